Background: an optimization exercise with open tools, aiming at small area, a short achievable clock period and few clock cycles. Do not read the settings as production practice. In this exercise RTL edits were held to simulation tests only and were not proved equivalent to the original. The runs stand in the order in which they began. Some may have run side by side, so a run need not build on the results above it, and the first need not be the original design. Some runs may be left out. An edit can pass the tests and still lose a function that they never use. Power is estimated from default activity; no workload was simulated.

<file path="flow/design.v">
`timescale 1ns / 1ps
`timescale 1ns / 1ps
 `timescale 1ns / 1ps
module ALU(
    input wire [31:0] Operand1,
    input wire [31:0] Operand2,
    input wire [3:0] AluContrl,
    output reg [31:0] AluOut
    );
    always@(*)
    begin
        case(AluContrl)
            4'd0: AluOut <= Operand1 << Operand2[4:0];
            4'd1: AluOut <= Operand1 >> Operand2[4:0];
            4'd2: AluOut <= $signed(Operand1) >>> Operand2[4:0];
            4'd3: AluOut <= $signed(Operand1) + $signed(Operand2);
            4'd4: AluOut <= $signed(Operand1) - $signed(Operand2);
            4'd5: AluOut <= Operand1 ^ Operand2;
            4'd6:  AluOut <= Operand1 | Operand2;
            4'd7: AluOut <= Operand1 & Operand2;
            4'd8: AluOut <= ($signed(Operand1) < $signed(Operand2)) ? 32'b1:32'b0;
            4'd9: AluOut<= (Operand1 < Operand2) ? 32'b1:32'b0;
            4'd10: AluOut <= Operand2; 
            default: AluOut <= 32'b0;
        endcase
    end
endmodule
`timescale 1ns / 1ps
 `timescale 1ns / 1ps
module BranchDecisionMaking(
    input wire [2:0] BranchTypeE,
    input wire [31:0] Operand1,Operand2,
    output reg BranchE);
    always@(*)
    begin
        case(BranchTypeE)
            3'd0: BranchE <= 0;
            3'd1: BranchE <= (Operand1 == Operand2);
            3'd2: BranchE <= (Operand1 != Operand2);
            3'd3: BranchE <= ($signed(Operand1) < $signed(Operand2));
            3'd4: BranchE <= (Operand1 < Operand2);
            3'd5: BranchE <= ($signed(Operand1) >= $signed(Operand2));
            3'd6:BranchE <= (Operand1 >= Operand2);
            default: BranchE <= 0;
        endcase
    end
endmodule
`timescale 1ns / 1ps
 `timescale 1ns / 1ps
module ControlUnit(
    input wire [6:0] Op,
    input wire [2:0] Fn3,
    input wire [6:0] Fn7,
    output wire JalD,
    output wire JalrD,
    output reg [2:0] RegWriteD,
    output wire MemToRegD,
    output reg [3:0] MemWriteD,
    output wire LoadNpcD,
    output wire [1:0] RegReadD, 
    output reg [2:0] BranchTypeD,
    output reg [3:0] AluContrlD,
    output wire [1:0] AluSrc2D,
    output wire AluSrc1D,
    output reg [2:0] ImmType        
    );
    localparam lui_op=  7'b0110111;
    localparam auipc_op=7'b0010111;
    localparam jal_op=  7'b1101111;
    localparam jalr_op= 7'b1100111;
    localparam br_op=   7'b1100011;
    localparam load_op= 7'b0000011;
    localparam store_op=7'b0100011;
    localparam IType_op=7'b0010011;  
    localparam RType_op=7'b0110011; 
    wire LUI,AUIPC,JAL,JALR;
    wire BEQ,BNE,BLT,BGE,BLTU,BGEU;
    wire LB,LH,LW,LBU,LHU;
    wire SB,SH,SW;
    wire ADDI,SLTI,SLTIU,XORI,ORI,ANDI,SLLI,SRLI,SRAI;
    wire ADD,SUB,SLL,SLT,SLTU,XOR,SRL,SRA,OR,AND;
    assign LUI= (Op == lui_op);
    assign AUIPC= (Op == auipc_op);
    assign JAL = (Op == jal_op);
    assign JALR = (Op == jalr_op);
    assign BEQ = (Op == br_op)&&(Fn3 == 3'b000);
    assign BNE = (Op == br_op)&&(Fn3 == 3'b001);
    assign BLT = (Op == br_op)&&(Fn3 == 3'b100);
    assign BGE = (Op == br_op)&&(Fn3 == 3'b101);
    assign BLTU = (Op == br_op)&&(Fn3 == 3'b110);
    assign BGEU = (Op == br_op)&&(Fn3 == 3'b111);
    assign LB = (Op == load_op)&&(Fn3 == 3'b000);
    assign LH = (Op == load_op)&&(Fn3 == 3'b001);
    assign LW = (Op == load_op)&&(Fn3 == 3'b010);
    assign LBU = (Op == load_op)&&(Fn3 == 3'b100);
    assign LHU = (Op == load_op)&&(Fn3 == 3'b101);
    assign SB = (Op == store_op)&&(Fn3 == 3'b000);
    assign SH = (Op == store_op)&&(Fn3 == 3'b001);
    assign SW = (Op == store_op)&&(Fn3 == 3'b010);
    assign ADDI = (Op == IType_op )&&(Fn3 == 3'b000);
    assign SLTI = (Op == IType_op )&&(Fn3 == 3'b010);
    assign SLTIU = (Op == IType_op )&&(Fn3 == 3'b011);
    assign XORI = (Op == IType_op )&&(Fn3 == 3'b100);
    assign ORI = (Op == IType_op )&&(Fn3 == 3'b110);
    assign ANDI = (Op == IType_op )&&(Fn3 == 3'b111);
    localparam Fn7_0=7'b0000000;
    localparam Fn7_1=7'b0100000;
    assign SLLI= (Op == IType_op)&&(Fn3 == 3'b001)&&(Fn7 == Fn7_0);
    assign SRLI= (Op == IType_op)&&(Fn3 == 3'b101)&&(Fn7 == Fn7_0);
    assign SRAI= (Op == IType_op)&&(Fn3 == 3'b101)&&(Fn7 == Fn7_1);
    assign ADD = (Op == RType_op)&&(Fn3 == 3'b000)&&(Fn7 == Fn7_0);
    assign SUB = (Op == RType_op)&&(Fn3 == 3'b000)&&(Fn7 == Fn7_1);
    assign SLL = (Op == RType_op)&&(Fn3 == 3'b001)&&(Fn7 == Fn7_0);
    assign SLT = (Op == RType_op)&&(Fn3 == 3'b010)&&(Fn7 == Fn7_0);
    assign SLTU = (Op == RType_op)&&(Fn3 == 3'b011)&&(Fn7 == Fn7_0);
    assign XOR = (Op == RType_op)&&(Fn3 == 3'b100)&&(Fn7 == Fn7_0);
    assign SRL = (Op == RType_op)&&(Fn3 == 3'b101)&&(Fn7 == Fn7_0);
    assign SRA = (Op == RType_op)&&(Fn3 == 3'b101)&&(Fn7 == Fn7_1);
    assign OR = (Op == RType_op)&&(Fn3 == 3'b110)&&(Fn7 == Fn7_0);
    assign AND = (Op == RType_op)&&(Fn3 == 3'b111)&&(Fn7 == Fn7_0);
    assign JalD=JAL;
    assign JalrD=JALR;
    wire OtherWriteReg; 
    assign OtherWriteReg=(LUI||AUIPC||JAL||JALR)||(Op==IType_op)||(Op==RType_op);
    always@(*)
    begin
        case ({LB,LH,LW,LBU,LHU,OtherWriteReg})
            6'b100000: RegWriteD <= 3'd1;
            6'b010000: RegWriteD <= 3'd2;
            6'b001000: RegWriteD <= 3'd3;
            6'b000100: RegWriteD <= 3'd4;
            6'b000010: RegWriteD <= 3'd5;
            6'b000001: RegWriteD <= 3'd3;
            default: RegWriteD <= 3'b0;
        endcase
    end
    assign MemToRegD=(LB || LH || LW || LBU || LHU);
    always@(*)
    begin
        case ({SB,SH,SW})
            3'b100: MemWriteD <= 4'b0001;
            3'b010: MemWriteD <= 4'b0011;
            3'b001: MemWriteD <= 4'b1111;
            default: MemWriteD <= 4'b0000;
        endcase
    end
    assign LoadNpcD=(JAL||JALR);
    assign RegReadD[1]=JALR||(Op==br_op)||(Op==load_op)||(Op==store_op)||(Op==IType_op)||(Op==RType_op);
    assign RegReadD[0]=(Op==br_op)||(Op==store_op)||(Op==RType_op);
    always@(*)
    begin
        case ({BEQ,BNE,BLT,BLTU,BGE,BGEU})
            6'b100000: BranchTypeD <= 3'd1;
            6'b010000: BranchTypeD <= 3'd2;
            6'b001000: BranchTypeD <= 3'd3;
            6'b000100: BranchTypeD <= 3'd4;
            6'b000010: BranchTypeD <= 3'd5;
            6'b000001: BranchTypeD <= 3'd6;
            default: BranchTypeD <= 3'd0;
        endcase
    end
    always@(*)
    begin
        if((Op==load_op)||(Op==store_op)||ADD||ADDI||AUIPC||JALR)begin AluContrlD <= 4'd3; end
        else if(SUB)begin AluContrlD <= 4'd4; end
        else if(LUI)begin AluContrlD <= 4'd10; end 
        else if(XOR||XORI)begin AluContrlD <= 4'd5; end
        else if(OR||ORI)begin AluContrlD <= 4'd6;  end
        else if(AND||ANDI)begin AluContrlD <= 4'd7; end
        else if(SLL||SLLI)begin AluContrlD <= 4'd0; end
        else if(SRL||SRLI)begin AluContrlD <= 4'd1; end
        else if(SRA||SRAI)begin AluContrlD <= 4'd2; end
        else if(SLT||SLTI)begin AluContrlD <= 4'd8; end
        else if(SLTU||SLTIU)begin AluContrlD <= 4'd9; end
        else begin AluContrlD <= 4'd0; end
    end
    assign AluSrc1D = (AUIPC);
    assign AluSrc2D = (SLLI||SRLI||SRAI)? 2'b01 : ((Op==br_op||Op==RType_op)? 2'b00 : 2'b10);
    always@(*)
    begin
        if(Op==RType_op)begin ImmType<=3'd0; end
        else if(Op==IType_op || Op==load_op || JALR) begin ImmType<=3'd1; end
        else if(Op==store_op)begin ImmType<=3'd2; end
        else if(Op==br_op)begin ImmType<=3'd3; end
        else if(LUI||AUIPC)begin ImmType<=3'd4; end
        else if(JAL)begin ImmType<=3'd5; end
        else begin ImmType<=3'd0; end
    end
endmodule
`timescale 1ns / 1ps
 `timescale 1ns / 1ps
module DataExt(
    input wire [31:0] IN,
    input wire [1:0] LoadedBytesSelect,
    input wire [2:0] RegWriteW,
    output reg [31:0] OUT
    );    
    always@(*)
    begin
        case (RegWriteW)
            3'b0: OUT <= 32'b0;
            3'd1: begin
                case (LoadedBytesSelect)
                    2'b00: OUT <= {{25{IN[7]}},IN[6:0]};
                    2'b01: OUT <= {{25{IN[15]}},IN[14:8]};
                    2'b10: OUT <= {{25{IN[23]}},IN[22:16]};
                    2'b11: OUT <= {{25{IN[31]}},IN[30:24]};
                    default: OUT <= 32'b0;
                endcase
            end
            3'd2: begin
                casex (LoadedBytesSelect)
                    2'b0x: OUT <= {{17{IN[15]}},IN[14:0]};
                    2'b1x: OUT <= {{17{IN[31]}},IN[30:16]}; 
                    default: OUT <= 32'b0;
                endcase
            end
            3'd3: OUT <= IN;
            3'd4: begin
                case (LoadedBytesSelect)
                    2'b00: OUT <= {24'b0,IN[7:0]};
                    2'b01: OUT <= {24'b0,IN[15:8]};
                    2'b10: OUT <= {24'b0,IN[23:16]};
                    2'b11: OUT <= {24'b0,IN[31:24]};
                    default: OUT <= 32'b0;
                endcase
            end
            3'd5: begin
                casex (LoadedBytesSelect)
                    2'b0x: OUT <= {16'b0,IN[15:0]};
                    2'b1x: OUT <= {16'b0,IN[31:16]};
                    default: OUT <= 32'b0;
                endcase
            end
            default: OUT <= 32'b0;
        endcase
    end
endmodule
`timescale 1ns / 1ps
module EXSegReg(
    input wire clk,
    input wire en,
    input wire clear,
    input wire [31:0] PCD,
    output reg [31:0] PCE, 
    input wire [31:0] JalNPC,
    output reg [31:0] BrNPC, 
    input wire [31:0] ImmD,
    output reg [31:0] ImmE,
    input wire [4:0] RdD,
    output reg [4:0] RdE,
    input wire [4:0] Rs1D,
    output reg [4:0] Rs1E,
    input wire [4:0] Rs2D,
    output reg [4:0] Rs2E,
    input wire [31:0] RegOut1D,
    output reg [31:0] RegOut1E,
    input wire [31:0] RegOut2D,
    output reg [31:0] RegOut2E,
    input wire JalrD,
    output reg JalrE,
    input wire [2:0] RegWriteD,
    output reg [2:0] RegWriteE,
    input wire MemToRegD,
    output reg MemToRegE,
    input wire [3:0] MemWriteD,
    output reg [3:0] MemWriteE,
    input wire LoadNpcD,
    output reg LoadNpcE,
    input wire [1:0] RegReadD,
    output reg [1:0] RegReadE, 
    input wire [2:0] BranchTypeD,
    output reg [2:0] BranchTypeE,
    input wire [4:0] AluContrlD,
    output reg [4:0] AluContrlE,
    input wire AluSrc1D,
    output reg AluSrc1E,
    input wire [1:0] AluSrc2D,
    output reg [1:0] AluSrc2E
    );
    always@(posedge clk) begin
        if(en)
            if(clear)
                begin
                PCE<=32'b0; 
                BrNPC<=32'b0; 
                ImmE<=32'b0;
                RdE<=32'b0;
                Rs1E<=5'b0;
                Rs2E<=5'b0;
                RegOut1E<=32'b0;
                RegOut2E<=32'b0;
                JalrE<=1'b0;
                RegWriteE<=1'b0;
                MemToRegE<=1'b0;
                MemWriteE<=1'b0;
                LoadNpcE<=1'b0;
                RegReadE<=2'b00;
                BranchTypeE <= 3'b0;
                AluContrlE<=5'b0;
                AluSrc1E<=1'b0; 
                AluSrc2E<=2'b0;     
            end else begin
                PCE<=PCD; 
                BrNPC<=JalNPC; 
                ImmE<=ImmD;
                RdE<=RdD;
                Rs1E<=Rs1D;
                Rs2E<=Rs2D;
                RegOut1E<=RegOut1D;
                RegOut2E<=RegOut2D;
                JalrE<=JalrD;
                RegWriteE<=RegWriteD;
                MemToRegE<=MemToRegD;
                MemWriteE<=MemWriteD;
                LoadNpcE<=LoadNpcD;
                RegReadE<=RegReadD;
                BranchTypeE <= BranchTypeD;
                AluContrlE<=AluContrlD;
                AluSrc1E<=AluSrc1D;
                AluSrc2E<=AluSrc2D;         
            end
        end
endmodule
`timescale 1ns / 1ps
module HarzardUnit(
    input wire CpuRst, ICacheMiss, DCacheMiss, 
    input wire BranchE, JalrE, JalD, 
    input wire [4:0] Rs1D, Rs2D, Rs1E, Rs2E, RdE, RdM, RdW,
    input wire [1:0] RegReadE,
    input wire [2:0] MemToRegE, RegWriteM, RegWriteW,
    output reg StallF, FlushF, StallD, FlushD, StallE, FlushE, StallM, FlushM, StallW, FlushW,
    output wire [1:0] Forward1E, Forward2E  
    );
    always@(*)
    begin
        if(CpuRst)begin
            StallF=1'b0;
            StallD=1'b0;
            StallE=1'b0;
            StallM=1'b0;
            StallW=1'b0;
            FlushF=1'b1;
            FlushD=1'b1;
            FlushE=1'b1;
            FlushM=1'b1;
            FlushW=1'b1;
        end
        else begin
            if(MemToRegE && ((RdE==Rs1D )||(RdE==Rs2D))&& RdE!=0)begin
                StallF=1'b1;  
                StallD=1'b1;
                StallE=1'b0;
                StallM=1'b0;
                StallW=1'b0;
                FlushF=1'b0;
                FlushD=1'b0;
                FlushE=1'b1;  
                FlushM=1'b0;
                FlushW=1'b0;
            end
            else if(BranchE || JalrE)begin
                StallF=1'b0;
                StallD=1'b0;
                StallE=1'b0;
                StallM=1'b0;
                StallW=1'b0;
                FlushF=1'b0;   
                FlushD=1'b1;
                FlushE=1'b1;
                FlushM=1'b0;
                FlushW=1'b0;
            end
            else if(JalD)begin
                StallF=1'b0;
                StallD=1'b0;
                StallE=1'b0;
                StallM=1'b0;
                StallW=1'b0;
                FlushF=1'b0;     
                FlushD=1'b1;
                FlushE=1'b0;
                FlushM=1'b0;
                FlushW=1'b0;
            end
            else begin
                StallF=1'b0;
                StallD=1'b0;
                StallE=1'b0;
                StallM=1'b0;
                StallW=1'b0;
                FlushF=1'b0;
                FlushD=1'b0;
                FlushE=1'b0;
                FlushM=1'b0;
                FlushW=1'b0;
            end
        end
    end
    assign Forward1E[0]=(|RegWriteW)&&(RdW!=0)&&(!((RdM==Rs1E)&&(|RegWriteM)))&&(RdW==Rs1E)&&RegReadE[1];
    assign Forward1E[1]=(|RegWriteM)&&(RdM!=0)&&(RdM==Rs1E)&&RegReadE[1];
    assign Forward2E[0]=(|RegWriteW)&&(RdW!=0)&&(!((RdM==Rs2E)&&(|RegWriteM)))&&(RdW==Rs2E)&&RegReadE[0];
    assign Forward2E[1]=(|RegWriteM)&&(RdM!=0)&&(RdM==Rs2E)&&RegReadE[1];
endmodule
`timescale 1ns / 1ps
module IDSegReg(
    input wire clk,
    input wire clear,
    input wire en,
    input wire [31:0] A,
    output wire [31:0] RD,
    input wire [31:0] RD_raw,
    input wire [31:0] PCF,
    output reg [31:0] PCD 
    );
    always@(posedge clk)
        if(en)
            PCD <= clear ? 0: PCF;
    reg stall_ff;
    reg clear_ff;
    reg [31:0] RD_old;
    always @ (posedge clk)
    begin
        stall_ff<=~en;
        clear_ff<=clear;
        RD_old<=RD_raw;
    end    
    assign RD = stall_ff ? RD_old : (clear_ff ? 32'b0 : RD_raw );
endmodule
`timescale 1ns / 1ps
module IFSegReg(
    input wire clk,
    input wire en, clear,
    input wire [31:0] PC_In,
    output reg [31:0] PCF
    );
    always@(posedge clk)
        if(en) begin
            if(clear)
                PCF <= 0;
            else 
                PCF <= PC_In;
        end
endmodule
`timescale 1ns / 1ps
 `timescale 1ns / 1ps
module ImmOperandUnit(
    input wire [31:7] In,
    input wire [2:0] Type,
    output reg [31:0] Out
    );
    always@(*)
    begin
        case(Type)
            3'd0: Out<=32'b0;
            3'd1: Out<={ {21{In[31]}}, In[30:20] };
            3'd2: Out<={ {21{In[31]}}, In[30:25],In[11:7]};
            3'd3: Out<={ {20{In[31]}},In[7],In[30:25],In[11:8],1'b0};   
            3'd4: Out<={ In[31:12],12'b0};
            3'd5: Out<={ {12{In[31]}},In[19:12],In[20],In[30:21],1'b0};                                     
            default:Out<=32'h00000000;
        endcase
    end
endmodule
`timescale 1ns / 1ps
module MEMSegReg(
    input wire clk,
    input wire en,
    input wire clear,
    input wire [31:0] AluOutE,
    output reg [31:0] AluOutM, 
    input wire [31:0] ForwardData2,
    output reg [31:0] StoreDataM, 
    input wire [4:0] RdE,
    output reg [4:0] RdM,
    input wire [31:0] PCE,
    output reg [31:0] PCM,
    input wire [2:0] RegWriteE,
    output reg [2:0] RegWriteM,
    input wire MemToRegE,
    output reg MemToRegM,
    input wire [3:0] MemWriteE,
    output reg [3:0] MemWriteM,
    input wire LoadNpcE,
    output reg LoadNpcM
    );
    always@(posedge clk)
        if(en) begin
            AluOutM    <= clear ?     0 : AluOutE;
            StoreDataM <= clear ?     0 : ForwardData2;
            RdM        <= clear ?  5'h0 : RdE;
            PCM        <= clear ?     0 : PCE;
            RegWriteM  <= clear ?  3'h0 : RegWriteE;
            MemToRegM  <= clear ?  1'b0 : MemToRegE;
            MemWriteM  <= clear ?  4'b0 : MemWriteE;
            LoadNpcM   <= clear ?     0 : LoadNpcE;
        end
endmodule
`timescale 1ns / 1ps
module NPC_Generator(
    input wire [31:0] PCF,JalrTarget, BranchTarget, JalTarget,
    input wire BranchE,JalD,JalrE,
    output reg [31:0] PC_In
    );
    always@(*)
    begin
        if(JalrE)begin PC_In<=JalrTarget; end
        else if(BranchE)begin PC_In<=BranchTarget; end
        else if(JalD)begin PC_In<=JalTarget; end
        else begin PC_In<=PCF+4; end
    end 
endmodule
`timescale 1ns / 1ps
module RegisterFile(
    input wire clk,
    input wire rst,
    input wire WE3,
    input wire [4:0] A1,
    input wire [4:0] A2,
    input wire [4:0] A3,
    input wire [31:0] WD3,
    output wire [31:0] RD1,
    output wire [31:0] RD2
    );
    reg [31:0] RegFile[31:1];
    integer i;
    always@(negedge clk or posedge rst) 
    begin 
        if(rst)                                 for(i=1;i<32;i=i+1) RegFile[i][31:0]<=32'b0;
        else if( (WE3==1'b1) && (A3!=5'b0) )    RegFile[A3]<=WD3;   
    end
    assign RD1= (A1==5'b0)?32'b0:RegFile[A1];
    assign RD2= (A2==5'b0)?32'b0:RegFile[A2];
endmodule
`timescale 1ns / 1ps
module WBSegReg(
    input wire clk,
    input wire en,
    input wire clear,
    input wire [31:0] A,
    input wire [31:0] WD,
    input wire [3:0] WE,
    output wire [31:0] RD,
    output reg [1:0] LoadedBytesSelect,
    input wire [31:0] RD_raw,
    output wire [3:0] WE_test,
    output wire [31:0] WD_test,
    input wire [31:0] ResultM,
    output reg [31:0] ResultW, 
    input wire [4:0] RdM,
    output reg [4:0] RdW,
    input wire [2:0] RegWriteM,
    output reg [2:0] RegWriteW,
    input wire MemToRegM,
    output reg MemToRegW
    );
    always@(posedge clk)
        if(en) begin
            LoadedBytesSelect <= clear ? 2'b00 : A[1:0];
            RegWriteW         <= clear ?  1'b0 : RegWriteM;
            MemToRegW         <= clear ?  1'b0 : MemToRegM;
            ResultW           <= clear ?     0 : ResultM;
            RdW               <= clear ?  5'b0 : RdM;
        end
	assign WE_test= (|WE)? ((WE==4'b0001)? (WE<<A[1:0]):((WE==4'b0011)? ((A[1]==1'b0)? 4'b0011:4'b1100):4'b1111)):WE;
	assign WD_test= (|WE)? ((WE==4'b0001)? ({WD[7:0],WD[7:0],WD[7:0],WD[7:0]}) : ((WE==4'b0011)? ({WD[15:0],WD[15:0]}) : WD)  ):WD;
    reg stall_ff;
    reg clear_ff;
    reg [31:0] RD_old;
    always @ (posedge clk)
    begin
        stall_ff<=~en;
        clear_ff<=clear;
        RD_old<=RD_raw;
    end    
    assign RD = stall_ff ? RD_old : (clear_ff ? 32'b0 : RD_raw );
endmodule
`timescale 1ns / 1ps
module RV32Core(
    input wire CPU_CLK,
    input wire CPU_RST,
    output wire [31:0] IMEM_Addr,
    input wire [31:0] IMEM_RData,
    output wire [31:0] DMEM_Addr,
    output wire [31:0] DMEM_WData,
    output wire [3:0] DMEM_WE,
    input wire [31:0] DMEM_RData
    );
    wire StallF, FlushF, StallD, FlushD, StallE, FlushE, StallM, FlushM, StallW, FlushW;
    wire [31:0] PC_In;
    wire [31:0] PCF;
    wire [31:0] Instr, PCD;
    wire JalD, JalrD, LoadNpcD, MemToRegD, AluSrc1D;
    wire [2:0] RegWriteD;
    wire [3:0] MemWriteD;
    wire [1:0] RegReadD;
    wire [2:0] BranchTypeD;
    wire [4:0] AluContrlD;
    wire [1:0] AluSrc2D;
    wire [2:0] RegWriteW;
    wire [4:0] RdW;
    wire [31:0] RegWriteData;
    wire [31:0] DM_RD_Ext;
    wire [2:0] ImmType;
    wire [31:0] ImmD;
    wire [31:0] JalNPC;
    wire [31:0] BrNPC; 
    wire [31:0] ImmE;
    wire [6:0] OpCodeD, Funct7D;
    wire [2:0] Funct3D;
    wire [4:0] Rs1D, Rs2D, RdD;
    wire [4:0] Rs1E, Rs2E, RdE;
    wire [31:0] RegOut1D;
    wire [31:0] RegOut1E;
    wire [31:0] RegOut2D;
    wire [31:0] RegOut2E;
    wire JalrE;
    wire [2:0] RegWriteE;
    wire MemToRegE;
    wire [3:0] MemWriteE;
    wire LoadNpcE;
    wire [1:0] RegReadE;
    wire [2:0] BranchTypeE;
    wire [3:0] AluContrlE;
    wire AluSrc1E;
    wire [1:0] AluSrc2E;
    wire [31:0] Operand1;
    wire [31:0] Operand2;
    wire BranchE;
    wire [31:0] AluOutE;
    wire [31:0] AluOutM; 
    wire [31:0] ForwardData1;
    wire [31:0] ForwardData2;
    wire [31:0] PCE;
    wire [31:0] StoreDataM; 
    wire [4:0] RdM;
    wire [31:0] PCM;
    wire [2:0] RegWriteM;
    wire MemToRegM;
    wire [3:0] MemWriteM;
    wire LoadNpcM;
    wire [31:0] DM_RD;
    wire [31:0] ResultM;
    wire [31:0] ResultW;
    wire MemToRegW;
    wire [1:0] Forward1E;
    wire [1:0] Forward2E;
    wire [1:0] LoadedBytesSelect;
    assign {Funct7D, Rs2D, Rs1D, Funct3D, RdD, OpCodeD} = Instr;
    assign JalNPC=ImmD+PCD;
    assign ForwardData1 = Forward1E[1]?(AluOutM):( Forward1E[0]?RegWriteData:RegOut1E );
    assign Operand1 = AluSrc1E?PCE:ForwardData1;
    assign ForwardData2 = Forward2E[1]?(AluOutM):( Forward2E[0]?RegWriteData:RegOut2E );
    assign Operand2 = AluSrc2E[1]?(ImmE):( AluSrc2E[0]?Rs2E:ForwardData2 );
    assign ResultM = LoadNpcM ? (PCM+4) : AluOutM;
    assign RegWriteData = ~MemToRegW?ResultW:DM_RD_Ext;
    assign IMEM_Addr = PCF;
    assign DMEM_Addr = AluOutM;
    NPC_Generator NPC_Generator1(
        .PCF(PCF),
        .JalrTarget(AluOutE), 
        .BranchTarget(BrNPC), 
        .JalTarget(JalNPC),
        .BranchE(BranchE),
        .JalD(JalD),
        .JalrE(JalrE),
        .PC_In(PC_In)
    );
    IFSegReg IFSegReg1(
        .clk(CPU_CLK),
        .en(~StallF),
        .clear(FlushF), 
        .PC_In(PC_In),
        .PCF(PCF)
    );
    IDSegReg IDSegReg1(
        .clk(CPU_CLK),
        .clear(FlushD),
        .en(~StallD),
        .A(PCF),
        .RD(Instr),
        .RD_raw(IMEM_RData),
        .PCF(PCF),
        .PCD(PCD) 
    );
    ControlUnit ControlUnit1(
        .Op(OpCodeD),
        .Fn3(Funct3D),
        .Fn7(Funct7D),
        .JalD(JalD),
        .JalrD(JalrD),
        .RegWriteD(RegWriteD),
        .MemToRegD(MemToRegD),
        .MemWriteD(MemWriteD),
        .LoadNpcD(LoadNpcD),
        .RegReadD(RegReadD),
        .BranchTypeD(BranchTypeD),
        .AluContrlD(AluContrlD),
        .AluSrc1D(AluSrc1D),
        .AluSrc2D(AluSrc2D),
        .ImmType(ImmType)
    );
    ImmOperandUnit ImmOperandUnit1(
        .In(Instr[31:7]),
        .Type(ImmType),
        .Out(ImmD)
    );
    RegisterFile RegisterFile1(
        .clk(CPU_CLK),
        .rst(CPU_RST),
        .WE3(|RegWriteW),
        .A1(Rs1D),
        .A2(Rs2D),
        .A3(RdW),
        .WD3(RegWriteData),
        .RD1(RegOut1D),
        .RD2(RegOut2D)
    );
    EXSegReg EXSegReg1(
        .clk(CPU_CLK),
        .en(~StallE),
        .clear(FlushE),
        .PCD(PCD),
        .PCE(PCE), 
        .JalNPC(JalNPC),
        .BrNPC(BrNPC), 
        .ImmD(ImmD),
        .ImmE(ImmE),
        .RdD(RdD),
        .RdE(RdE),
        .Rs1D(Rs1D),
        .Rs1E(Rs1E),
        .Rs2D(Rs2D),
        .Rs2E(Rs2E),
        .RegOut1D(RegOut1D),
        .RegOut1E(RegOut1E),
        .RegOut2D(RegOut2D),
        .RegOut2E(RegOut2E),
        .JalrD(JalrD),
        .JalrE(JalrE),
        .RegWriteD(RegWriteD),
        .RegWriteE(RegWriteE),
        .MemToRegD(MemToRegD),
        .MemToRegE(MemToRegE),
        .MemWriteD(MemWriteD),
        .MemWriteE(MemWriteE),
        .LoadNpcD(LoadNpcD),
        .LoadNpcE(LoadNpcE),
        .RegReadD(RegReadD),
        .RegReadE(RegReadE),
        .BranchTypeD(BranchTypeD),
        .BranchTypeE(BranchTypeE),
        .AluContrlD(AluContrlD),
        .AluContrlE(AluContrlE),
        .AluSrc1D(AluSrc1D),
        .AluSrc1E(AluSrc1E),
        .AluSrc2D(AluSrc2D),
        .AluSrc2E(AluSrc2E)
    	); 
    ALU ALU1(
        .Operand1(Operand1),
        .Operand2(Operand2),
        .AluContrl(AluContrlE),
        .AluOut(AluOutE)
    	);
    BranchDecisionMaking BranchDecisionMaking1(
        .BranchTypeE(BranchTypeE),
        .Operand1(Operand1),
        .Operand2(Operand2),
        .BranchE(BranchE)
        );
    MEMSegReg MEMSegReg1(
        .clk(CPU_CLK),
        .en(~StallM),
        .clear(FlushM),
        .AluOutE(AluOutE),
        .AluOutM(AluOutM), 
        .ForwardData2(ForwardData2),
        .StoreDataM(StoreDataM), 
        .RdE(RdE),
        .RdM(RdM),
        .PCE(PCE),
        .PCM(PCM),
        .RegWriteE(RegWriteE),
        .RegWriteM(RegWriteM),
        .MemToRegE(MemToRegE),
        .MemToRegM(MemToRegM),
        .MemWriteE(MemWriteE),
        .MemWriteM(MemWriteM),
        .LoadNpcE(LoadNpcE),
        .LoadNpcM(LoadNpcM)
    );
    WBSegReg WBSegReg1(
        .clk(CPU_CLK),
        .en(~StallW),
        .clear(FlushW),
        .A(AluOutM),
        .WD(StoreDataM),
        .WE(MemWriteM),
        .RD(DM_RD),
        .LoadedBytesSelect(LoadedBytesSelect),
        .RD_raw(DMEM_RData),
        .WE_test(DMEM_WE),
        .WD_test(DMEM_WData),
        .ResultM(ResultM),
        .ResultW(ResultW), 
        .RdM(RdM),
        .RdW(RdW),
        .RegWriteM(RegWriteM),
        .RegWriteW(RegWriteW),
        .MemToRegM(MemToRegM),
        .MemToRegW(MemToRegW)
    );
    DataExt DataExt1(
        .IN(DM_RD),
        .LoadedBytesSelect(LoadedBytesSelect),
        .RegWriteW(RegWriteW),
        .OUT(DM_RD_Ext)
    );
    HarzardUnit HarzardUnit1(
        .CpuRst(CPU_RST),
        .BranchE(BranchE),
        .JalrE(JalrE),
        .JalD(JalD),
        .Rs1D(Rs1D),
        .Rs2D(Rs2D),
        .Rs1E(Rs1E),
        .Rs2E(Rs2E),
        .RegReadE(RegReadE),
        .MemToRegE(MemToRegE),
        .RdE(RdE),
        .RdM(RdM),
        .RegWriteM(RegWriteM),
        .RdW(RdW),
        .RegWriteW(RegWriteW),
        .ICacheMiss(1'b0),
        .DCacheMiss(1'b0),
        .StallF(StallF),
        .FlushF(FlushF),
        .StallD(StallD),
        .FlushD(FlushD),
        .StallE(StallE),
        .FlushE(FlushE),
        .StallM(StallM),
        .FlushM(FlushM),
        .StallW(StallW),
        .FlushW(FlushW),
        .Forward1E(Forward1E),
        .Forward2E(Forward2E)
    	);    
endmodule
</file>
<file path="flow/config.mk">
export PLATFORM = sky130hd
export DESIGN_NAME = RV32Core
export DESIGN_NICKNAME = RV32Core
export VERILOG_FILES = /design/flow/design.v
export SDC_FILE = /design/flow/constraint.sdc
export NUM_CORES = 4
export LEC_CHECK = 0
export CAP_MARGIN = 20
export CORE_MARGIN = 2
export CORE_UTILIZATION = 40
export SLEW_MARGIN = 20
</file>
<file path="flow/run.sh">
#!/bin/bash
# synth_recipe.tcl (not shown) runs the flow's synth.tcl, then flattens the netlist and writes it again
# the make line also repeats each setting of config.mk as NAME=value (left out here)
make -C /OpenROAD-flow-scripts/flow DESIGN_CONFIG=/design/flow/config.mk WORK_HOME=/design/flow/orfs CLKGATE_MAP_FILE= SYNTH_SCRIPT=/design/flow/synth_recipe.tcl finish
</file>
<file path="flow/constraint.sdc">
create_clock -name core_clock -period 10.0 [get_ports {CPU_CLK}]
set_input_delay 2.0000 -clock core_clock [delete_from_list [all_inputs] [get_ports {CPU_CLK}]]
set_output_delay 2.0000 -clock core_clock [all_outputs]
set_load 0.01 [all_outputs]
</file>
==> flow_summary.json, run 1 <==
{
  "endpoint_kind": "register",
  "maxClockFrequency_ghz": 0.1060,
  "cts.sinks": 1439,
  "htreeDepth": 4,
  "crit_fanout": 33,
  "crit_start": "DMEM_RData[23]",
  "cts_tree": "done",
  "wl_per_cell_um": 36.95,
  "maxCapViolCount": 0,
  "ctsResizeCount": 0,
  "yosysSeqAreaShare_pct": 45.54,
  "synth_top_area_share_pct": 32.85,
  "gp_congestion": 1.058,
  "grt_max_degree": 133,
  "period_share_pct": 94.34,
  "final_cells": 11280,
  "core-area_um2": 187800,
  "ir_drop_uv": 164.3,
  "synthArstFlopShare_pct": 68.94,
  "max-slew-margin-rel_pct": 13.06,
  "antenna_found_initial": 27,
  "ioPinCount": 166,
  "status": "no timing/DRC/antenna violations",
  "ys_top_cells_by_area": "dfrtn_1 33%, dfxtp_1 10%, o21ai_0 8.0%",
  "drt_wl_total_um": 416600,
  "postSynthCellCount": 8633,
  "synth_area_per_cell_um2": 8.754,
  "initial_core_util_pct": 40.24,
  "hold_path.startpoint": "EXSegReg1.RegWriteE[1]",
  "row_count": 159,
  "synth-edff-count": 64,
  "final_hold_viol_count": 0,
  "ys_ff_latch": 1439,
  "vias_per_cell": 6.980,
  "layout.nets": 8822,
  "post_cts_buffers": 0,
  "vias": 78700,
  "power.leakage_nw": 36.73,
  "area_growth_pct": 15.28,
  "arrival_ns": 9.96,
  "dieHeight_um": 438.7,
  "utilization_pct": 46.39,
  "cts_hold_buf": 0,
  "place_ws_ns": 0.2575,
  "hold_class": "reg -> reg",
  "ys.flop_type": "dfrtn_1",
  "final_common_cell": "nand2_1",
  "tightest_slew_ns": 1.304,
  "skew_ns": 0.1088,
  "synth.largest_area_cell": "dfrtn_1",
  "crit_top_cell": "buf_4",
  "dp_hpwl_um": 269900,
  "ys_types": 107,
  "rr_worst_depth": 24,
  "largest_register_ffs": 992,
  "drt-initial-drc-count": 14570,
  "cts.clk_slew.worst_paths_ns": 0.07,
  "crit_type": "in -> reg",
  "root_buffer": "clkbuf_16",
  "final_cell_mix": "1245 x nand2_1, 1207 x o21ai_0, 992 x dfrtn_1",
  "slowest_delay_ns": 0.74,
  "grt_pass1_wl_um": 570400,
  "track_usage_pct": 41.93,
  "drc_errors": 0,
  "postRouteAntennaNets": 0,
  "io_buffers": 165,
  "top_register": "RegisterFile1.RegFile",
  "slew_viol_final": 0,
  "grt_overflow": 0,
  "critPathRequiredTime_ns": 10.53,
  "die-width_um": 438.7,
  "min_period_ns": 9.434,
  "finalPower_mw": 14.47,
  "r2r-start": "WBSegReg1.MemToRegW",
  "cts_buffers": 151,
  "rsz0062_at_grt": "false",
  "yosysWarnings": 17,
  "cts_buffer_depth": 3,
  "start_kind": "input pin",
  "holdPathStages": 1,
  "slowest_stage": "o311ai_1",
  "dp.cells": 10970,
  "clk-insertion-delay-late_ns": 0.85,
  "dr.pass1.iters": 13,
  "syn_area_um2": 75570,
  "timing.final.ws_setup_ns": 0.5657,
  "setup_viol": 0,
  "dieArea_um2": 192400,
  "drive_gt1_share_pct": 10.48,
  "first_global_vias": 72310,
  "powerDensity_nw_per_um2": 166.0
}
[cell usage after synthesis (60+ instances only)]
master,instances
a211oi_1,92
a21oi_1,431
a221oi_1,148
a222oi_1,60
a22o_1,142
a22oi_1,673
and2_1,112
clkbuf_1,645
dfrtn_1,992
dfxtp_1,383
edfxtp_1,64
ha_1,130
inv_1,136
mux2i_1,135
nand2_1,1269
nand3_1,174
nand4_1,189
nor2_1,402
nor2b_1,107
nor3_1,160
nor4_1,60
o211ai_1,69
o21ai_0,1207
xnor2_1,72
[cell type report]
type,count,area [um^2]
sequential,1439,34420
tap,2495,3122
timing repair buffer,589,5305
clock buffer,225,4473
inverter,141,556.8
multi-input combinational,6301,38560
fill,18180,100700
antenna,40,100.1
clock inverter,46,583.1
[path summary, 6_finish.rpt]
path / end / slack [ns]
setup / recovery: IFSegReg1.PCF[7] / 0.57
hold / removal: MEMSegReg1.RegWriteM[1] / 0.45
setup reg to reg: IFSegReg1.PCF[7] / 1.15
hold reg to reg: MEMSegReg1.RegWriteM[1] / 0.45
max in group asynchronous: RegisterFile1.RegFile[22][30] / 2.57
min in group asynchronous: RegisterFile1.RegFile[29][6] / 6.23
[per-stage QoR]
| stage | hold WS, ns | instance area, um^2 | setup TNS [ns] |
|---|---|---|---|
| after detailed placement | 0.4340 | 81920 | 0 |
| after floorplan | 0.4138 | 75620 | -329.42 |
| final | 0.4463 | 87110 | 0 |
| after global placement | 0.4304 | 81920 | 0 |
| after CTS | 0.4472 | 86980 | 0 |
| after global routing | 0.4643 | 87020 | 0 |
[cell families (layout without fill, tap and decap cells)]
group / Yosys count / count (layout) / synth area share (%)
other: 0 / 40 / 0
AND/OR/NAND/NOR: 2636 / 2636 / 15.90
multiplexers: 181 / 181 / 2.492
adder cells (fa/ha/maj): 133 / 133 / 2.232
AO/OA/AOI/OAI: 3223 / 3223 / 27.71
buffers and inverters: 893 / 1001 / 4.646
XOR/XNOR: 128 / 128 / 1.483
flip-flops: 1439 / 1439 / 45.54
[report_power, final]
group,total [mW],internal (mW),switching [mW]
registers,6.09,5.96,0.134
clock network,5.91,3.32,2.59
logic,2.46,0.766,1.70
[per-layer routing]
metal | vias up | global-route usage [%] | wire (um)
met5 | - | 1.563 | 391
met4 | 19 | 25.15 | 32160
met3 | 1995 | 18.07 | 65090
met2 | 7081 | 56.51 | 162500
met1 | 37860 | 54.92 | 156500
li1 | 31750 | - | -
[worst max-delay path: cells and delay by family]
| family | cells | cell delay (ns) |
|---|---|---|
| AOI/OAI and AO/OA | 12 | 4.48 |
| muxes | 1 | 0.35 |
| buffers and inverters | 7 | 1.57 |
| adders and majority gates | 1 | 0.38 |
| and+or+nand+nor | 6 | 1.16 |
Testbench counts, summed over its fixed seeds: cycles 14,393.
==> inputs of run 2 (changes only) <==
==> flow/design.v (replaced) <==
`timescale 1ns / 1ps
module RV32Core(
    input  wire        CPU_CLK,
    input  wire        CPU_RST,
    output wire [31:0] IMEM_Addr,
    input  wire [31:0] IMEM_RData,
    output wire [31:0] DMEM_Addr,
    output wire [31:0] DMEM_WData,
    output wire [3:0]  DMEM_WE,
    input  wire [31:0] DMEM_RData
    );
    wire clk = CPU_CLK;
    wire rst = CPU_RST;
    reg  [31:2] pc;                  
    reg  [31:2] f_pc;                
    reg         f_v;                 
    reg  [31:0] s_ir;                
    reg  [31:2] s_pc;
    reg         s_v;
    reg  [31:0] d_ir;                
    reg  [31:2] d_pc;
    reg         d_v;
    reg  [31:0] e_a, e_b, e_c;       
    reg  [3:0]  e_fa, e_fb, e_fc;    
    reg  [4:0]  e_rd;
    reg         e_wen, e_ld, e_st, e_jalr;
    reg         e_beq, e_bne, e_blt, e_bge, e_bltu, e_bgeu;
    reg         e_sub, e_sra;
    reg         e_sadd, e_sslt, e_ssltu, e_sxor, e_sor, e_sand, e_ssll, e_ssr, e_sc;
    reg  [2:0]  e_f3;
    reg  [31:0] m_res;
    reg  [31:0] m_wdata;
    reg  [3:0]  m_we;
    reg  [4:0]  m_rd;
    reg         m_wen, m_ld;
    reg  [2:0]  m_f3;
    reg  [31:0] w_res;
    reg  [4:0]  w_rd;
    reg         w_wen, w_ld;
    reg  [2:0]  w_f3;
    reg  [31:0] x_res;
    reg  [4:0]  x_rd;
    reg         x_wen;
    reg  [31:0] rf [1:31];
    wire [4:0] d_opc   = d_ir[6:2];
    wire       d_lui   = d_opc == 5'b01101;
    wire       d_auipc = d_opc == 5'b00101;
    wire       d_jal   = d_opc == 5'b11011;
    wire       d_jalr  = d_opc == 5'b11001;
    wire       d_br    = d_opc == 5'b11000;
    wire       d_ld    = d_opc == 5'b00000;
    wire       d_st    = d_opc == 5'b01000;
    wire       d_opi   = d_opc == 5'b00100;
    wire       d_opr   = d_opc == 5'b01100;
    wire [2:0] d_f3    = d_ir[14:12];
    wire [4:0] d_rd    = d_ir[11:7];
    wire [4:0] d_rs1   = d_ir[19:15];
    wire [4:0] d_rs2   = d_ir[24:20];
    wire       d_alu   = d_opi | d_opr;
    wire d_use1 = d_jalr | d_br | d_ld | d_st | d_alu;
    wire d_use2 = d_br | d_st | d_opr;
    wire d_wen  = (d_lui | d_auipc | d_jal | d_jalr | d_ld | d_alu) & (d_rd != 5'd0);
    wire [31:0] imm_i = {{20{d_ir[31]}}, d_ir[31:20]};
    wire [31:0] imm_s = {{20{d_ir[31]}}, d_ir[31:25], d_ir[11:7]};
    wire [31:0] imm_u = {d_ir[31:12], 12'b0};
    wire [31:2] imm_b = {{19{d_ir[31]}}, d_ir[31], d_ir[7], d_ir[30:25], d_ir[11:9]};
    wire [31:2] imm_j = {{11{d_ir[31]}}, d_ir[31], d_ir[19:12], d_ir[20], d_ir[30:22]};
    wire [31:2] d_tgt  = d_pc + (d_br ? imm_b : imm_j);
    wire [31:2] d_link = d_pc + 30'd1;
    wire [31:0] rf1 = (d_rs1 == 5'd0) ? 32'b0 : (x_wen && x_rd == d_rs1) ? x_res : rf[d_rs1];
    wire [31:0] rf2 = (d_rs2 == 5'd0) ? 32'b0 : (x_wen && x_rd == d_rs2) ? x_res : rf[d_rs2];
    wire e_hit1 = e_wen && e_rd == d_rs1;
    wire m_hit1 = m_wen && m_rd == d_rs1;
    wire w_hit1 = w_wen && w_rd == d_rs1;
    wire e_hit2 = e_wen && e_rd == d_rs2;
    wire m_hit2 = m_wen && m_rd == d_rs2;
    wire w_hit2 = w_wen && w_rd == d_rs2;
    wire lu1 = e_hit1 ? e_ld : (m_hit1 & m_ld);
    wire lu2 = e_hit2 ? e_ld : (m_hit2 & m_ld);
    wire hold = d_v & ((d_use1 & lu1) | (d_use2 & lu2));
    wire [3:0] fs1 = e_hit1 ? 4'b0010 : m_hit1 ? 4'b0100 : w_hit1 ? 4'b1000 : 4'b0001;
    wire [3:0] fs2 = e_hit2 ? 4'b0010 : m_hit2 ? 4'b0100 : w_hit2 ? 4'b1000 : 4'b0001;
    wire [31:0] a_val = d_auipc ? {d_pc, 2'b00} : d_lui ? 32'b0 : rf1;
    wire [31:0] b_val = (d_opr | d_br) ? rf2 : d_st ? imm_s : (d_lui | d_auipc) ? imm_u : imm_i;
    wire [31:0] c_val = d_st ? rf2 : d_br ? {d_tgt, 2'b00} : {d_link, 2'b00};
    wire [31:0] A = ({32{e_fa[0]}} & e_a) | ({32{e_fa[1]}} & m_res) |
                    ({32{e_fa[2]}} & w_res) | ({32{e_fa[3]}} & x_res);
    wire [31:0] B = ({32{e_fb[0]}} & e_b) | ({32{e_fb[1]}} & m_res) |
                    ({32{e_fb[2]}} & w_res) | ({32{e_fb[3]}} & x_res);
    wire [31:0] C = ({32{e_fc[0]}} & e_c) | ({32{e_fc[1]}} & m_res) |
                    ({32{e_fc[2]}} & w_res) | ({32{e_fc[3]}} & x_res);
    wire [32:0] sum = {1'b0, A} + {1'b0, B ^ {32{e_sub}}} + {32'b0, e_sub};
    wire        ltu = ~sum[32];
    wire        lt  = (A[31] ^ B[31]) ? A[31] : sum[31];
    wire        eq  = (A == B);
    wire [31:0] a_rev;
    genvar gi;
    generate
        for (gi = 0; gi < 32; gi = gi + 1) begin : g_rev
            assign a_rev[gi] = A[31 - gi];
        end
    endgenerate
    wire [31:0] sh_in  = e_ssll ? a_rev : A;
    wire [31:0] sh_out = $signed({e_sra & A[31], sh_in}) >>> B[4:0];
    wire [31:0] sh_rev;
    generate
        for (gi = 0; gi < 32; gi = gi + 1) begin : g_rev2
            assign sh_rev[gi] = sh_out[31 - gi];
        end
    endgenerate
    wire [31:0] res = ({32{e_sadd}}  & sum[31:0]) |
                      ({32{e_sslt}}  & {31'b0, lt}) |
                      ({32{e_ssltu}} & {31'b0, ltu}) |
                      ({32{e_sxor}}  & (A ^ B)) |
                      ({32{e_sor}}   & (A | B)) |
                      ({32{e_sand}}  & (A & B)) |
                      ({32{e_ssll}}  & sh_rev) |
                      ({32{e_ssr}}   & sh_out) |
                      ({32{e_sc}}    & e_c);
    wire taken = (e_beq & eq) | (e_bne & ~eq) | (e_blt & lt) | (e_bge & ~lt) |
                 (e_bltu & ltu) | (e_bgeu & ~ltu);
    wire redir_e = taken | e_jalr;
    wire [31:2] tgt_e = e_jalr ? sum[31:2] : e_c[31:2];
    wire [3:0] st_we = (e_f3[1:0] == 2'b00) ? (4'b0001 << sum[1:0]) :
                       (e_f3[1:0] == 2'b01) ? (sum[1] ? 4'b1100 : 4'b0011) : 4'b1111;
    wire [31:0] st_data = (e_f3[1:0] == 2'b00) ? {4{C[7:0]}} :
                          (e_f3[1:0] == 2'b01) ? {2{C[15:0]}} : C;
    wire [1:0]  w_off = w_res[1:0];
    wire [15:0] ld_h  = w_off[1] ? DMEM_RData[31:16] : DMEM_RData[15:0];
    wire [7:0]  ld_b  = w_off[0] ? ld_h[15:8] : ld_h[7:0];
    wire [31:0] ld_val = (w_f3[1:0] == 2'b00) ? {{24{ld_b[7] & ~w_f3[2]}}, ld_b} :
                         (w_f3[1:0] == 2'b01) ? {{16{ld_h[15] & ~w_f3[2]}}, ld_h} :
                         DMEM_RData;
    wire jal_d = d_v & d_jal & ~redir_e;
    wire d_go  = d_v & ~hold & ~redir_e;
    always @(posedge clk or posedge rst) begin
        if (rst) begin
            pc  <= 30'b0;
            f_v <= 1'b0;
            s_v <= 1'b0;
            d_v <= 1'b0;
        end else begin
            f_v <= ~(redir_e | jal_d);
            if (redir_e)     pc <= tgt_e;
            else if (jal_d)  pc <= d_tgt;
            else if (!hold)  pc <= pc + 30'd1;
            if (redir_e | jal_d) begin
                s_v <= 1'b0;
                d_v <= 1'b0;
            end else if (hold) begin
                if (!s_v) s_v <= f_v;
            end else begin
                s_v <= 1'b0;
                d_v <= s_v | f_v;
            end
        end
    end
    always @(posedge clk) begin
        f_pc <= pc;
        if (hold) begin
            if (!s_v) begin
                s_ir <= IMEM_RData;
                s_pc <= f_pc;
            end
        end else begin
            d_ir <= s_v ? s_ir : IMEM_RData;
            d_pc <= s_v ? s_pc : f_pc;
        end
    end
    always @(posedge clk or posedge rst) begin
        if (rst) begin
            e_wen <= 1'b0; e_ld <= 1'b0; e_st <= 1'b0; e_jalr <= 1'b0;
            e_beq <= 1'b0; e_bne <= 1'b0; e_blt <= 1'b0; e_bge <= 1'b0;
            e_bltu <= 1'b0; e_bgeu <= 1'b0;
        end else begin
            e_wen  <= d_go & d_wen;
            e_ld   <= d_go & d_ld;
            e_st   <= d_go & d_st;
            e_jalr <= d_go & d_jalr;
            e_beq  <= d_go & d_br & (d_f3 == 3'b000);
            e_bne  <= d_go & d_br & (d_f3 == 3'b001);
            e_blt  <= d_go & d_br & (d_f3 == 3'b100);
            e_bge  <= d_go & d_br & (d_f3 == 3'b101);
            e_bltu <= d_go & d_br & (d_f3 == 3'b110);
            e_bgeu <= d_go & d_br & (d_f3 == 3'b111);
        end
    end
    always @(posedge clk) begin
        e_a   <= a_val;
        e_b   <= b_val;
        e_c   <= c_val;
        e_fa  <= (d_use1 & ~d_lui & ~d_auipc) ? fs1 : 4'b0001;
        e_fb  <= (d_opr | d_br) ? fs2 : 4'b0001;
        e_fc  <= d_st ? fs2 : 4'b0001;
        e_rd  <= d_rd;
        e_f3  <= d_f3;
        e_sub <= d_br | (d_alu & (d_f3 == 3'b010 || d_f3 == 3'b011)) |
                 (d_opr & d_f3 == 3'b000 & d_ir[30]);
        e_sra <= d_ir[30];
        e_sadd  <= d_lui | d_auipc | d_ld | d_st | (d_alu & d_f3 == 3'b000);
        e_sslt  <= d_alu & d_f3 == 3'b010;
        e_ssltu <= d_alu & d_f3 == 3'b011;
        e_sxor  <= d_alu & d_f3 == 3'b100;
        e_sor   <= d_alu & d_f3 == 3'b110;
        e_sand  <= d_alu & d_f3 == 3'b111;
        e_ssll  <= d_alu & d_f3 == 3'b001;
        e_ssr   <= d_alu & d_f3 == 3'b101;
        e_sc    <= d_jal | d_jalr;
    end
    always @(posedge clk or posedge rst) begin
        if (rst) begin
            m_we  <= 4'b0;
            m_wen <= 1'b0;
            m_ld  <= 1'b0;
        end else begin
            m_we  <= e_st ? st_we : 4'b0;
            m_wen <= e_wen;
            m_ld  <= e_ld;
        end
    end
    always @(posedge clk) begin
        m_res   <= res;
        m_wdata <= st_data;
        m_rd    <= e_rd;
        m_f3    <= e_f3;
    end
    always @(posedge clk or posedge rst) begin
        if (rst) begin
            w_wen <= 1'b0;
            w_ld  <= 1'b0;
            x_wen <= 1'b0;
        end else begin
            w_wen <= m_wen;
            w_ld  <= m_ld;
            x_wen <= w_wen;
        end
    end
    always @(posedge clk) begin
        w_res <= m_res;
        w_rd  <= m_rd;
        w_f3  <= m_f3;
        x_res <= w_ld ? ld_val : w_res;
        x_rd  <= w_rd;
    end
    always @(posedge clk) begin
        if (x_wen) rf[x_rd] <= x_res;
    end
    assign IMEM_Addr  = {pc, 2'b00};
    assign DMEM_Addr  = m_res;
    assign DMEM_WData = m_wdata;
    assign DMEM_WE    = m_we;
endmodule
==> run 2 against run 1 <==
Still clean. Via count shrank 35%. Cell count shrank 29%. Non-clock buffer count shrank 284. Hold slack lost 0.12 ns. Global-route usage shrank 14 points. Worst setup slack gained 3.0 ns. Sequential power grew 34%. Final area shrank 2.5%. Register-to-register slack gained 2.4 ns. Critical path type is now reg -> reg. Critical endpoint is now pc[6]. Highest routed layer unchanged.
==> flow_summary.json, run 2 <==
{
  "status": "no timing/DRC/antenna violations",
  "synth-compound-area-share_pct": 9.837,
  "final_cell_mix": "1112 x edfxtp_1, 595 x mux4_2, 328 x nand2_1",
  "post_cts_buffers": 0,
  "path_buf_inv": 4,
  "drt_wl_total_um": 267800,
  "slew_viol_final": 0,
  "arrival_ns": 7.13,
  "final_hold_viol_count": 0,
  "ir_drop_uv": 154.8,
  "cts_hold_buf": 0,
  "synth-edff-count": 1112,
  "powerDensity_nw_per_um2": 213.9,
  "gr-usage-met1_pct": 35.91,
  "synth_common_cells": "1112 x edfxtp_1, 595 x mux4_2, 352 x nor2_1",
  "final_common_cell": "edfxtp_1",
  "cts_tree": "done",
  "crit_fanout": 33,
  "tns_ns": 0,
  "row_count": 158,
  "synthSimpleGateAreaFrac_pct": 5.940,
  "maxCapViolCount": 0,
  "first_global_vias": 49920,
  "ys.flop_type": "edfxtp_1",
  "grt_max_degree": 128,
  "critPathRequiredTime_ns": 10.69,
  "antenna_found_initial": 16,
  "synth-adder-area-share_pct": 2.163,
  "start_kind": "register",
  "cts.clk_slew.worst_paths_ns": 0.06,
  "core-area_um2": 185600,
  "critPathTopFamily": "compound AO/OA/AOI/OAI gates",
  "postSynthCellCount": 5236,
  "slowest_stage": "dfxtp_1",
  "busiest_layer": "met2",
  "met3_usage_pct": 7.089,
  "htreeDepth": 4,
  "max-slew-margin-rel_pct": 16.22,
  "ctsResizeCount": 0,
  "dr.pass1.iters": 10,
  "syn_area_um2": 74740,
  "skew_ns": 0.07852,
  "wl_per_cell_um": 33.68,
  "synth_area_per_cell_um2": 14.27,
  "slowest_delay_ns": 0.98,
  "drc_errors": 0,
  "initial_core_util_pct": 40.26,
  "crit_top_cell": "buf_4",
  "die-width_um": 436.3,
  "vias": 51210,
  "min_period_ns": 6.437,
  "gp_congestion": 1.050,
  "root_buffer": "clkbuf_16",
  "tightest_slew_ns": 1.257,
  "area_growth_pct": 13.61,
  "dieArea_um2": 190300,
  "synthArstFlopShare_pct": 3.514,
  "yosysMostFrequentCell": "edfxtp_1",
  "cts_buffers": 161,
  "synthXorXnorAreaFrac_pct": 1.934,
  "synth_top_area_share_pct": 44.68,
  "ys_top_cells_by_area": "edfxtp_1 45%, mux4_2 18%, dfxtp_1 8.5%",
  "dp_hpwl_um": 173600,
  "vias_per_cell": 6.441,
  "cts_buffer_depth": 3,
  "drt-initial-drc-count": 6825,
  "largest_register_ffs": 992,
  "path_cells": "a22oi_1, nand2_1, buf_4, clkinv_2, xnor2_1, inv_1, fa_1, nand2b_1, a21oi_1, o21ba_2, a31oi_1, o31a_2, nand4b_1, nor3b_2, buf_4, nand2_2, mux2_1",
  "power.leakage_nw": 29.56,
  "muxShareOfSynthArea_pct": 22.54,
  "endpoint_kind": "register",
  "io_buffers": 161,
  "hold_class": "reg -> reg",
  "crit_type": "reg -> reg",
  "grt_pass1_wl_um": 375900,
  "rr_worst_depth": 17,
  "final_cells": 7950,
  "met2_usage_pct": 42.78,
  "yosysSeqAreaShare_pct": 54.88,
  "critical_path_depth": 17,
  "period_share_pct": 64.37,
  "dp.cells": 7638,
  "rsz0062_at_grt": "false",
  "ys_ff_latch": 1480,
  "maxClockFrequency_ghz": 0.1554,
  "dieHeight_um": 436.3,
  "clk-insertion-delay-late_ns": 0.85,
  "track_usage_pct": 27.58,
  "grt_overflow": 0,
  "drive_gt1_share_pct": 21.76,
  "postRouteAntennaNets": 0,
  "setup_viol": 0,
  "layout.nets": 5515,
  "synth_top_family_by_area": "multiplexers",
  "synth.largest_area_cell": "edfxtp_1",
  "ioPinCount": 166,
  "cts.sinks": 1480,
  "yosysWarnings": 1,
  "ys_types": 97,
  "holdPathStages": 0,
  "top_register": "rf"
}
==> run 2: changes by cell type after synthesis, moves of 397 or more <==
| cell | delta |
|---|---|
| a22oi_1 | -481 |
| clkbuf_1 | -397 |
| dfrtn_1 | -992 |
| edfxtp_1 | +1048 |
| mux4_2 | +595 |
| nand2_1 | -940 |
| o21ai_0 | -1078 |
==> run 2: cell families (layout without fill, tap and decap cells) <==
| kind of cell | count (synthesis) | in the layout |
|---|---|---|
| xor+xnor | 165 | 165 |
| buf+inv | 490 | 712 |
| other cells | 1 | 13 |
| mux | 928 | 928 |
| flops | 1480 | 1480 |
| compound gates | 1062 | 1062 |
| simple gates | 982 | 982 |
| fa+ha+maj | 128 | 128 |
==> run 2: per-layer routing <==
metal	wire (um)	part of all wire, %
met1	102400	38
met2	122200	46
met3	27600	10
met4	15100	5.6
met5	470	0.18
==> run 2: metrics by stage <==
stage	total power, mW	utilization (%)	setup WS [ns]	hold slack, ns	instance area [um^2]
after detailed placement	11.92	42.73	3.648	0.3138	79330
after global routing	18.63	45.73	3.251	0.3297	84890
after floorplan	9.955	-	5.280	0.3096	74740
after global placement	11.89	42.73	3.672	0.3148	79330
after CTS	18.07	45.72	3.619	0.3274	84880
final	18.16	45.74	3.563	0.3253	84910
==> run 2: worst paths after layout <==
path	from	end	slack, ns
setup reg to reg	w_res[1]	pc[6]	3.56
hold / removal	m_f3[1]	w_f3[1]	0.33
setup / recovery	w_res[1]	pc[6]	3.56
max in group asynchronous	CPU_RST	e_jalr	7.70
hold reg to reg	m_f3[1]	w_f3[1]	0.33
min in group asynchronous	CPU_RST	e_st	1.73
==> run 2: cell type report <==
cell class	count	area, um^2
Fill cell	16120	100700
Sequential cell	1480	41060
Multi-Input combinational cell	3267	32000
Clock buffer	207	4378
Tap cell	2480	3103
Timing Repair Buffer	305	2768
Clock inverter	94	1172
Inverter	106	399.1
Antenna cell	11	27.53
==> run 2: power breakdown <==
part,switching (mW),internal (mW)
clock network,2.63,3.56
logic,2.32,1.51
registers,0.927,7.22
total,5.88,12.3
Testbench counts for the RTL of run 2, summed over its fixed seeds: cycles 15,970.
==> inputs of run 3 (changes only) <==
--- a/flow/config.mk
+++ b/flow/config.mk
@@ -6,6 +6,9 @@
 export NUM_CORES = 4
 export LEC_CHECK = 0
+export ABC_CLOCK_PERIOD_IN_PS = 3000
 export CAP_MARGIN = 20
 export CORE_MARGIN = 2
-export CORE_UTILIZATION = 40
+export CORE_UTILIZATION = 50
+export SETUP_SLACK_MARGIN = 5
 export SLEW_MARGIN = 20
+export TNS_END_PERCENT = 100
==> run 3 against run 2 <==
Global-route usage grew 7.9 points. Via count grew 0.74%. Power shrank 0.34%. First-iteration DRC count grew 7.0%. Clock skew shrank 0.045 ns. Maximum frequency grew 33%. Die area shrank 20%. Combinational power grew 3%. Non-clock buffer count grew 19.
==> flow_summary.json, run 3 <==
{
  "status": "no timing/DRC/antenna violations",
  "dieHeight_um": 390.6,
  "start_kind": "register",
  "fillers": 11800,
  "io_buffers": 161,
  "die-width_um": 390.6,
  "drive_gt1_share_pct": 22.21,
  "cts_buffer_depth": 3,
  "synth_area_per_cell_um2": 14.27,
  "swShare_pct": 32.43,
  "muxShareOfSynthArea_pct": 22.54,
  "critPathTopFamily": "compound AO/OA/AOI/OAI gates",
  "dr.pass1.iters": 7,
  "synth_top_family_by_area": "multiplexers",
  "synth_common_cells": "1112 x edfxtp_1, 595 x mux4_2, 352 x nor2_1",
  "core-area_um2": 148000,
  "seqPwrFrac_pct": 45.0,
  "holdPathStages": 0,
  "slowest_delay_ns": 0.52,
  "internal-power_mw": 12.23,
  "synth.largest_area_cell": "edfxtp_1",
  "rsz0062_at_grt": "true",
  "yosysWarnings": 1,
  "fin_hold_ws_ns": 0.3268,
  "maxCapViolCount": 0,
  "dp_hpwl_um": 181300,
  "yosysSeqAreaShare_pct": 54.88,
  "period_share_pct": 48.42,
  "max-slew-margin-rel_pct": 18.98,
  "area_growth_pct": 13.01,
  "drc_errors": 0,
  "hold_class": "reg -> reg",
  "drt-initial-drc-count": 7302,
  "drt_wl_total_um": 273500,
  "setup_viol": 0,
  "rr_endpoint": "e_c[30]",
  "skew_ns": 0.03386,
  "slowest_stage": "edfxtp_1",
  "synthArstFlopShare_pct": 3.514,
  "critPathRequiredTime_ns": 10.73,
  "vias_per_cell": 6.962,
  "track_usage_pct": 35.49,
  "yosysMostFrequentCell": "edfxtp_1",
  "synthXorXnorAreaFrac_pct": 1.934,
  "final_cell_mix": "1112 x edfxtp_1, 595 x mux4_2, 327 x nand2_1",
  "maxClockFrequency_ghz": 0.2065,
  "place_ws_ns": 3.826,
  "postRouteAntennaNets": 0,
  "clk-insertion-delay-late_ns": 0.82,
  "synth_top_area_share_pct": 44.68,
  "slew_viol_final": 0,
  "grt_overflow": 0,
  "htreeDepth": 4,
  "root_buffer": "clkbuf_16",
  "timing.final.ws_setup_ns": 5.158,
  "final_common_cell": "edfxtp_1",
  "tns_ns": 0,
  "synth-adder-area-share_pct": 2.163,
  "seq_area_um2": 41070,
  "largest_register_ffs": 992,
  "finalPower_mw": 18.10,
  "ys_types": 97,
  "antenna_found_initial": 17,
  "power.share.clock_pct": 33.3,
  "row_count": 141,
  "path_buf_inv": 1,
  "grt_pass1_wl_um": 378900,
  "combPwrFrac_pct": 21.7,
  "synth-edff-count": 1112,
  "ys_ff_latch": 1480,
  "initial_core_util_pct": 50.49,
  "multi_input_area_um2": 32120,
  "powerDensity_nw_per_um2": 214.3,
  "grt_max_degree": 104,
  "cts_tree": "done",
  "crit_fanout": 38,
  "synthSimpleGateAreaFrac_pct": 5.940,
  "ys.flop_type": "edfxtp_1",
  "top_register": "rf",
  "postSynthCellCount": 5236,
  "syn_area_um2": 74740,
  "vias": 51590,
  "cts_buffers": 160,
  "path_cells": "nor4b_2, bufbuf_16, nand2_8, mux2_2, ha_1, fa_1, a211oi_1, o21ai_0, a31o_2, a211o_1, a21oi_2, o41ai_1, a21oi_1, mux2i_1, and3_1",
  "r2r-start": "d_ir[3]",
  "p_sw_mw": 5.870,
  "arrival_ns": 5.58,
  "gp_congestion": 1.034,
  "min_period_ns": 4.842,
  "wl_per_cell_um": 36.91,
  "cts.clk_slew.worst_paths_ns": 0.06,
  "min_to": "w_f3[0]",
  "crit_type": "reg -> reg",
  "synth-compound-area-share_pct": 9.837,
  "final_hold_viol_count": 0,
  "r2r_slack_ns": 5.16,
  "ys_top_cells_by_area": "edfxtp_1 45%, mux4_2 18%, dfxtp_1 8.5%",
  "tightest_slew_ns": 1.215,
  "hold_path.startpoint": "m_f3[0]",
  "ioPinCount": 166,
  "rr_worst_depth": 15,
  "dieArea_um2": 152600,
  "layout.nets": 5535,
  "cts.sinks": 1480,
  "first_global_vias": 49640,
  "power.leakage_nw": 29.67,
  "endpoint_kind": "register",
  "ir_drop_uv": 156.5
}
-- run 3: cell counts after synthesis --
Identical to the previous run, type by type.
-- run 3: logic make-up (layout without fill, tap and decap cells) --
family,count (synthesis),count (layout)
AOI/OAI and AO/OA,1062,1062
xor gates and xnor gates,165,165
adders and majority gates,128,128
buffers and inverters,490,727
DFF,1480,1480
muxes,928,928
other,1,7
and+or+nand+nor,982,983
-- run 3: cell type report --
class / count / share of cell area [%]
antenna: 5 / 0.01481
clock buffer: 206 / 5.201
clock inverter: 90 / 1.110
inverter: 106 / 0.4800
multi-input combinational: 3268 / 38.02
sequential: 1480 / 48.62
tap: 1930 / 2.859
timing repair buffer: 324 / 3.681
timing repair inverter: 1 / 0.005926
-- run 3: worst max-delay path by stage --
| stage | from | to | slack (ns) | cells after the start |
|---|---|---|---|---|
| after detailed placement | w_res[1] | pc[6] | 3.83 | 16 |
| after global routing | d_ir[21] | s_pc[25] | 4.92 | 9 |
| after CTS | e_fb[2] | pc[6] | 5.01 | 18 |
| after global placement | w_res[1] | pc[6] | 3.89 | 16 |
| after floorplan | d_ir[16] | s_ir[10] | 5.28 | 8 |
| final | d_ir[3] | e_c[30] | 5.16 | 15 |
-- run 3: power groups by stage --
| stage | Clock (mW) | Sequential [mW] | Combinational [mW] |
|---|---|---|---|
| floorplan | 0 | 7.77 | 2.18 |
| CTS | 6.08 | 8.07 | 3.83 |
| global route | 6.32 | 8.11 | 4.13 |
| detailed placement | 0 | 8.19 | 3.80 |
| finish | 6.02 | 8.14 | 3.94 |
| global placement | 0 | 8.20 | 3.78 |
-- run 3: per-stage QoR --
step | std cells | cell area, um^2 | util [%]
4_1_cts | 7392 | 84200 | 56.89
6_report | 7410 | 84460 | 57.06
3_3_place_gp | 7088 | 78680 | 53.15
3_5_place_dp | 7091 | 78740 | 53.20
5_1_grt | 7405 | 84450 | 57.05
2_1_floorplan | 5237 | 74740 | -
-- run 3: routing by layer --
metal	global-route usage (%)	vias to the layer above	part of all wire [%]
li1	-	21190	-
met1	49.59	26740	40
met2	53.97	3068	45
met3	8.402	573	11
met4	13.87	18	4.4
met5	0	-	0.050
-- run 3: what timing repair did --
item	in CTS	in global routing
gates cloned	1	1
buffers inserted	4	9
resized for setup	15	26
setup endpoints to repair	58	53
hold buffers	0	0
pin swaps	0	2
==> inputs of run 4 (changes only) <==
==> flow/design.v (replaced) <==
`timescale 1ns / 1ps
module RV32Core(
    input  wire        CPU_CLK,
    input  wire        CPU_RST,
    output wire [31:0] IMEM_Addr,
    input  wire [31:0] IMEM_RData,
    output wire [31:0] DMEM_Addr,
    output wire [31:0] DMEM_WData,
    output wire [3:0]  DMEM_WE,
    input  wire [31:0] DMEM_RData
    );
    wire clk = CPU_CLK;
    wire rst = CPU_RST;
    reg  [13:2] pc;                  
    reg         f_v;                 
    reg         d_old;               
    reg         r_ff;                
    reg  [31:0] ir_old;
    reg  [13:2] d_pc;                
    wire [31:0] d_ir = d_old ? ir_old : IMEM_RData;
    wire        d_v  = (d_old | f_v) & ~r_ff;
    reg  [31:0] e_a, e_b, e_c;       
    reg  [2:0]  e_fa, e_fb, e_fc;    
    reg  [4:0]  e_rd;
    reg         e_wen, e_ld, e_st, e_jalr;
    reg         e_br, e_beqne, e_binv;   
    reg         e_csgn;                  
    reg         e_sub, e_sra;
    reg         e_sadd, e_sslt, e_sxor, e_sor, e_sand, e_ssll, e_ssr, e_sc;
    reg  [2:0]  e_f3;
    reg  [31:0] m_res;
    reg  [31:0] m_wdata;
    reg  [3:0]  m_we;
    reg  [4:0]  m_rd;
    reg         m_wen, m_ld;
    reg  [2:0]  m_f3;
    reg  [31:0] w_res;
    reg  [4:0]  w_rd;
    reg         w_wen;
    reg         w_s00, w_s01, w_s02, w_s03, w_s11, w_s13, w_sw, w_alu;
    reg         w_f1, w_f23;         
    reg         w_g7, w_g15, w_g23, w_g31;   
    reg  [31:0] rf [1:31];
    wire [4:0] d_opc   = d_ir[6:2];
    wire       d_lui   = d_opc == 5'b01101;
    wire       d_auipc = d_opc == 5'b00101;
    wire       d_jal   = d_opc == 5'b11011;
    wire       d_jalr  = d_opc == 5'b11001;
    wire       d_br    = d_opc == 5'b11000;
    wire       d_ld    = d_opc == 5'b00000;
    wire       d_st    = d_opc == 5'b01000;
    wire       d_opi   = d_opc == 5'b00100;
    wire       d_opr   = d_opc == 5'b01100;
    wire [2:0] d_f3    = d_ir[14:12];
    wire [4:0] d_rd    = d_ir[11:7];
    wire [4:0] d_rs1   = d_ir[19:15];
    wire [4:0] d_rs2   = d_ir[24:20];
    wire       d_alu   = d_opi | d_opr;
    wire d_use1 = d_jalr | d_br | d_ld | d_st | d_alu;
    wire d_use2 = d_br | d_st | d_opr;
    wire d_wen  = (d_lui | d_auipc | d_jal | d_jalr | d_ld | d_alu) & (d_rd != 5'd0);
    wire [31:0] imm_i = {{20{d_ir[31]}}, d_ir[31:20]};
    wire [31:0] imm_s = {{20{d_ir[31]}}, d_ir[31:25], d_ir[11:7]};
    wire [31:0] imm_u = {d_ir[31:12], 12'b0};
    wire [31:2] imm_b = {{19{d_ir[31]}}, d_ir[31], d_ir[7], d_ir[30:25], d_ir[11:9]};
    wire [31:2] imm_j = {{11{d_ir[31]}}, d_ir[31], d_ir[19:12], d_ir[20], d_ir[30:22]};
    wire [13:2] tgt_b  = d_pc + imm_b[13:2];
    wire [13:2] tgt_j  = d_pc + imm_j[13:2];
    wire [13:2] d_tgt  = d_jal ? tgt_j : tgt_b;
    wire [14:2] d_link = {1'b0, d_pc} + 13'd1;
    wire [31:0] wb_data;
    reg  [31:0] rd1, rd2;
    integer ri;
    always @(*) begin
        rd1 = 32'b0;
        rd2 = 32'b0;
        for (ri = 1; ri < 32; ri = ri + 1) begin
            rd1 = rd1 | ({32{d_rs1 == ri}} & rf[ri]);
            rd2 = rd2 | ({32{d_rs2 == ri}} & rf[ri]);
        end
    end
    wire byp1 = w_wen && w_rd == d_rs1;
    wire byp2 = w_wen && w_rd == d_rs2;
    wire [31:0] rf1 = byp1 ? wb_data : rd1;
    wire [31:0] rf2 = byp2 ? wb_data : rd2;
    wire e_hit1 = e_wen && e_rd == d_rs1;
    wire m_hit1 = m_wen && m_rd == d_rs1;
    wire e_hit2 = e_wen && e_rd == d_rs2;
    wire m_hit2 = m_wen && m_rd == d_rs2;
    wire lu1 = e_hit1 ? e_ld : (m_hit1 & m_ld);
    wire lu2 = e_hit2 ? e_ld : (m_hit2 & m_ld);
    wire hold = d_v & ((d_use1 & lu1) | (d_use2 & lu2));
    wire [2:0] fs1 = e_hit1 ? 3'b010 : m_hit1 ? 3'b100 : 3'b001;
    wire [2:0] fs2 = e_hit2 ? 3'b010 : m_hit2 ? 3'b100 : 3'b001;
    wire [31:0] a_val = d_auipc ? {18'b0, d_pc, 2'b00} : d_lui ? 32'b0 : rf1;
    wire [31:0] b_val = (d_opr | d_br) ? rf2 : d_st ? imm_s : (d_lui | d_auipc) ? imm_u : imm_i;
    wire d_bpred = d_br & d_ir[31];
    wire [31:0] c_val = d_st ? rf2 : (d_br & ~d_bpred) ? {18'b0, tgt_b, 2'b00} : {17'b0, d_link, 2'b00};
    wire [31:0] A = ({32{e_fa[0]}} & e_a) | ({32{e_fa[1]}} & m_res) | ({32{e_fa[2]}} & w_res);
    wire [31:0] B = ({32{e_fb[0]}} & e_b) | ({32{e_fb[1]}} & m_res) | ({32{e_fb[2]}} & w_res);
    wire [31:0] C = ({32{e_fc[0]}} & e_c) | ({32{e_fc[1]}} & m_res) | ({32{e_fc[2]}} & w_res);
    wire [31:0] sum = A + (B ^ {32{e_sub}}) + {31'b0, e_sub};
    wire        lt  = {A[31] ^ e_csgn, A[30:0]} < {B[31] ^ e_csgn, B[30:0]};
    wire        eq  = (A == B);
    wire [31:0] a_rev;
    genvar gi;
    generate
        for (gi = 0; gi < 32; gi = gi + 1) begin : g_rev
            assign a_rev[gi] = A[31 - gi];
        end
    endgenerate
    wire [31:0] sh_in  = e_ssll ? a_rev : A;
    wire [31:0] sh_out = $signed({e_sra & A[31], sh_in}) >>> B[4:0];
    wire [31:0] sh_rev;
    generate
        for (gi = 0; gi < 32; gi = gi + 1) begin : g_rev2
            assign sh_rev[gi] = sh_out[31 - gi];
        end
    endgenerate
    wire [31:0] res = ({32{e_sadd}}  & sum[31:0]) |
                      ({32{e_sslt}}  & {31'b0, lt}) |
                      ({32{e_sxor}}  & (A ^ B)) |
                      ({32{e_sor}}   & (A | B)) |
                      ({32{e_sand}}  & (A & B)) |
                      ({32{e_ssll}}  & sh_rev) |
                      ({32{e_ssr}}   & sh_out) |
                      ({32{e_sc}}    & e_c);
    wire e_brk   = e_br & ~r_ff;
    wire e_jalrk = e_jalr & ~r_ff;
    wire redir_e = (e_brk & ((e_beqne ? eq : lt) ^ e_binv)) | e_jalrk;
    wire [13:2] tgt_e = e_jalr ? sum[13:2] : e_c[13:2];
    wire [3:0] st_we = (e_f3[1:0] == 2'b00) ? (4'b0001 << sum[1:0]) :
                       (e_f3[1:0] == 2'b01) ? (sum[1] ? 4'b1100 : 4'b0011) : 4'b1111;
    wire [31:0] st_data = (e_f3[1:0] == 2'b00) ? {4{C[7:0]}} :
                          (e_f3[1:0] == 2'b01) ? {2{C[15:0]}} : C;
    wire [31:0] R = DMEM_RData;
    wire        ld_sgn = (w_g7 & R[7]) | (w_g15 & R[15]) | (w_g23 & R[23]) | (w_g31 & R[31]);
    assign wb_data[7:0]   = ({8{w_s00}} & R[7:0]) | ({8{w_s01}} & R[15:8]) |
                            ({8{w_s02}} & R[23:16]) | ({8{w_s03}} & R[31:24]) |
                            ({8{w_alu}} & w_res[7:0]);
    assign wb_data[15:8]  = ({8{w_s11}} & R[15:8]) | ({8{w_s13}} & R[31:24]) |
                            {8{w_f1 & ld_sgn}} | ({8{w_alu}} & w_res[15:8]);
    assign wb_data[31:16] = ({16{w_sw}} & R[31:16]) | {16{w_f23 & ld_sgn}} |
                            ({16{w_alu}} & w_res[31:16]);
    wire d_go    = d_v & ~hold;
    wire redir_d = d_go & (d_jal | d_bpred);
    always @(posedge clk or posedge rst) begin
        if (rst) begin
            pc    <= 12'b0;
            f_v   <= 1'b0;
            d_old <= 1'b0;
            r_ff  <= 1'b0;
        end else begin
            f_v   <= ~redir_d;
            d_old <= hold;
            r_ff  <= redir_e;
            if (redir_e)      pc <= tgt_e;
            else if (redir_d) pc <= d_tgt;
            else if (!hold)  pc <= pc + 12'd1;
        end
    end
    always @(posedge clk) begin
        ir_old <= d_ir;
        if (!hold) d_pc <= pc;
    end
    always @(posedge clk or posedge rst) begin
        if (rst) begin
            e_wen <= 1'b0; e_ld <= 1'b0; e_st <= 1'b0; e_jalr <= 1'b0;
            e_br <= 1'b0;
        end else begin
            e_wen  <= d_go & d_wen;
            e_ld   <= d_go & d_ld;
            e_st   <= d_go & d_st;
            e_jalr <= d_go & d_jalr;
            e_br   <= d_go & d_br;
        end
    end
    always @(posedge clk) begin
        e_a   <= a_val;
        e_b   <= b_val;
        e_c   <= c_val;
        e_fa  <= (d_use1 & ~d_lui & ~d_auipc) ? fs1 : 3'b001;
        e_fb  <= (d_opr | d_br) ? fs2 : 3'b001;
        e_fc  <= d_st ? fs2 : 3'b001;
        e_rd  <= d_rd;
        e_f3  <= d_f3;
        e_sub <= d_opr & d_f3 == 3'b000 & d_ir[30];
        e_beqne <= ~d_f3[2];
        e_binv  <= d_f3[0] ^ d_bpred;
        e_csgn  <= d_br ? ~d_f3[1] : ~d_f3[0];
        e_sra <= d_ir[30];
        e_sadd  <= d_lui | d_auipc | d_ld | d_st | (d_alu & d_f3 == 3'b000);
        e_sslt  <= d_alu & d_f3[2:1] == 2'b01;
        e_sxor  <= d_alu & d_f3 == 3'b100;
        e_sor   <= d_alu & d_f3 == 3'b110;
        e_sand  <= d_alu & d_f3 == 3'b111;
        e_ssll  <= d_alu & d_f3 == 3'b001;
        e_ssr   <= d_alu & d_f3 == 3'b101;
        e_sc    <= d_jal | d_jalr;
    end
    always @(posedge clk or posedge rst) begin
        if (rst) begin
            m_we  <= 4'b0;
            m_wen <= 1'b0;
            m_ld  <= 1'b0;
        end else begin
            m_we  <= (e_st & ~r_ff) ? st_we : 4'b0;
            m_wen <= e_wen & ~r_ff;
            m_ld  <= e_ld & ~r_ff;
        end
    end
    always @(posedge clk) begin
        m_res   <= res;
        m_wdata <= st_data;
        m_rd    <= e_rd;
        m_f3    <= e_f3;
    end
    wire [1:0] m_a   = m_res[1:0];
    wire       m_isb = m_f3[1:0] == 2'b00;
    wire       m_ish = m_f3[1:0] == 2'b01;
    wire       m_isw = m_f3[1:0] == 2'b10;
    wire       m_sx  = ~m_f3[2];
    always @(posedge clk or posedge rst) begin
        if (rst) begin
            w_wen <= 1'b0;
        end else begin
            w_wen <= m_wen;
        end
    end
    always @(posedge clk) begin
        w_res <= m_res;
        w_rd  <= m_rd;
        w_alu <= ~m_ld;
        w_s00 <= m_ld & ((m_isb & m_a == 2'd0) | (m_ish & ~m_a[1]) | m_isw);
        w_s01 <= m_ld & m_isb & m_a == 2'd1;
        w_s02 <= m_ld & ((m_isb & m_a == 2'd2) | (m_ish & m_a[1]));
        w_s03 <= m_ld & m_isb & m_a == 2'd3;
        w_s11 <= m_ld & ((m_ish & ~m_a[1]) | m_isw);
        w_s13 <= m_ld & m_ish & m_a[1];
        w_sw  <= m_ld & m_isw;
        w_f1  <= m_ld & m_isb;
        w_f23 <= m_ld & (m_isb | m_ish);
        w_g7  <= m_ld & m_sx & m_isb & m_a == 2'd0;
        w_g15 <= m_ld & m_sx & ((m_isb & m_a == 2'd1) | (m_ish & ~m_a[1]));
        w_g23 <= m_ld & m_sx & m_isb & m_a == 2'd2;
        w_g31 <= m_ld & m_sx & ((m_isb & m_a == 2'd3) | (m_ish & m_a[1]));
    end
    always @(posedge clk) begin
        for (ri = 1; ri < 32; ri = ri + 1)
            if (w_wen && w_rd == ri) rf[ri] <= wb_data;
    end
    assign IMEM_Addr  = {18'b0, pc, 2'b00};
    assign DMEM_Addr  = m_res;
    assign DMEM_WData = m_wdata;
    assign DMEM_WE    = m_we;
endmodule
==> flow/flow/run.sh (new file) <==
#!/bin/bash
# The standard layout (standard.sh: standard synthesis and ORFS flow) with:
#  - ABC area-oriented mapping (timing repair then works on the critical paths),
#  - sky130_fd_sc_hd__buf_4 as the port buffer (the default pick is a slow
#    delay cell that footprint-matched resizing cannot swap out),
#  - CTS without dummy loads.
# The make output goes to flow_make.log; ORFS writes each step's log under orfs/logs.
set -uo pipefail
bash standard.sh \
  SETUP_SLACK_MARGIN=6 \
  ABC_AREA=1 \
  TNS_END_PERCENT=100 \
  CORE_UTILIZATION=50 \
  "BUFFER_PORTS_ARGS=-buffer_cell sky130_fd_sc_hd__buf_4" \
  "CTS_ARGS=-sink_clustering_enable -repair_clock_nets -dont_use_dummy_load" \
  finish > flow_make.log 2>&1
==> flow/standard.sh (new file) <==
#!/bin/bash
# synth_recipe.tcl (not shown) runs the flow's synth.tcl, then flattens the netlist and writes it again
# the make line also repeats each setting of config.mk as NAME=value (left out here)
make -C /OpenROAD-flow-scripts/flow DESIGN_CONFIG=/design/flow/config.mk WORK_HOME=/design/flow/orfs CLKGATE_MAP_FILE= SYNTH_SCRIPT=/design/flow/synth_recipe.tcl "${@:-finish}"
--- a/flow/config.mk
+++ b/flow/config.mk
@@ -6,9 +6,6 @@
 export NUM_CORES = 4
 export LEC_CHECK = 0
-export ABC_CLOCK_PERIOD_IN_PS = 3000
 export CAP_MARGIN = 20
 export CORE_MARGIN = 2
 export CORE_UTILIZATION = 50
-export SETUP_SLACK_MARGIN = 5
 export SLEW_MARGIN = 20
-export TNS_END_PERCENT = 100
removed: flow/run.sh
==> run 4 against run 3 <==
Global-route usage increased by 17 points. Critical path type is now in -> reg. Wire length increased by 35%. Flip-flop and latch count decreased by 179. Via count increased by 29%. Critical endpoint is now e_a[3]. Power decreased by 23%.
==> flow_summary.json, run 4 <==
{
  "status": "no timing/DRC/antenna violations",
  "path_cells": "buf_4, o21ai_2, nand2_4, nor2_2, nand2_2, buf_12, inv_4, nand2_1, o2111ai_1, nor2_1, nand4_1, nand2_2, nand2_1",
  "gp_congestion": 1.050,
  "cts_tree": "done",
  "start_kind": "input pin",
  "hold_class": "reg -> reg",
  "ir_drop_uv": 166.1,
  "syn_area_um2": 66510,
  "wl_per_cell_um": 38.32,
  "powerDensity_nw_per_um2": 183.6,
  "final_hold_viol_count": 0,
  "utilization_pct": 57.78,
  "dieHeight_um": 368.7,
  "slowest_stage": "nand4_1",
  "top_register": "rf",
  "ys_types": 64,
  "track_usage_pct": 52.44,
  "cts_buffer_depth": 3,
  "layout.nets": 8008,
  "drc_errors": 0,
  "synthArstFlopShare_pct": 2.075,
  "ys_ff_latch": 1301,
  "cts_hold_buf": 0,
  "synth-edff-count": 1004,
  "grt_pass1_wl_um": 483400,
  "slowest_delay_ns": 0.39,
  "arrival_ns": 4.88,
  "synth_common_cells": "1784 x nand2_1, 1073 x inv_1, 1004 x edfxtp_1",
  "grt_overflow": 0,
  "crit_type": "in -> reg",
  "period_share_pct": 41.83,
  "swShare_pct": 32.31,
  "seqPwrFrac_pct": 46.1,
  "final_cell_mix": "1752 x nand2_1, 1043 x inv_1, 1004 x edfxtp_1",
  "vias_per_cell": 6.941,
  "tns_ns": 0,
  "die-width_um": 368.7,
  "clk-insertion-delay-late_ns": 0.82,
  "finalPower_mw": 13.98,
  "first_global_vias": 58820,
  "ys.flop_type": "edfxtp_1",
  "drt-initial-drc-count": 13800,
  "cts_buffers": 142,
  "slew_viol_final": 0,
  "synth_top_area_share_pct": 45.33,
  "synth_area_per_cell_um2": 8.853,
  "dieArea_um2": 135900,
  "dr.pass1.iters": 10,
  "min_period_ns": 4.183,
  "skew_ns": 0.09366,
  "internal-power_mw": 9.462,
  "yosysMostFrequentCell": "nand2_1",
  "synth.largest_area_cell": "edfxtp_1",
  "p_sw_mw": 4.517,
  "dp_hpwl_um": 227600,
  "rsz0062_at_grt": "true",
  "max-slew-margin-rel_pct": 8.555,
  "core-area_um2": 131800,
  "grt_max_degree": 70,
  "yosysSeqAreaShare_pct": 54.48,
  "cts.clk_slew.worst_paths_ns": 0.06,
  "ys_top_cells_by_area": "edfxtp_1 45%, nand2_1 10%, dfxtp_1 8.1%",
  "antenna_found_initial": 44,
  "row_count": 133,
  "root_buffer": "clkbuf_16",
  "final_common_cell": "nand2_1",
  "power.share.clock_pct": 32.5,
  "postSynthCellCount": 7512,
  "maxCapViolCount": 0,
  "drive_gt1_share_pct": 11.25,
  "postRouteAntennaNets": 0,
  "tightest_slew_ns": 1.367,
  "area_growth_pct": 14.51,
  "r2r_slack_ns": 6.06,
  "maxClockFrequency_ghz": 0.2391,
  "endpoint_kind": "register",
  "htreeDepth": 4,
  "io_buffers": 143,
  "yosysWarnings": 2,
  "critPathRequiredTime_ns": 10.70,
  "largest_register_ffs": 992,
  "setup_viol": 0,
  "combPwrFrac_pct": 21.4,
  "drt_wl_total_um": 368100,
  "vias": 66660,
  "initial_core_util_pct": 50.46,
  "crit_fanout": 18,
  "ioPinCount": 166,
  "power.leakage_nw": 32.23,
  "cts.sinks": 1301
}
## run 4: cell count changes in the layout (fill, tap and decap cells not counted), sizes merged, moves of 203 or more
cell,before,now
nand2,332,1825
inv,109,1082
mux4,595,0
o22ai,7,510
nand3,62,549
buf,158,436
nor2,352,617
mux2i,245,5
a22oi,204,1
## run 4: critical path: cells and delay by family
kind	cells	cell delay, ns
buf+inv	3	0.81
simple gates	8	1.58
compound gates	2	0.43
## run 4: cells by family (layout without fill, tap and decap cells)
group	after synthesis	count (layout)	share of synthesized area (%)
AND/OR/NAND/NOR	3229	3230	20.40
buffers and inverters	1438	1699	8.641
AO/OA/AOI/OAI	1314	1314	12.59
flip-flops	1301	1301	54.48
adder cells (fa/ha/maj)	147	147	2.799
XOR/XNOR	77	77	1.014
multiplexers	5	5	0.07526
other	1	76	0.005639
## run 4: through the flow
step / cells / cell area [um^2] / setup WS (ns) / hold slack (ns)
2_1_floorplan: 7531 / 66580 / 6.004 / 0.3237
3_3_place_gp: 9297 / 70000 / 4.327 / 0.3792
3_5_place_dp: 9298 / 70050 / 4.276 / 0.3746
4_1_cts: 9511 / 75020 / 5.956 / 0.3843
5_1_grt: 9557 / 76040 / 5.867 / 0.3965
6_report: 9604 / 76150 / 5.817 / 0.3858
## run 4: final timing paths
| path | from | cells after the start | to |
|---|---|---|---|
| worst max-delay path | IMEM_RData[16] | 13 | e_a[3] |
| worst min-delay path | m_rd[0] | 0 | w_rd[0] |
| worst max register to register | d_old | 14 | e_c[6] |
| worst min register to register | m_rd[0] | 0 | w_rd[0] |
| max in group asynchronous | CPU_RST | 3 | d_old |
| min in group asynchronous | CPU_RST | 3 | pc[11] |
## run 4: power by group through the flow
| stage | clock (mW) | combinational, mW | sequential [mW] |
|---|---|---|---|
| floorplan | 0 | 1.52 | 6.43 |
| global placement | 0 | 2.75 | 6.54 |
| detailed placement | 0 | 2.76 | 6.54 |
| CTS | 4.50 | 2.81 | 6.43 |
| global route | 4.67 | 3.12 | 6.45 |
| finish | 4.54 | 2.99 | 6.44 |
## run 4: timing repair
| item | 4_1_cts | 5_1_grt |
|---|---|---|
| setup endpoints to repair | 218 | 140 |
| endpoints found under the hold margin | 0 | 0 |
| gates cloned | 1 | 4 |
| setup buffers | 70 | 31 |
| gates resized for setup | 201 | 161 |
| pin swaps | 6 | 15 |
## run 4: routing by layer
| metal | global-route usage, % | part of all wire (%) |
|---|---|---|
| met1 | 60.24 | 32 |
| met2 | 73.44 | 40 |
| met5 | 6.161 | 0.45 |
| met3 | 24.18 | 16 |
| met4 | 44.18 | 12 |
## run 4: area by class of cell
type	count	area [um^2]
timing repair buffer	442	4155
sequential	1301	36240
timing repair inverter	1	5.005
fill	11890	55640
multi-input combinational	4793	25490
inverter	1114	4373
antenna	56	140.1
clock buffer	142	3553
tap	1755	2196
Testbench counts for the RTL of run 4, summed over its fixed seeds: cycles 14,695.
==> inputs of run 5 (changes only) <==
--- a/flow/design.v
+++ b/flow/design.v
@@ -14,10 +14,8 @@
     reg  [13:2] pc;                  
     reg         f_v;                 
-    reg         d_old;               
     reg         r_ff;                
-    reg  [31:0] ir_old;
     reg  [13:2] d_pc;                
-    wire [31:0] d_ir = d_old ? ir_old : IMEM_RData;
-    wire        d_v  = (d_old | f_v) & ~r_ff;
+    wire [31:0] d_ir = IMEM_RData;
+    wire        d_v  = f_v & ~r_ff;
     reg  [31:0] e_a, e_b, e_c;       
     reg  [2:0]  e_fa, e_fb, e_fc;    
@@ -149,18 +147,16 @@
             pc    <= 12'b0;
             f_v   <= 1'b0;
-            d_old <= 1'b0;
             r_ff  <= 1'b0;
         end else begin
-            f_v   <= ~redir_d;
-            d_old <= hold;
+            f_v   <= ~(redir_d | hold);
             r_ff  <= redir_e;
             if (redir_e)      pc <= tgt_e;
+            else if (hold)    pc <= d_pc;
             else if (redir_d) pc <= d_tgt;
-            else if (!hold)  pc <= pc + 12'd1;
-        end
-    end
-    always @(posedge clk) begin
-        ir_old <= d_ir;
-        if (!hold) d_pc <= pc;
+            else              pc <= pc + 12'd1;
+        end
+    end
+    always @(posedge clk) begin
+        d_pc <= pc;
     end
     always @(posedge clk or posedge rst) begin
--- a/flow/flow/run.sh
+++ b/flow/flow/run.sh
@@ -8,5 +8,5 @@
 set -uo pipefail
 bash standard.sh \
-  SETUP_SLACK_MARGIN=6 \
+  SETUP_SLACK_MARGIN=6.5 \
   ABC_AREA=1 \
   TNS_END_PERCENT=100 \
==> run 5 against run 4 <==
Still clean on timing, DRC and antenna. Via count is 0.13% higher. Die area fell by 1.8%. Sequential share of layout area shrank 1.7 points. Global-route usage up 1.7 points. Largest power group unchanged.
==> flow_summary.json, run 5 <==
{
  "power.leakage_nw": 31.76,
  "die-width_um": 365.4,
  "min_period_ns": 3.739,
  "root_buffer": "clkbuf_16",
  "vias_per_cell": 7.011,
  "dr.pass1.iters": 13,
  "crit_start": "IMEM_RData[19]",
  "row_count": 132,
  "period_share_pct": 37.39,
  "layout.nets": 7952,
  "initial_core_util_pct": 50.38,
  "dieHeight_um": 365.4,
  "drt-initial-drc-count": 14160,
  "r2r_slack_ns": 6.54,
  "drc_errors": 0,
  "ir_drop_uv": 172.9,
  "ys.flop_type": "edfxtp_1",
  "gp_congestion": 1.032,
  "htreeDepth": 4,
  "core-area_um2": 129600,
  "ys_top_cells_by_area": "edfxtp_1 46%, nand2_1 11%, dfxtp_1 8.0%",
  "fin_area_um2": 77800,
  "status": "no timing/DRC/antenna violations",
  "grt_overflow": 0,
  "skew_ns": 0.09514,
  "first_global_vias": 57800,
  "dieArea_um2": 133500,
  "wl_per_cell_um": 39.19,
  "slew_viol_final": 0,
  "grt_max_degree": 66,
  "final_common_cell": "nand2_1",
  "synth-edff-count": 992,
  "cts.clk_slew.worst_paths_ns": 0.06,
  "track_usage_pct": 54.13,
  "synth_common_cells": "1911 x nand2_1, 992 x edfxtp_1, 882 x inv_1",
  "area_growth_pct": 19.12,
  "final_cells": 9520,
  "maxClockFrequency_ghz": 0.2674,
  "r2r-start": "e_fa[0]",
  "synth_area_per_cell_um2": 8.913,
  "critPathRequiredTime_ns": 10.61,
  "setup_viol": 0,
  "hold_path.startpoint": "e_f3[2]",
  "ys_types": 66,
  "ioPinCount": 166,
  "dp.cells": 9086,
  "cts_buffers": 140,
  "tns_ns": 0,
  "syn_area_um2": 65310,
  "final_cell_mix": "1867 x nand2_1, 992 x edfxtp_1, 852 x inv_1",
  "synth.largest_area_cell": "edfxtp_1",
  "final_hold_viol_count": 0,
  "start_kind": "input pin",
  "powerDensity_nw_per_um2": 175.7,
  "hold_class": "reg -> reg",
  "postSynthCellCount": 7328,
  "max-slew-margin-rel_pct": 15.71,
  "drive_gt1_share_pct": 14.42,
  "yosysSeqAreaShare_pct": 54.60,
  "cts_buffer_depth": 3,
  "yosysMostFrequentCell": "nand2_1",
  "maxCapViolCount": 0,
  "crit_fanout": 10,
  "endpoint_kind": "register",
  "largest_register_ffs": 992,
  "grt_pass1_wl_um": 484400,
  "postRouteAntennaNets": 0,
  "tightest_slew_ns": 1.264,
  "io_buffers": 143,
  "placed_area_um2": 68840,
  "dp_hpwl_um": 219800,
  "yosysWarnings": 2,
  "crit_type": "in -> reg",
  "antenna_found_initial": 45,
  "synth_top_area_share_pct": 45.61,
  "fillers": 11130,
  "vias": 66750,
  "drt_wl_total_um": 373100,
  "ys_ff_latch": 1279,
  "top_register": "rf",
  "cts.sinks": 1279,
  "rsz0062_at_grt": "true",
  "clk-insertion-delay-late_ns": 0.80,
  "fin_hold_ws_ns": 0.3284,
  "cts_tree": "done",
  "synthArstFlopShare_pct": 2.033,
  "arrival_ns": 4.35
}
## run 5: cell count changes after synthesis, moves of 43 or more
cell	delta
nand4_1	+77
nand2_1	+127
o22ai_1	-208
a22oi_1	+43
nand3_1	+60
nor2_1	-115
o21ai_0	+85
a211oi_1	-75
inv_1	-191
## run 5: final timing paths
check | endpoint | depth (start not counted)
hold reg to reg | m_f3[2] | 0
hold / removal | m_f3[2] | 0
max in group asynchronous | pc[8] | 3
setup / recovery | e_a[8] | 13
min in group asynchronous | pc[10] | 2
setup reg to reg | pc[13] | 17
## run 5: where the power goes
group / internal [mW] / total (mW) / switching [mW] / leakage [nW]
Combinational: 0.833 / 2.86 / 2.03 / 18.4
Sequential: 6.03 / 6.31 / 0.285 / 11.6
Clock: 2.45 / 4.50 / 2.05 / 1.73
Total: 9.31 / 13.7 / 4.37 / 31.8
## run 5: cell type report
class                           count  area [um^2]  area share (%)
Multi-Input combinational cell   4807        26240           33.73
Clock buffer                      140         3503           4.503
Timing Repair Buffer              566         6093           7.832
Antenna cell                       41        102.6          0.1319
Timing Repair inverter              5        36.28         0.04664
Inverter                          940         3958           5.087
Sequential cell                  1279        35690           45.87
Tap cell                         1742         2180           2.802
## run 5: cells by family (layout without fill, tap and decap cells)
family | Yosys count | count (layout) | share of synthesized area [%]
compound gates | 1167 | 1167 | 11.36
xor+xnor | 70 | 70 | 0.9387
fa+ha+maj | 147 | 147 | 2.851
buf+inv | 1261 | 1651 | 7.804
flops | 1279 | 1279 | 54.60
mux | 1 | 1 | 0.01533
other cells | 1 | 61 | 0.005742
simple gates | 3402 | 3402 | 22.42
## run 5: per-layer routing
layer | track usage [%] | wire [um]
met5 | 5.701 | 1217
met2 | 74.46 | 146300
met3 | 27.97 | 63620
met4 | 48.95 | 46550
met1 | 60.10 | 115500
## run 5: metrics by stage
| step | power, mW | utilization, % | worst slack (ns) |
|---|---|---|---|
| after detailed placement | 8.923 | 53.10 | 4.111 |
| final | 13.67 | 60.01 | 6.261 |
| after CTS | 13.35 | 57.90 | 6.460 |
| after floorplan | 7.731 | - | 6.317 |
| after global placement | 8.914 | 53.06 | 4.063 |
| after global routing | 13.93 | 59.95 | 6.231 |
## run 5: repair_timing
item                                    in CTS  in global routing
endpoints found under the setup margin     267                203
hold buffers                                 0                  0
setup buffers                               89                147
gates cloned                                 7                 10
pin swaps                                   37                 72
gates resized for setup                    453                291
## run 5: critical path: stages
cell	delay, ns
buf_16	0.10
clkinvlp_4	0.14
buf_6	0.15
buf_12	0.13
nand2_4	0.08
buf_12	0.15
buf_6	0.30
buf_8	0.24
o21ai_0	0.17
nor4_1	0.40
nand3_1	0.19
nand2_1	0.14
o21ai_0	0.11
Testbench counts for the RTL of run 5, summed over its fixed seeds: cycles 14,759.
==> inputs of run 6 (changes only) <==
--- a/flow/flow/run.sh
+++ b/flow/flow/run.sh
@@ -4,5 +4,5 @@
 #  - sky130_fd_sc_hd__buf_4 as the port buffer (the default pick is a slow
 #    delay cell that footprint-matched resizing cannot swap out),
-#  - CTS without dummy loads.
+#  - CTS with clkbuf_8 buffers and without dummy loads.
 # The make output goes to flow_make.log; ORFS writes each step's log under orfs/logs.
 set -uo pipefail
@@ -13,4 +13,4 @@
   CORE_UTILIZATION=50 \
   "BUFFER_PORTS_ARGS=-buffer_cell sky130_fd_sc_hd__buf_4" \
-  "CTS_ARGS=-sink_clustering_enable -repair_clock_nets -dont_use_dummy_load" \
+  "CTS_ARGS=-sink_clustering_enable -repair_clock_nets -dont_use_dummy_load -buf_list sky130_fd_sc_hd__clkbuf_8" \
   finish > flow_make.log 2>&1
==> run 6 against run 5 <==
Still clean on timing, DRC and antenna. Register-to-register slack worse by 0.03 ns. Synthesized area stayed put. Flip-flop and latch count stayed put. Non-clock buffer count is 81 lower.
==> flow_summary.json, run 6 <==
{
  "status": "no timing/DRC/antenna violations",
  "dp_hpwl_um": 219800,
  "placed_area_um2": 68840,
  "drt-initial-drc-count": 13410,
  "row_count": 132,
  "synth_area_per_cell_um2": 8.913,
  "area_growth_pct": 16.18,
  "yosysWarnings": 2,
  "timing.final.ws_setup_ns": 6.304,
  "vias": 66220,
  "ir_drop_uv": 153.2,
  "vias_per_cell": 6.944,
  "crit_type": "in -> reg",
  "rr_worst_depth": 17,
  "cts_buffers": 213,
  "endpoint_kind": "register",
  "drc_errors": 0,
  "setup_viol": 0,
  "start_kind": "input pin",
  "top_register": "rf",
  "synth_common_cells": "1911 x nand2_1, 992 x edfxtp_1, 882 x inv_1",
  "max-slew-margin-rel_pct": 16.76,
  "final_common_cell": "nand2_1",
  "first_global_vias": 58050,
  "final_cells": 9536,
  "holdPathStages": 0,
  "critPathTopFamily": "simple AND/OR/NAND/NOR gates",
  "critical_path_depth": 15,
  "drt_wl_total_um": 366100,
  "arrival_ns": 4.47,
  "postRouteAntennaNets": 0,
  "antenna_found_initial": 37,
  "cts_hold_buf": 0,
  "gp_congestion": 1.032,
  "min_period_ns": 3.696,
  "path_cells": "buf_6, inv_4, nand2_4, nor2_1, buf_4, nand2_8, buf_12, inv_4, buf_12, nand2_1, o21ai_0, nor4_2, nand4_1, nand2_2, o21ai_0",
  "io_buffers": 143,
  "synthArstFlopShare_pct": 2.033,
  "skew_ns": 0.1714,
  "yosysSeqAreaShare_pct": 54.60,
  "ioPinCount": 166,
  "ys_types": 66,
  "ys.flop_type": "edfxtp_1",
  "fin_area_um2": 75880,
  "cts_tree": "done",
  "synth.largest_area_cell": "edfxtp_1",
  "root_buffer": "clkbuf_8",
  "die-width_um": 365.4,
  "syn_area_um2": 65310,
  "synth-edff-count": 992,
  "htreeDepth": 4,
  "track_usage_pct": 53.58,
  "path_buf_inv": 6,
  "ys_ff_latch": 1279,
  "layout.nets": 7942,
  "postSynthCellCount": 7328,
  "core-area_um2": 129600,
  "rsz0062_at_grt": "true",
  "powerDensity_nw_per_um2": 172.1,
  "dp.cells": 9086,
  "critPathRequiredTime_ns": 10.77,
  "cts.sinks": 1279,
  "slew_viol_final": 0,
  "grt_overflow": 0,
  "power.leakage_nw": 30.93,
  "largest_register_ffs": 992,
  "grt_max_degree": 66,
  "period_share_pct": 36.96,
  "ys_top_cells_by_area": "edfxtp_1 46%, nand2_1 11%, dfxtp_1 8.0%",
  "dr.pass1.iters": 13,
  "dieHeight_um": 365.4,
  "finalPower_mw": 13.06,
  "yosysMostFrequentCell": "nand2_1",
  "crit_fanout": 9,
  "synth_top_area_share_pct": 45.61,
  "slowest_stage": "nand4_1",
  "final_cell_mix": "1877 x nand2_1, 992 x edfxtp_1, 859 x inv_1",
  "hold_class": "reg -> reg",
  "grt_pass1_wl_um": 480400,
  "wl_per_cell_um": 38.39,
  "initial_core_util_pct": 50.38,
  "tns_ns": 0,
  "clk-insertion-delay-late_ns": 1.01,
  "maxCapViolCount": 0,
  "dieArea_um2": 133500,
  "slowest_delay_ns": 0.42,
  "cts_buffer_depth": 3,
  "final_hold_viol_count": 0,
  "drive_gt1_share_pct": 13.77,
  "place_ws_ns": 4.111,
  "tightest_slew_ns": 1.249,
  "cts.clk_slew.worst_paths_ns": 0.06,
  "maxClockFrequency_ghz": 0.2706
}
## run 6: cell counts after synthesis
Identical to the previous run, type by type.
## run 6: layout make-up
type                    count  area (um^2)
fillers                 11390        53770
flip-flops and latches   1279        35770
multi-input cells        4807        25920
repair buffers            485         5009
inverters                 940         3874
clock buffers             213         2932
well taps                1742         2180
diodes                     67        167.7
repair inverters            3        26.28
## run 6: final timing paths
check / start / endpoint / slack (ns)
worst min register to register: e_f3[2] / m_f3[2] / 0.33
max in group asynchronous: CPU_RST / e_br / 8.36
worst max register to register: m_res[15] / pc[9] / 6.51
worst max-delay path: IMEM_RData[16] / e_a[6] / 6.30
worst min-delay path: e_f3[2] / m_f3[2] / 0.33
min in group asynchronous: CPU_RST / pc[10] / 1.13
## run 6: stage by stage
| stage | utilization (%) | hold slack, ns |
|---|---|---|
| 2_1_floorplan | - | 0.3096 |
| 3_3_place_gp | 53.06 | 0.3145 |
| 3_5_place_dp | 53.10 | 0.3171 |
| 4_1_cts | 56.98 | 0.3310 |
| 5_1_grt | 58.42 | 0.3457 |
| 6_report | 58.53 | 0.3303 |
## run 6: per-layer routing
metal / vias to the layer above / GRT usage, % / part of all wire (%)
li1: 26010 / - / -
met1: 30720 / 59.97 / 31
met2: 7097 / 74.70 / 39
met3: 2344 / 25.85 / 17
met4: 46 / 48.15 / 12
met5: - / 5.556 / 0.46
## run 6: what timing repair did
action / 4_1_cts / 5_1_grt
pin swaps: 25 / 38
buffers inserted: 75 / 84
gates cloned: 4 / 7
gates resized for setup: 393 / 236
setup endpoints to repair: 235 / 179
## run 6: cells by family (layout without fill, tap and decap cells)
logic type / Yosys count / in the layout / synth area share, %
AO/OA/AOI/OAI: 1167 / 1167 / 11.36
XOR/XNOR: 70 / 70 / 0.9387
adder cells (fa/ha/maj): 147 / 147 / 2.851
buffers and inverters: 1261 / 1641 / 7.804
flip-flops: 1279 / 1279 / 54.60
multiplexers: 1 / 1 / 0.01533
other: 1 / 87 / 0.005742
AND/OR/NAND/NOR: 3402 / 3402 / 22.42
## run 6: power breakdown
| part | internal, mW | switching [mW] | total (mW) |
|---|---|---|---|
| Combinational | 0.852 | 2.03 | 2.88 |
| Clock | 1.86 | 2.02 | 3.88 |
| Sequential | 6.03 | 0.261 | 6.30 |
| Total | 8.74 | 4.32 | 13.1 |
==> inputs of run 7 (changes only) <==
--- a/flow/design.v
+++ b/flow/design.v
@@ -21,5 +21,5 @@
     reg  [2:0]  e_fa, e_fb, e_fc;    
     reg  [4:0]  e_rd;
-    reg         e_wen, e_ld, e_st, e_jalr;
+    reg         e_wen, e_ld, e_st, e_jalr, e_auipc;
     reg         e_br, e_beqne, e_binv;   
     reg         e_csgn;                  
@@ -65,5 +65,7 @@
     wire [13:2] tgt_b  = d_pc + imm_b[13:2];
     wire [13:2] tgt_j  = d_pc + imm_j[13:2];
-    wire [13:2] d_tgt  = d_jal ? tgt_j : tgt_b;
+    wire [13:2] tgt_ai = e_a[13:2] + {e_b[13:12], 10'b0} + imm_i[13:2];
+    wire        d_fuse;
+    wire [13:2] d_tgt  = d_fuse ? tgt_ai : d_jal ? tgt_j : tgt_b;
     wire [14:2] d_link = {1'b0, d_pc} + 13'd1;
     wire [31:0] wb_data;
@@ -142,5 +144,6 @@
                             ({16{w_alu}} & w_res[31:16]);
     wire d_go    = d_v & ~hold;
-    wire redir_d = d_go & (d_jal | d_bpred);
+    assign d_fuse  = d_jalr & e_auipc & e_hit1;
+    wire redir_d = d_go & (d_jal | d_bpred | d_fuse);
     always @(posedge clk or posedge rst) begin
         if (rst) begin
@@ -162,5 +165,5 @@
     always @(posedge clk or posedge rst) begin
         if (rst) begin
-            e_wen <= 1'b0; e_ld <= 1'b0; e_st <= 1'b0; e_jalr <= 1'b0;
+            e_wen <= 1'b0; e_ld <= 1'b0; e_st <= 1'b0; e_jalr <= 1'b0; e_auipc <= 1'b0;
             e_br <= 1'b0;
         end else begin
@@ -168,5 +171,6 @@
             e_ld   <= d_go & d_ld;
             e_st   <= d_go & d_st;
-            e_jalr <= d_go & d_jalr;
+            e_jalr <= d_go & d_jalr & ~d_fuse;
+            e_auipc <= d_go & d_auipc;
             e_br   <= d_go & d_br;
         end
==> run 7 against run 6 <==
Clock skew decreased by 0.036 ns. Synthesized cell count grew 1.7%. Cell count rose by 1.6%. Flip-flop and latch count rose by 1. Final area increased by 1.5%. First-iteration DRC count grew 0.16%. Combinational power rose by 7.3%.
==> flow_summary.json, run 7 <==
{
  "row_count": 133,
  "dp_hpwl_um": 222000,
  "critPathRequiredTime_ns": 10.80,
  "synth.largest_area_cell": "edfxtp_1",
  "slew_viol_final": 0,
  "synth-edff-count": 992,
  "wl_per_cell_um": 38.03,
  "ys_top_cells_by_area": "edfxtp_1 45%, nand2_1 11%, dfxtp_1 7.9%",
  "core-area_um2": 131000,
  "first_global_vias": 59150,
  "p_sw_mw": 4.433,
  "tightest_slew_ns": 1.174,
  "arrival_ns": 4.51,
  "dr.pass1.iters": 11,
  "endpoint_kind": "register",
  "final_cell_mix": "1917 x nand2_1, 992 x edfxtp_1, 899 x inv_1",
  "cts.clk_slew.worst_paths_ns": 0.06,
  "dieHeight_um": 366.8,
  "drt_wl_total_um": 368500,
  "max-slew-margin-rel_pct": 21.71,
  "io_buffers": 143,
  "tns_ns": 0,
  "final_hold_viol_count": 0,
  "vias_per_cell": 6.961,
  "ys_ff_latch": 1280,
  "antenna_found_initial": 34,
  "power.share.clock_pct": 28.8,
  "final_cells": 9688,
  "internal-power_mw": 8.789,
  "maxClockFrequency_ghz": 0.2698,
  "cts_hold_buf": 0,
  "placed_area_um2": 69830,
  "yosysSeqAreaShare_pct": 54.24,
  "cts_buffer_depth": 3,
  "postSynthCellCount": 7453,
  "drc_errors": 0,
  "initial_core_util_pct": 50.25,
  "path_buf_inv": 3,
  "min_period_ns": 3.706,
  "top_register": "rf",
  "synth_common_cells": "1960 x nand2_1, 992 x edfxtp_1, 936 x inv_1",
  "grt_pass1_wl_um": 480500,
  "setup_viol": 0,
  "power.leakage_nw": 31.61,
  "rsz0062_at_grt": "true",
  "cts_buffers": 209,
  "layout.nets": 8095,
  "htreeDepth": 4,
  "syn_area_um2": 65800,
  "synth_area_per_cell_um2": 8.829,
  "crit_type": "in -> reg",
  "final_common_cell": "nand2_1",
  "combPwrFrac_pct": 23.4,
  "grt_overflow": 0,
  "root_buffer": "clkbuf_8",
  "synth_top_area_share_pct": 45.27,
  "path_cells": "buf_6, nor2_4, nand3_4, buf_4, o22ai_1, nor4_2, nand4_1, nand2_1, inv_1",
  "ys.flop_type": "edfxtp_1",
  "yosysWarnings": 2,
  "skew_ns": 0.1358,
  "slowest_stage": "buf_4",
  "die-width_um": 366.8,
  "critPathTopFamily": "simple AND/OR/NAND/NOR gates",
  "area_growth_pct": 17.07,
  "synthArstFlopShare_pct": 2.109,
  "postRouteAntennaNets": 0,
  "drt-initial-drc-count": 13430,
  "fin_area_um2": 77040,
  "powerDensity_nw_per_um2": 171.6,
  "swShare_pct": 33.53,
  "period_share_pct": 37.06,
  "yosysMostFrequentCell": "nand2_1",
  "seqPwrFrac_pct": 47.8,
  "gp_congestion": 1.017,
  "dp.cells": 9231,
  "ioPinCount": 166,
  "clk-insertion-delay-late_ns": 0.98,
  "grt_max_degree": 66,
  "crit_fanout": 15,
  "fillers": 11760,
  "start_kind": "input pin",
  "maxCapViolCount": 0,
  "status": "no timing/DRC/antenna violations",
  "hold_class": "reg -> reg",
  "dieArea_um2": 134500,
  "slowest_delay_ns": 0.57,
  "track_usage_pct": 52.32,
  "cts_tree": "done",
  "ys_types": 56,
  "ir_drop_uv": 150.2,
  "cts.sinks": 1280,
  "drive_gt1_share_pct": 14.14,
  "vias": 67440,
  "largest_register_ffs": 992
}
==> run 7: changes by cell type after synthesis, moves of 34 or more <==
| cell | change |
|---|---|
| nor2_1 | -60 |
| nand3_1 | +54 |
| nand2_1 | +49 |
| clkbuf_1 | +54 |
| inv_1 | +54 |
| buf_2 | -34 |
==> run 7: stage by stage <==
stage               worst slack [ns]  util [%]  hold WS, ns  power (mW)
floorplan                      6.335         -       0.3096       7.893
global placement               4.349     53.32       0.3150       9.130
detailed placement             4.301     53.32       0.3249       9.147
CTS                            6.422     57.04       0.3473       12.92
global route                   6.418     58.70       0.3478       13.52
finish                         6.294     58.82       0.3486       13.22
==> run 7: metal layers <==
| layer | global-route usage [%] | part of all wire, % |
|---|---|---|
| met1 | 60.82 | 32 |
| met2 | 72.60 | 40 |
| met3 | 23.84 | 17 |
| met4 | 45.37 | 12 |
| met5 | 1.318 | 0.22 |
==> run 7: logic make-up (layout without fill, tap and decap cells) <==
family | Yosys count | in the layout | share of synthesized area, %
xor+xnor | 79 | 79 | 1.051
buf+inv | 1302 | 1687 | 7.800
flops | 1280 | 1280 | 54.24
compound gates | 1185 | 1185 | 11.32
fa+ha+maj | 169 | 169 | 3.270
other cells | 1 | 95 | 0.005699
simple gates | 3437 | 3438 | 22.31
==> run 7: worst paths after layout <==
check / from / end / slack [ns] / cells past startpoint
min: e_f3[2] / m_f3[2] / 0.35 / 0
max in group asynchronous: CPU_RST / pc[4] / 8.44 / 3
max: IMEM_RData[16] / e_a[26] / 6.29 / 9
max reg2reg: e_fa[2] / m_res[24] / 6.51 / 16
min in group asynchronous: CPU_RST / m_ld / 1.22 / 3
min reg2reg: e_f3[2] / m_f3[2] / 0.35 / 0
==> run 7: power groups by stage <==
stage	sequential, mW	clock, mW	combinational (mW)
final	6.32	3.81	3.09
after global routing	6.31	3.97	3.24
after CTS	6.30	3.77	2.85
after detailed placement	6.41	0	2.74
after global placement	6.41	0	2.72
after floorplan	6.30	0	1.59
==> run 7: final cells by class <==
type,count,area (um^2),share of cell area [%]
Multi-Input combinational cell,4891,26770,34.75
Antenna cell,75,187.7,0.2436
Sequential cell,1280,35770,46.43
Timing Repair Buffer,501,5290,6.867
Inverter,975,3935,5.108
Tap cell,1755,2196,2.850
Clock buffer,209,2877,3.734
Timing Repair inverter,2,12.51,0.01624
==> run 7: repair_timing <==
| action | 4_1_cts | 5_1_grt |
|---|---|---|
| cloned | 6 | 10 |
| buffers inserted | 59 | 97 |
| setup endpoints to repair | 204 | 114 |
| gates resized for setup | 378 | 247 |
| pin swaps | 31 | 45 |
Testbench counts for the RTL of run 7, summed over its fixed seeds: cycles 14,593.
==> inputs of run 8 (changes only) <==
--- a/flow/flow/run.sh
+++ b/flow/flow/run.sh
@@ -8,5 +8,5 @@
 set -uo pipefail
 bash standard.sh \
-  SETUP_SLACK_MARGIN=6.5 \
+  SETUP_SLACK_MARGIN=6.75 \
   ABC_AREA=1 \
   TNS_END_PERCENT=100 \
==> run 8 against run 7 <==
Clock skew decreased by 0.047 ns. Clock power about the same. Synthesized cell count is the same. Critical path depth is 4 higher. Sequential share of layout area decreased by 2.3 points. Non-clock buffer count is 171 higher. Die area is the same. First-iteration DRC count increased by 7.1%. Combinational power rose by 9.4%. Hold slack improved by 0.045 ns.
==> flow_summary.json, run 8 <==
{
  "setup_viol": 0,
  "final_hold_viol_count": 0,
  "critPathRequiredTime_ns": 10.84,
  "clk-insertion-delay-late_ns": 1.00,
  "ir_drop_uv": 151.8,
  "htreeDepth": 4,
  "initial_core_util_pct": 50.25,
  "drt_wl_total_um": 385100,
  "yosysMostFrequentCell": "nand2_1",
  "yosysSeqAreaShare_pct": 54.24,
  "io_buffers": 143,
  "ioPinCount": 166,
  "crit_fanout": 7,
  "antenna_found_initial": 46,
  "dieHeight_um": 366.8,
  "endpoint_kind": "register",
  "maxClockFrequency_ghz": 0.2831,
  "cts_buffers": 208,
  "ys_top_cells_by_area": "edfxtp_1 45%, nand2_1 11%, dfxtp_1 7.9%",
  "min_period_ns": 3.533,
  "gp_congestion": 1.057,
  "period_share_pct": 35.33,
  "die-width_um": 366.8,
  "rsz0062_at_grt": "true",
  "final_common_cell": "nand2_1",
  "postRouteAntennaNets": 0,
  "status": "no timing/DRC/antenna violations",
  "layout.nets": 8279,
  "dp_hpwl_um": 216300,
  "cts_tree": "done",
  "largest_register_ffs": 992,
  "drc_errors": 0,
  "finalPower_mw": 13.52,
  "synth_area_per_cell_um2": 8.829,
  "fillers": 11350,
  "grt_max_degree": 65,
  "slowest_delay_ns": 0.58,
  "yosysWarnings": 2,
  "power.leakage_nw": 33.10,
  "final_cells": 9866,
  "postSynthCellCount": 7453,
  "tns_ns": 0,
  "grt_pass1_wl_um": 493400,
  "critPathTopFamily": "simple AND/OR/NAND/NOR gates",
  "final_cell_mix": "1884 x nand2_1, 992 x edfxtp_1, 880 x inv_1",
  "path_buf_inv": 4,
  "slew_viol_final": 0,
  "skew_ns": 0.08891,
  "synthArstFlopShare_pct": 2.109,
  "synth_common_cells": "1960 x nand2_1, 992 x edfxtp_1, 936 x inv_1",
  "vias": 69470,
  "synth-edff-count": 992,
  "maxCapViolCount": 0,
  "track_usage_pct": 53.88,
  "slowest_stage": "nand4_1",
  "crit_type": "in -> reg",
  "dr.pass1.iters": 22,
  "synth.largest_area_cell": "edfxtp_1",
  "ys_types": 56,
  "grt_overflow": 0,
  "drive_gt1_share_pct": 18.99,
  "core-area_um2": 131000,
  "root_buffer": "clkbuf_8",
  "hold_class": "reg -> reg",
  "dieArea_um2": 134500,
  "max-slew-margin-rel_pct": 16.62,
  "wl_per_cell_um": 39.03,
  "vias_per_cell": 7.041,
  "top_register": "rf",
  "first_global_vias": 60130,
  "synth_top_area_share_pct": 45.27,
  "dp.cells": 9156,
  "path_cells": "buf_16, inv_8, nand2_8, buf_12, nor2_4, nand2_8, clkinv_16, nand2_2, o21ai_2, nor4_2, nand4_1, nand2_1, nand2_1",
  "ys.flop_type": "edfxtp_1",
  "arrival_ns": 4.38,
  "cts_buffer_depth": 3,
  "tightest_slew_ns": 1.251,
  "row_count": 133,
  "powerDensity_nw_per_um2": 166.4,
  "ys_ff_latch": 1280,
  "cts.sinks": 1280,
  "start_kind": "input pin",
  "syn_area_um2": 65800,
  "drt-initial-drc-count": 14390,
  "cts.clk_slew.worst_paths_ns": 0.06,
  "area_growth_pct": 23.51
}
-- run 8: cell counts after synthesis --
No cell type changed its count.
-- run 8: report_power, final --
group | switching (mW) | total [mW] | internal (mW)
sequential | 0.263 | 6.31 | 6.04
combinational | 2.28 | 3.38 | 1.10
clock | 2.02 | 3.84 | 1.82
total | 4.57 | 13.5 | 8.96
-- run 8: final cells by class --
class / instances / area [um^2] / area share [%]
Antenna cell: 69 / 172.7 / 0.2125
Clock buffer: 208 / 2863 / 3.522
Tap cell: 1755 / 2196 / 2.702
Multi-Input combinational cell: 4899 / 28630 / 35.23
Timing Repair inverter: 8 / 65.06 / 0.08006
Timing Repair Buffer: 672 / 7149 / 8.797
Sequential cell: 1280 / 35880 / 44.14
Inverter: 975 / 4319 / 5.314
-- run 8: kinds of logic (layout without fill, tap and decap cells) --
group / count (synthesis) / in the layout / share of synthesized area (%)
and+or+nand+nor: 3437 / 3446 / 22.31
xor gates and xnor gates: 79 / 79 / 1.051
DFF: 1280 / 1280 / 54.24
other: 1 / 89 / 0.005699
buffers and inverters: 1302 / 1863 / 7.800
AOI/OAI and AO/OA: 1185 / 1185 / 11.32
adders and majority gates: 169 / 169 / 3.270
-- run 8: repair_timing --
| action | CTS | global route |
|---|---|---|
| pin swaps | 53 | 120 |
| endpoints found under the setup margin | 290 | 342 |
| gates resized for setup | 568 | 343 |
| cloned | 15 | 21 |
| hold buffers | 0 | 0 |
| buffers inserted | 199 | 198 |
-- run 8: routing by layer --
layer | share of wire, % | GRT usage, % | wire length (um) | vias up
li1 | - | - | - | 26850
met1 | 31 | 60.98 | 120500 | 32510
met2 | 39 | 74.41 | 151100 | 7517
met3 | 17 | 26.88 | 65700 | 2546
met4 | 12 | 47.45 | 46550 | 45
met5 | 0.32 | 2.885 | 1233 | -
-- run 8: stage by stage --
step	utilization [%]	hold slack (ns)	instance area [um^2]	worst slack [ns]
floorplan	-	0.3096	68440	6.335
global placement	53.81	0.3779	70470	4.199
detailed placement	53.81	0.3805	70470	4.481
CTS	59.11	0.3935	77420	6.475
global route	61.95	0.4032	81140	6.474
finish	62.06	0.3939	81270	6.467
-- run 8: worst register-to-register path, cell delays in order, from the launching register on --
cell and delay, ns:
dfxtp_4 0.40, buf_12 0.16, buf_4 0.22, nand2_1 0.08, nand3_1 0.19, xor2_1 0.29, ha_4 0.28, a21oi_1 0.26
o21ai_0 0.19, a21oi_2 0.31, nand3_2 0.25, nand2_1 0.12, nand2_1 0.06, o21ai_0 0.15, nand4_1 0.09
-- run 8: worst paths after layout --
kind | start | to | slack [ns] | depth (start not counted)
worst max-delay path | IMEM_RData[17] | e_a[5] | 6.47 | 13
worst min-delay path | e_rd[2] | m_rd[2] | 0.39 | 0
worst max register to register | e_fb[1] | m_res[24] | 6.80 | 14
worst min register to register | e_rd[2] | m_rd[2] | 0.39 | 0
max in group asynchronous | CPU_RST | pc[4] | 8.53 | 3
min in group asynchronous | CPU_RST | pc[11] | 1.14 | 3

==> port drivers added, routing unchanged <==
The flow's constraints put no driver on any port. The routed layouts listed below were extracted and timed again, unchanged, in two steps.
Step 1 sets driving cells, clkbuf_16 on the clock port and buf_2 on the other inputs (assumed; they add their load-dependent delay and slew).
Step 2 adds t to the input delays and takes it off the output delays; t is the mean of the earliest and latest rising clock arrival at the registers after step 1. Input paths then give back, and output paths get back, about the clock's delay inside the block.
a / b / c = ideal ports / drivers / drivers and shift; a / b = the first two.
| run | t, ns | setup WS [ns] | worst setup path at the end | worst register clock-pin slew, ns |
|---|---|---|---|---|
| run 2 | 0.902 | 3.563 / 3.563 / 3.563 | register to register | 0.07 / 0.07 |
| run 3 | 0.885 | 5.158 / 5.158 / 5.158 | register to register | 0.07 / 0.07 |
| run 4 | 0.859 | 5.817 / 5.877 / 5.018 | input to register | 0.07 / 0.07 |
| run 5 | 0.843 | 6.261 / 6.144 / 5.301 | input to register | 0.06 / 0.06 |
| run 6 | 1.001 | 6.304 / 6.293 / 5.292 | input to register | 0.07 / 0.07 |
| run 7 | 1.009 | 6.294 / 6.219 / 5.210 | input to register | 0.07 / 0.07 |
| run 8 | 1.044 | 6.467 / 6.404 / 5.412 | input to register | 0.07 / 0.07 |
After both steps setup and hold are still met in every run listed. The setup slack of run 7, which loses most, moves by -0.075 ns with the drivers and by -1.084 ns with both steps.
